Context: an optimization exercise on an open-source flow, tuned for small area, a short achievable clock period and few clock cycles. The choices shown serve that exercise and are no tape-out recipe.
In this exercise RTL edits were held to simulation tests only and were not proved equivalent to the original.
Order is by start time. A run may have started before the one above it ended, and the first run may already hold edits.
The series may have gaps, and a smaller design here may also do less where the tests do not look.
Power is estimated from default activity; no workload was simulated.

<file path="flow/design.v">
module pipectrl(    
    input wire loaduse_hazard_i,
    input wire [32-1:0] jump_addr_i,
    input wire je_i,
    input wire mtype_stall_i,
    input wire trap_taken_i,
    input wire [32-1:0] trap_entry_i,
    input wire system_ret_i,
    input wire [32-1:0] system_retaddr_i,
    output reg stallpc_o,
    output reg je_o,
    output reg [32-1:0] jump_addr_o,
    output reg trap_taken_o,
    output reg [32-1:0] trap_entry_o,
    output reg system_ret_o,
    output reg [32-1:0] system_retaddr_o,
    output reg stallif_o,
    output reg flushif_o,
    output reg flushid_o,
    output reg stallid_o,
    output reg stallexe_o,
    output reg flushexe_o,
    output reg stallmem_o,
    output reg flushmem_o,
    output reg stallwb_o
);
assign jump_addr_o = jump_addr_i;
assign je_o = je_i;
assign trap_entry_o = trap_entry_i;
assign trap_taken_o = trap_taken_i;
assign system_ret_o = system_ret_i;
assign system_retaddr_o = system_retaddr_i;
wire redirect = trap_taken_i | system_ret_i;
assign stallpc_o = (loaduse_hazard_i | mtype_stall_i) & ~redirect;
assign stallif_o = (loaduse_hazard_i | mtype_stall_i) & ~redirect;
assign stallid_o = mtype_stall_i & ~redirect;
assign stallexe_o = mtype_stall_i & ~redirect;
assign stallmem_o = mtype_stall_i & ~redirect;
assign stallwb_o = mtype_stall_i & ~redirect;
assign flushif_o = je_i | trap_taken_i | system_ret_i;
assign flushid_o = loaduse_hazard_i | je_i | trap_taken_i | system_ret_i ;
assign flushexe_o = trap_taken_i | system_ret_i;
assign flushmem_o = trap_taken_i | system_ret_i;
endmodule
module program_counter(
    input wire clk_i,
    input wire rst_i,
    input wire stall_i,
    input wire [32-1:0] jump_addr_i,
    input wire je_i,
    input wire [32-1:0] trap_entry_i, 
    input wire trap_taken_i,
    input wire [32-1:0] system_retaddr_i,  
    input wire system_ret_i,
    output reg[32-1:0] pc_o 
);
always @(posedge clk_i) begin
    if (rst_i) begin
        pc_o <= 32'b0 ;
    end else if (trap_taken_i)begin   
        pc_o <= trap_entry_i;
    end else if (system_ret_i) begin
        pc_o <= system_retaddr_i;
    end else if (stall_i) begin
        pc_o <= pc_o;    
    end else if (je_i) begin
        pc_o <= jump_addr_i;
    end else begin 
        pc_o <= pc_o +4;
    end
end
endmodule
module inst_fetch
    (
    input wire clk_i,
    input wire rst_i,
    input wire stall_i,
    input wire flush_i,
    input wire [32-1:0] inst_i,
    input wire [32-1:0] pc_i,
    output reg[32-1:0] pc_o,
    output reg[32-1:0] inst_o
    );
always @(posedge clk_i) begin
    if(rst_i)begin
        inst_o <= 32'h00000013;
        pc_o <= 0;
    end else if (flush_i) begin
        inst_o <= 32'h00000013;
        pc_o <= pc_i;        
    end else if (stall_i) begin
        inst_o <= inst_o;
        pc_o <= pc_o;
    end else begin 
        inst_o <= inst_i;
        pc_o <= pc_i; 
    end 
end 
endmodule
module regfiles(
    input wire rst_i,
    input wire clk_i,
    input wire [4:0]rs1_addr_i,
    input wire [4:0]rs2_addr_i,
    input wire [4:0]rd_addr_i,
    input wire [32-1:0] rd_data_i,
    input wire rd_we_i,
    output reg [32-1:0] rs1_data_o,
    output reg [32-1:0] rs2_data_o
);
reg [32-1:0] x[0:31];
wire we = rd_we_i & (|rd_addr_i);   
assign rs1_data_o = (we & (rs1_addr_i == rd_addr_i)) ? rd_data_i : x[rs1_addr_i];
assign rs2_data_o = (we & (rs2_addr_i == rd_addr_i)) ? rd_data_i : x[rs2_addr_i];
integer i;
always @(posedge clk_i)begin
    if(rst_i)begin
        for (i=0;i<32;i=i+1)
        x[i] <= 0;
    end else begin
        if(we) begin
            x[rd_addr_i] <= rd_data_i;
        end
    end
end
endmodule
module csrfile (
    input wire clk_i,
    input wire rst_i,
    input wire timer_irq_i,
    input wire software_irq_i,
    input wire external_irq_i,  
    input wire [11:0] csr_raddr_i,
    input wire [32-1:0] mempc_i,
    input wire system_ret_i,
    input wire [32-1:0] exception_i,
    input wire [32-1:0] exceptionpc_i,
    input wire csr_we_i,
    input wire [11:0] csr_waddr_i,
    input wire [32-1:0] csr_wdata_i,
    output reg [32-1:0] csr_rdata_o,
    output reg [32-1:0] trap_entry_o,
    output reg trap_taken_o,
    output reg [32-1:0] system_retaddr_o,
    output reg system_ret_o
);
wire [32-1:0] mvendorid = 0;
wire [32-1:0] marchid = 0;
wire [32-1:0] mimpid = 0;
wire [32-1:0] mhartid = 0;
reg [32-1:0] misa;
wire [1:0]  mxl = 2'b01 ;  
wire [25:0] mextensions = 26'b00000000000001000100000000;  
assign misa = {mxl, 4'b0, mextensions};
reg [32-1:0] mstatus;
reg [32-1:0] mip;  
reg [32-1:0] mie;
reg [32-1:0] mtvec;
reg [32-1:0] mcounteren;
reg [32-1:0] mscratch;  
reg [32-1:0] mepc;
reg [32-1:0] mcause;
reg [32-1:0] mtval;
reg [63:0] mcycle;   
always @(posedge clk_i) begin  
    if (rst_i) begin
        mip <= 0;
    end else begin
        mip <= {20'b0, external_irq_i, 3'b0, timer_irq_i, 3'b0, software_irq_i, 3'b0} & mie;
    end
end
always @(posedge clk_i) begin  
    if (rst_i) begin
        mie <= 0;
    end else if (csr_we_i && csr_waddr_i == 12'h304) begin
        mie <= {20'b0,csr_wdata_i[11],3'b0,csr_wdata_i[7],3'b0,csr_wdata_i[3],3'b0};  
    end else begin
        mie <= mie;
    end
end
always @(posedge clk_i) begin  
    if (rst_i) begin
        mcycle <= 64'b0;
    end else if (csr_we_i) begin
        case (csr_waddr_i)
            12'hB00 :
                mcycle [31:0] <= csr_wdata_i;
            12'hB80 :
                mcycle [63:32] <= csr_wdata_i;
            default : mcycle <= mcycle;
        endcase
    end else begin
        mcycle <= mcycle + 1;
    end
end
always @(posedge clk_i) begin  
    if (rst_i) begin
        mstatus <=  {19'b0, 2'b11, 7'b0, 1'b1, 3'b0};  
    end else if (trap_taken) begin
        mstatus[3] <= 0;  
        mstatus[7] <= mstatus[3];  
    end else if (system_ret_i) begin
        mstatus[3] <= mstatus[7];  
        mstatus[7] <= 1;  
    end else if (csr_we_i && csr_waddr_i == 12'h300) begin
        mstatus <= csr_wdata_i; 
    end else begin
        mstatus <= mstatus;
    end
end
always @(posedge clk_i) begin  
    if (rst_i) begin
        mcause <= 0;
    end else if (trap_taken) begin
        mcause <= interrupt_cause;
    end else if (csr_we_i && csr_waddr_i == 12'h342) begin
        mcause <= csr_wdata_i; 
    end else begin
        mcause <= mcause;
    end
end
always @(posedge clk_i) begin  
    if (rst_i) begin
        mtvec <= 0;
    end else if (csr_we_i && csr_waddr_i == 12'h305) begin
        mtvec <= csr_wdata_i; 
    end else begin
        mtvec <= mtvec;
    end
end
always @(posedge clk_i) begin  
    if (rst_i) begin
        mtval <= 0;
    end else if (csr_we_i && csr_waddr_i == 12'h343) begin
        mtval <= csr_wdata_i; 
    end else begin
        mtval <= mtval;
    end
end
always @(posedge clk_i) begin  
    if (rst_i) begin
        mepc <= 0;
    end else if (exception_i != 0) begin
        mepc <= exceptionpc_i;    
    end else if (trap_taken && (exception_i == 0)) begin
        mepc <= mempc_i;
    end else if (csr_we_i && csr_waddr_i == 12'h341) begin
        mepc <= csr_wdata_i; 
    end else begin
        mepc <= mepc;
    end
end
always @(posedge clk_i) begin  
    if (rst_i) begin
        mscratch <= 0;
    end else if (csr_we_i && csr_waddr_i == 12'h340) begin
        mscratch <= csr_wdata_i; 
    end else begin
        mscratch <= mscratch;
    end
end
always @(posedge clk_i) begin  
    if (rst_i) begin
        mcounteren <= 0;
    end else if (csr_we_i && csr_waddr_i == 12'h306) begin
        mcounteren <= csr_wdata_i; 
    end else begin
        mcounteren <= mcounteren;
    end
end
always @ (*) begin  
    if ((csr_waddr_i == csr_raddr_i) && (csr_we_i)) begin   
        csr_rdata_o = csr_wdata_i;
    end else begin
        case (csr_raddr_i)
            12'hF11: csr_rdata_o = mvendorid;
            12'hF12: csr_rdata_o = marchid;
            12'hF13: csr_rdata_o = mimpid;
            12'hF14: csr_rdata_o = mhartid;
            12'h301: csr_rdata_o = misa;
            12'hB00, 12'hC00: csr_rdata_o = mcycle[31:0];
            12'hB80, 12'hC80: csr_rdata_o = mcycle[63:32];
            12'h300: csr_rdata_o = mstatus;
            12'h304: csr_rdata_o = mie;
            12'h305: csr_rdata_o = mtvec;
            12'h340: csr_rdata_o = mscratch;
            12'h341: csr_rdata_o = mepc;
            12'h342: csr_rdata_o = mcause;
            12'h344: csr_rdata_o = mip;
            12'h343: csr_rdata_o = mtval;
            default: csr_rdata_o = 0;
        endcase  
    end 
end 
reg [32-1:0] interrupt_cause;  
reg [32-1:0] trap_entry;
reg trap_taken;
wire [32-1:0] mtvec_base;
assign mtvec_base = {mtvec[31:2],2'b00};
always @(*) begin
    trap_taken = 0;
    interrupt_cause = 0;
    trap_entry = 0;
    if (mstatus[3] & (exception_i == 0)) begin
        if (external_irq_i & mie[11]) begin
            trap_taken = 1;
            interrupt_cause = {1'b1,27'b0,4'd11};
            trap_entry = (mtvec[1:0] == 2'b00)? mtvec_base:mtvec_base + (interrupt_cause[30:0] << 2);
        end else if (timer_irq_i & mie[7]) begin
            trap_taken = 1;
            interrupt_cause = {1'b1,27'b0,4'd7};
            trap_entry = (mtvec[1:0] == 2'b00)? mtvec_base:mtvec_base + (interrupt_cause[30:0] << 2);
        end else if (software_irq_i & mie[3]) begin
            trap_taken = 1;
            interrupt_cause = {1'b1,27'b0,4'd3};
            trap_entry = (mtvec[1:0] == 2'b00)? mtvec_base:mtvec_base + (interrupt_cause[30:0] << 2);
        end else begin
            trap_taken = 0;
            interrupt_cause = 0;
            trap_entry = 0;
        end
    end else if (exception_i != 0) begin
        trap_taken= 1;
        interrupt_cause = exception_i;
        trap_entry = mtvec_base;
    end 
end
assign trap_taken_o = trap_taken;
assign trap_entry_o = trap_entry;
assign system_ret_o = system_ret_i;
assign system_retaddr_o = mepc ;
endmodule
module decode (
    input wire clk_i,
    input wire rst_i,
    input wire [32-1:0] pc_i,
    input wire [32-1:0] inst_i,
    input wire [32-1:0] reg_data1_i,
    input wire [32-1:0] reg_data2_i,
    input wire [32-1:0] csr_data_i,
    input wire flush_i,
    input wire stall_i,
    output reg [4:0] rs1_addr_o,
    output reg [4:0] rs2_addr_o,
    output reg [11:0] csr_addr_o,
    output reg [32-1:0] pc_o,
    output reg [32-1:0] imm_o,
    output reg [4:0] rd_addr_o,
    output reg rd_we_o,
    output reg [2:0] opfunc3_o,
    output reg [2:0] optype_o,
    output reg shiftsel_o,
    output reg addsubsel_o,
    output reg typesel_o,
    output reg mem_re_o,
    output reg mem_we_o,
    output reg csr_we_o,
    output reg system_ret_o,
    output reg [32-1:0] exception_o,
    output reg [32-1:0] exceptionpc_o,    
    output reg [32-1:0] rs1_o,
    output reg [32-1:0] rs2_o,
    output reg [4:0] fwd_raddr1_o,
    output reg [4:0] fwd_raddr2_o,
    output reg [11:0] fwd_csr_addr_o,
    output reg [32-1:0] fwd_csr_data_o,
    output reg loaduse_hazard_o
);
wire [32-1:0] rv32inst = inst_i;
wire [6:0] opcode = rv32inst[6:0];
wire [2:0] opfunc3 = (LUItype|AUPICtype)? 3'b000:rv32inst[14: 12];
wire [6:0] opfunc7 = rv32inst[32-1 : 25];
assign rs1_addr_o = rv32inst[19:15];
assign rs2_addr_o = rv32inst[24:20];
assign csr_addr_o = rv32inst[31:20];
wire [4:0] rd_addr = rv32inst[11:7];
reg [2:0] optype;
wire mem_re,mem_we;
assign mem_re = Ltype ;
assign mem_we = Stype ;
wire reg_we;
assign reg_we = Itype | Rtype | Ltype | LUItype | AUPICtype | JALtype | JALRtype | Mtype | CSRtype;
wire csr_we;
assign csr_we = CSRtype;
wire [32-1:0] immI,immL,immS,immU,immJ,immB,immCSR;
assign immI = {{20{rv32inst[31]}}, rv32inst[31:20]};
assign immL = {{20{rv32inst[31]}}, rv32inst[31:20]};
assign immS = {{20{rv32inst[31]}}, rv32inst[31:25],rv32inst[11:7]};
assign immU = {rv32inst[31:12], 12'b0};
assign immJ = {{12{rv32inst[31]}}, rv32inst[19:12], rv32inst[20], rv32inst[30:21],1'b0};
assign immB = {{20{inst_i[31]}}, inst_i[7], inst_i[30:25], inst_i[11:8], 1'b0};
assign immCSR = {27'b0,rv32inst[19:15]};
wire Itype = (opcode == 7'b0010011);
wire Rtype = (opcode == 7'b0110011) && (opfunc7 != 7'b0000001);
wire Mtype = (opcode == 7'b0110011) && (opfunc7 == 7'b0000001);
wire Ltype = (opcode == 7'b0000011);
wire Stype = (opcode == 7'b0100011);
wire LUItype = (opcode == 7'b0110111) ;
wire AUPICtype = (opcode == 7'b0010111);
wire JALtype = (opcode == 7'b1101111);
wire JALRtype = (opcode == 7'b1100111);
wire Btype = (opcode == 7'b1100011);
wire CSRtype = (opcode == 7'b1110011) && (opfunc3 != 3'b000);
wire MRETtype = (opcode == 7'b1110011) && (opfunc3 == 3'b000) && (rv32inst[31:20] == 12'b001100000010);
wire ECALLtype = (opcode == 7'b1110011) && (opfunc3 == 3'b000) && (rv32inst[31:20] == 12'b000000000000);
wire shiftsel = (opfunc7 == 7'b0100000)? 1 : 0 ;  
wire addsubsel = (opcode == 7'b0110011) && (opfunc7 == 7'b0100000) && (opfunc3 == 3'b000);  
wire typesel = (JALtype || LUItype)?  1:0 ;  
wire raddr1_thesame = (rs1_addr_o == rd_addr_o) && (Rtype || Stype || Btype || Itype || Ltype || JALRtype || CSRtype || MRETtype || Mtype);
wire raddr2_thesame = (rs2_addr_o == rd_addr_o) && (Rtype || Stype || Btype || Mtype);
assign loaduse_hazard_o = (raddr1_thesame | raddr2_thesame ) && mem_re_o;
wire [32-1:0] exception;
assign exception = (ECALLtype)? 'd11:0;  
wire [32-1:0] imm;
assign imm = ({32{Itype}} & immI)
    |({32{Ltype}} & immL)
    |({32{Stype}} & immS)
    |({32{LUItype}} & immU)
    |({32{AUPICtype}} & immU)
    |({32{JALtype}} & immJ)
    |({32{JALRtype}} & immI)
    |({32{Btype}} & immB)
    |({32{CSRtype}} & immCSR)
        ;
always @(*) begin
    if (Rtype)
        optype = 3'b000;
    else if (Itype)
        optype = 3'b001;
    else if (Btype)
        optype = 3'b010;
    else if (Stype)
        optype = 3'b011;
    else if (LUItype | AUPICtype) 
        optype = 3'b100;
    else if (Mtype) 
        optype = 3'b101;
    else if (JALtype | JALRtype)
        optype = 3'b110;
    else 
        optype = 3'b111; 
end
always @(posedge clk_i) begin
    if(rst_i || flush_i) begin
        pc_o <= (flush_i)? pc_i:0;
        fwd_raddr1_o <= 0;
        fwd_raddr2_o <= 0;
        rs1_o <= 0;
        rs2_o <= 0;   
        rd_addr_o <= 0;
        rd_we_o <= 1;  
        imm_o <= 0;
        opfunc3_o <= 0;
        optype_o <= 1;
        shiftsel_o <= 0;
        addsubsel_o <= 0;
        typesel_o <=0;
        mem_re_o <= 0;
        mem_we_o <= 0;
        fwd_csr_addr_o <= 0;
        fwd_csr_data_o <= 0;
        csr_we_o <= 0;
        system_ret_o <= 0;
        exception_o <= 0;
        exceptionpc_o <= 0;
    end else if(stall_i)begin
        pc_o <= pc_o;
        fwd_raddr1_o <= fwd_raddr1_o;
        fwd_raddr2_o <= fwd_raddr2_o;
        rs1_o <= rs1_o;
        rs2_o <= rs2_o;   
        rd_addr_o <= rd_addr_o;
        rd_we_o <= rd_we_o;  
        imm_o <= imm_o;
        opfunc3_o <= opfunc3_o;
        optype_o <= optype_o;
        shiftsel_o <= shiftsel_o;
        addsubsel_o <= addsubsel_o;
        typesel_o <= typesel_o;
        mem_re_o <= mem_re_o;
        mem_we_o <= mem_we_o;    
        fwd_csr_addr_o <= fwd_csr_addr_o;
        fwd_csr_data_o <= fwd_csr_data_o;
        csr_we_o <= csr_we_o;
        system_ret_o <= system_ret_o;
        exception_o <= exception_o;
        exceptionpc_o <= exceptionpc_o;
    end else begin
        pc_o <= pc_i;
        fwd_raddr1_o <= rs1_addr_o;
        fwd_raddr2_o <= rs2_addr_o;
        rd_addr_o <= rd_addr;
        rd_we_o <= reg_we;
        rs1_o <= reg_data1_i;
        rs2_o <= reg_data2_i;
        imm_o <= imm;
        opfunc3_o <= opfunc3;
        optype_o <= optype;
        shiftsel_o <= shiftsel; 
        addsubsel_o <= addsubsel;
        typesel_o <= typesel;
        mem_re_o <= mem_re;
        mem_we_o <= mem_we;
        fwd_csr_addr_o <= csr_addr_o;
        fwd_csr_data_o <= csr_data_i;
        csr_we_o <= csr_we; 
        system_ret_o <= MRETtype;
        exception_o <= exception;
        exceptionpc_o <= pc_i;
    end
end
endmodule
module mul (
    input wire clk_i,
    input wire rst_i,
    input wire start_i,
    input wire[32-1:0] a_i,
    input wire [32-1:0] b_i,
    output reg [32*2-1:0] mulresult_o,
    output reg isdone_o
);
wire is_a_zero, is_b_zero;
assign is_a_zero = ~(|a_i);
assign is_b_zero = ~(|b_i);
wire [32-1 : 0] op_a, op_b;
assign op_a = a_i;
assign op_b = b_i;
wire              is_calc_done;
reg  [32-1 : 0] reg32;
reg  [32*2 : 0] result;        
reg  [ 5 : 0]     cnt;
assign is_calc_done = ~|cnt;
localparam           S_IDLE        = 3'b000;
localparam           S_CALC        = 3'b001;
localparam           S_DONE        = 3'b011;
reg [2 : 0] S, S_nxt;
always @(posedge clk_i)
begin
    if (rst_i|~start_i|isdone_o)   
        S <= S_IDLE;
    else
        S <= S_nxt;
end
always @(*)
begin
    case (S)
        S_IDLE:
            S_nxt = (is_a_zero | is_b_zero)? S_DONE : S_CALC;
        S_CALC:
            S_nxt = (is_calc_done)? S_DONE : S_CALC;
        S_DONE:
            S_nxt = S_IDLE;
        default:
            S_nxt = S_IDLE;
    endcase
end
wire mul_add = result[0];
wire [32-1 : 0] adder_opa, adder_opb;
assign adder_opa = reg32;
assign adder_opb = result[32*2-1: 32];
wire [32 : 0] adder_tmp = adder_opa + adder_opb;
wire [32*2 : 0] result_tmp = {adder_tmp, result[31: 0]};
always @(posedge clk_i)
begin
    if (S == S_IDLE && start_i==1'b1)
    begin
      if (is_a_zero | is_b_zero)
      begin
          result <= 65'b0;
      end
      else
      begin
          cnt <= 'd31;
          reg32 <= op_a;
          result <= {1'b0, 32'b0, op_b};   
      end
    end
    else if (S == S_CALC)
    begin
        cnt <= cnt - 'd1;
        result <= (mul_add)? {1'b0, result_tmp[64 : 1]} : {1'b0, result[64 : 1]};
    end
end
always @(posedge clk_i)
begin
    if (S == S_DONE) begin
        mulresult_o <=  result[32*2-1:0];
        isdone_o <= 1'b1;
    end else begin
        mulresult_o <= mulresult_o;
        isdone_o <= 1'b0;
    end
end
endmodule
module div(
    input wire clk_i,
    input wire rst_i,
    input wire [32-1 : 0] a_i,
    input wire [32-1 : 0] b_i,
    input wire start_i,
    input wire is_q_i,
    output reg [32-1 : 0] divresult_o,
    output reg isdone_o
);
wire is_a_zero, is_b_zero;
assign is_a_zero = (a_i == 32'b0);
assign is_b_zero = (b_i == 32'b0);
wire [32-1 : 0] op_a, op_b;
assign op_a = a_i;
assign op_b = b_i;
wire              is_calc_done;
reg  [32-1 : 0] reg32;
reg  [32*2 : 0] result;        
reg  [ 5 : 0]     cnt;
assign is_calc_done = ~|cnt;
wire [32-1 : 0] quotient, remainder;
assign quotient = result[31 : 0];
assign remainder = result[64 : 33];
localparam S_IDLE        = 3'b000,
           S_CALC        = 3'b001,
           S_DONE        = 3'b011;
reg [2 : 0] S, S_next;
always @(posedge clk_i)
begin
    if (rst_i | ~start_i | isdone_o)   
        S <= S_IDLE;
    else
        S <= S_next;
end
always @(*)
begin
    case (S)
        S_IDLE:
            S_next = (start_i)? (is_a_zero | is_b_zero)? S_DONE : S_CALC : S_IDLE;
        S_CALC:
            S_next = (is_calc_done)? S_DONE : S_CALC;
        S_DONE:
            S_next = S_IDLE;
        default:
            S_next = S_IDLE;
    endcase
end
wire div_sub = (result[63: 32] >= reg32); 
wire [32 : 0] sub_tmp = result[63: 32] - reg32;
wire [64 : 0] result_tmp = {sub_tmp, result[31: 0]};
always @(posedge clk_i)
begin
    if ( (S == S_IDLE) & start_i)
    begin
        if (is_b_zero)
        begin                    
            result[64: 33] <= a_i;
            result[32]  <= 1'b0;
            result[31: 0] <= {32{1'b1}};
        end
        else
        begin
            cnt <= 'd32;
            reg32 <= op_b;
            result <= {1'b0, 32'b0, op_a};   
        end
    end
    else if (S == S_CALC)
    begin
        cnt <= cnt - 'd1;
        result <= (div_sub)? {result_tmp[63 : 0], 1'b1} : {result[63 : 0], 1'b0};
    end
end
always @(posedge clk_i)
begin
    if (S == S_DONE)
        isdone_o <= 1;
    else
        isdone_o <= 0;
end
always @(posedge clk_i)
begin
    if (S == S_DONE) begin
        if (is_q_i)
            divresult_o <= quotient;
        else
            divresult_o <= remainder;
    end else
        divresult_o <= divresult_o;
end
endmodule
module exe (
    input wire rst_i,  
    input wire clk_i,
    input wire stall_i,
    input wire flush_i,
    input wire [32-1:0] pc_i,
    input wire [32-1:0] imm_i,
    input wire [4:0]rd_addr_i,
    input wire rd_we_i,
    input wire [2:0] opfunc3_i,
    input wire [2:0] optype_i,
    input wire shiftsel_i,
    input wire addsubsel_i,
    input wire typesel_i,
    input wire mem_re_i,
    input wire mem_we_i,
    input wire [11:0] csr_addr_i,
    input wire csr_we_i,
    input wire system_ret_i,
    input wire [32-1:0] exception_i,
    input wire [32-1:0] exceptionpc_i,
    input wire [32-1:0] rs1_i,
    input wire [32-1:0] rs2_i,
    input wire [32-1:0] csr_data_i,
    output reg [32-1:0] pc_o,
    output reg [4:0] rd_addr_o,
    output reg [32-1:0] rd_data_o,
    output reg rd_we_o,
    output reg [32-1:0] mem_addr_o,
    output reg mem_re_o,
    output reg mem_we_o,
    output reg [2:0] opfunc3_o,
    output reg [32-1:0] csr_data_o,
    output reg [11:0] csr_addr_o,
    output reg csr_we_o,
    output reg system_ret_o,
    output reg [32-1:0] exception_o,
    output reg [32-1:0] exceptionpc_o,
    output reg [32-1:0] jump_addr_o,
    output reg je_o,
    output reg mtype_stall_o
);
wire [32-1:0] op1,op2;
assign op1 = (optype_i == 4)? (typesel_i)? 0:pc_i : rs1_i;
assign op2 = (optype_i == 1 || optype_i == 4)? imm_i:rs2_i;
reg [32-1:0] op_result,mtypea,mtypeb,csr_data;
reg csr_we;
wire [32-1:0] mem_addr;
assign mem_addr = (mem_re_i | mem_we_i)? $signed(rs1_i) + $signed(imm_i) : 0;
wire [32-1:0] divresult;
wire [63:0] mulresult;
wire [63:0] invertresult = ~mulresult+1;
wire mulstart = (optype_i == 5) & (opfunc3_i[2] == 0);
wire divstart = (optype_i == 5) & (opfunc3_i[2] == 1);
wire is_q_operation = (optype_i == 5) & (opfunc3_i[1] == 0);
wire mulisdone,divisdone;
wire is_b_zero = ~(|rs2_i);
always @(*) begin
    op_result = 0;
    mtypea = 0;
    mtypeb = 0;
    je_o = 0;
    jump_addr_o = 0;
    mtype_stall_o = 0;
    csr_data = 0;
    csr_we = 0;
    if (optype_i == 0 || optype_i == 1 || optype_i == 4) begin  
        case(opfunc3_i)
            3'b000: op_result = (addsubsel_i)? op1 + (~op2 +1'b1) : op1 + op2 ;  
            3'b001: op_result = op1 << op2[4:0];  
            3'b010: op_result = ($signed(op1) < $signed(op2))? 1 : 0;  
            3'b011: op_result = (op1 < op2)? 1 : 0;  
            3'b100: op_result = op1 ^ op2;  
            3'b110: op_result = op1 | op2;  
            3'b111: op_result = op1 & op2;  
            3'b101: op_result = (shiftsel_i)? ($signed(op1) >>> op2[4:0]) : ($signed(op1) >> op2[4:0]);  
        endcase
    end else if (optype_i == 2)begin  
        jump_addr_o = pc_i + imm_i;
        case(opfunc3_i)
            3'b000: je_o = (op1 == op2)? 1:0 ;  
            3'b001: je_o = (op1 != op2)? 1:0 ;  
            3'b100: je_o = ($signed(op1) < $signed(op2))? 1:0 ;  
            3'b101: je_o = ($signed(op1) >= $signed(op2))? 1:0 ;  
            3'b110: je_o = (op1 < op2)? 1:0 ;  
            3'b111: je_o = (op1 >= op2)? 1:0 ;  
            default : je_o = 0;
        endcase
    end else if (optype_i == 3)begin  
        op_result = op2;
    end else if (optype_i == 5)begin  
        mtype_stall_o = ((!mulisdone) & (mulstart)) | ((!divisdone) & (divstart)) ;
        case(opfunc3_i)
            3'b000: begin   
                mtypea = rs1_i;
                mtypeb = rs2_i;
                op_result = mulresult[32-1:0] & {32{mulisdone}}; 
            end
            3'b001: begin  
                mtypea = (rs1_i[31] == 1)? ~rs1_i+1:rs1_i;
                mtypeb = (rs2_i[31] == 1)? ~rs2_i+1:rs2_i;
                op_result =(rs1_i[31] ^ rs2_i[31])? invertresult[63:32] & {32{mulisdone}} : mulresult[63:32] & {32{mulisdone}}; 
            end
            3'b010: begin  
                mtypea = (rs1_i[31] == 1)? ~rs1_i+1:rs1_i;
                mtypeb = rs2_i;
                op_result = (rs1_i[31] == 1)? invertresult[63:32] & {32{mulisdone}} : mulresult[63:32] & {32{mulisdone}}; 
            end
            3'b011: begin  
                mtypea = rs1_i;
                mtypeb = rs2_i;
                op_result = mulresult[63:32] & {32{mulisdone}}; 
            end
            3'b100: begin   
                mtypea = (rs1_i[31] == 1)? -rs1_i:rs1_i;
                mtypeb = (rs2_i[31] == 1)? -rs2_i:rs2_i;
                op_result = (is_b_zero)? divresult & {32{divisdone}}: (rs1_i[31] ^ rs2_i[31])? -divresult & {32{divisdone}}: divresult & {32{divisdone}};
            end
            3'b101: begin  
                mtypea = rs1_i;
                mtypeb = rs2_i;
                op_result = divresult & {32{divisdone}};
            end
            3'b110: begin  
                mtypea = (rs1_i[31] == 1)? -rs1_i:rs1_i;
                mtypeb = (rs2_i[31] == 1)? -rs2_i:rs2_i;
                op_result = (rs1_i[31] == 1)? -divresult & {32{divisdone}}: divresult & {32{divisdone}};  
            end
            3'b111: begin  
                mtypea = rs1_i;
                mtypeb = rs2_i;
                op_result = divresult & {32{divisdone}};
            end
            default:op_result = 0;
        endcase
    end else if (optype_i == 6)begin  
        op_result = pc_i + 4 ;
        jump_addr_o = typesel_i?  pc_i + imm_i : (rs1_i + imm_i) & {{31{1'b1}},1'b0};  
        je_o = 1;
    end else if (csr_we_i)begin  
        case(opfunc3_i)
            3'b001:begin  
                op_result = csr_data_i;
                csr_data = op1; 
                csr_we = 1;
            end
            3'b010:begin  
                op_result = csr_data_i;
                csr_data = csr_data_i | op1 ;
                csr_we = (op1 == 0)? 0:1;
            end
            3'b011:begin  
                op_result = csr_data_i;
                csr_data = csr_data_i & ~op1;
                csr_we = (op1 == 0)? 0:1;
            end
            3'b101:begin  
                op_result = csr_data_i;
                csr_data = imm_i; 
                csr_we = 1;
            end
            3'b110:begin  
                op_result = csr_data_i;
                csr_data = csr_data_i | imm_i;
                csr_we = (imm_i == 0)? 0:1;
            end
            3'b111:begin  
                op_result = csr_data_i;
                csr_data = csr_data_i & ~imm_i;
                csr_we = (imm_i == 0)? 0:1;
            end
            default:begin
                op_result = 0;
                csr_data = 0;
                csr_we = 0;
            end
        endcase
    end else begin
        op_result = 0;
        je_o = 0;
        jump_addr_o = 0;
    end
end
mul mul0(
    .clk_i(clk_i),
    .rst_i(rst_i),
    .a_i(mtypea),
    .b_i(mtypeb),
    .start_i(mulstart),
    .mulresult_o(mulresult),
    .isdone_o(mulisdone)
);
div div0(
    .clk_i(clk_i),
    .rst_i(rst_i),
    .a_i(mtypea),
    .b_i(mtypeb),
    .start_i(divstart),
    .is_q_i(is_q_operation),
    .divresult_o(divresult),
    .isdone_o(divisdone)
);
always@(posedge clk_i) begin
    if (rst_i | flush_i) begin
        pc_o <= 0;
        rd_addr_o <= 0;
        rd_data_o <= 0;
        rd_we_o <= 0;
        mem_addr_o <= 0;
        mem_re_o <= 0 ;
        mem_we_o <= 0 ;
        opfunc3_o <= 0;
        csr_addr_o <= 0;
        csr_data_o <= 0;
        csr_we_o <= 0;
        system_ret_o <= 0;
        exception_o <= 0;
        exceptionpc_o <= 0;
    end else if (stall_i)begin
        pc_o <= pc_o;
        rd_addr_o <= rd_addr_o;
        rd_data_o <= rd_data_o;
        rd_we_o <= rd_we_o;
        mem_addr_o <= mem_addr_o;
        mem_re_o <= mem_re_o;
        mem_we_o <= mem_we_o ;
        opfunc3_o <= opfunc3_o;
        csr_addr_o <= csr_addr_o;
        csr_data_o <= csr_data_o;
        csr_we_o <= csr_we_o;
        system_ret_o <= system_ret_o;
        exception_o <= exception_o;
        exceptionpc_o <= exceptionpc_o;
    end else begin
        pc_o <= pc_i;
        rd_addr_o <= rd_addr_i;
        rd_data_o <= op_result;
        rd_we_o <= rd_we_i;
        mem_addr_o <= mem_addr;
        mem_re_o <= mem_re_i;
        mem_we_o <= mem_we_i ;
        opfunc3_o <= opfunc3_i;
        csr_addr_o <= csr_addr_i;
        csr_data_o <= csr_data;
        csr_we_o <= csr_we;
        system_ret_o <= system_ret_i;
        exception_o <= exception_i;
        exceptionpc_o <= exceptionpc_i;
    end
end    
endmodule
module mem(
    input wire rst_i,
    input wire clk_i,
    input wire stall_i,
    input wire flush_i,
    input wire [32-1:0] pc_i,
    input wire [4:0] rd_addr_i,
    input wire [32-1:0] rd_data_i,
    input wire rd_we_i,
    input wire [32-1:0] mem_addr_i,
    input wire mem_re_i,
    input wire mem_we_i,
    input wire [2:0] opfunc3_i,
    input wire [11:0] csr_addr_i,
    input wire [32-1:0] csr_data_i,
    input wire csr_we_i, 
    input wire system_ret_i,
    input wire [32-1:0] exception_i,
    input wire [32-1:0] exceptionpc_i,    
    input wire [32-1:0] ram_data_i,
    output reg [32-1:0] ram_addr_o,
    output reg [32-1:0] ram_data_o,
    output reg ram_we_o,
    output reg ram_re_o,
    output reg [4:0]rd_addr_o,
    output reg [32-1:0] rd_data_o,
    output reg rd_we_o,
    output reg [11:0] csr_addr_o,
    output reg [32-1:0] csr_data_o,
    output reg csr_we_o,
    output reg [32-1:0] pc_o,
    output reg system_ret_o,
    output reg [32-1:0] exception_o,
    output reg [32-1:0] exceptionpc_o
);
assign pc_o = pc_i;  
assign system_ret_o = system_ret_i;  
assign exception_o = exception_i;
assign exceptionpc_o = exceptionpc_i;
wire[1:0] ram_addr_offset;
assign ram_addr_offset = mem_addr_i[1:0] & 2'b11;  
assign ram_re_o = mem_re_i;
assign ram_we_o = mem_we_i;
reg [32-1:0] rd_data;
always @(*) begin
    rd_data = rd_data_i;
    if(mem_re_i)begin
        case(opfunc3_i)
            3'b000:begin  
                case(ram_addr_offset)
                    2'b00:rd_data = {{24{ram_data_i[7]}}, ram_data_i[7:0]};
                    2'b01:rd_data = {{24{ram_data_i[15]}}, ram_data_i[15:8]};
                    2'b10:rd_data = {{24{ram_data_i[23]}}, ram_data_i[23:16]};
                    2'b11:rd_data = {{24{ram_data_i[31]}}, ram_data_i[31:24]};
                endcase
            end
            3'b001:begin  
                case(ram_addr_offset)
                    2'b00:rd_data = {{16{ram_data_i[15]}}, ram_data_i[15:0]};
                    2'b10:rd_data = {{16{ram_data_i[31]}}, ram_data_i[31:16]};
                    default:rd_data = 0;
                endcase
            end
            3'b010:begin  
                rd_data = ram_data_i;
            end
            3'b100:begin  
                case(ram_addr_offset)
                    2'b00:rd_data = {24'b0, ram_data_i[7:0]};
                    2'b01:rd_data = {24'b0, ram_data_i[15:8]};
                    2'b10:rd_data = {24'b0, ram_data_i[23:16]};
                    2'b11:rd_data = {24'b0, ram_data_i[31:24]};
                endcase
            end
            3'b101:begin  
                case(ram_addr_offset)
                    2'b00:rd_data = {16'b0, ram_data_i[15:0]};
                    2'b10:rd_data = {16'b0, ram_data_i[31:16]};
                    default:rd_data = 0;
                endcase
            end
            default:begin
                rd_data = rd_data_i;
            end
        endcase
    end
end
always @(*) begin
    ram_addr_o = 0;
    ram_data_o = 0;
    if(mem_we_i) begin
        case(opfunc3_i)
            3'b000:begin  
                ram_addr_o = mem_addr_i;
                case(ram_addr_offset)
                    2'b00:ram_data_o = {ram_data_i[31:8],rd_data_i[7:0]};
                    2'b01:ram_data_o = {ram_data_i[31:16],rd_data_i[7:0], ram_data_i[7:0]};
                    2'b10:ram_data_o = {ram_data_i[31:24],rd_data_i[7:0], ram_data_i[15:0]};
                    2'b11:ram_data_o = {rd_data_i[7:0],ram_data_i[23:0]};
                endcase
            end
            3'b001:begin  
                ram_addr_o = mem_addr_i;
                case(ram_addr_offset)
                    2'b00:ram_data_o = {ram_data_i[31:16],rd_data_i[15:0]};
                    2'b10:ram_data_o = {rd_data_i[15:0],ram_data_i[15:0]};
                    default:ram_data_o = 0;
                endcase
            end
            3'b010:begin  
                ram_addr_o = mem_addr_i;
                ram_data_o = rd_data_i;
            end
            default:begin
                ram_addr_o = 0;
                ram_data_o = 0;
            end
        endcase
    end else if(mem_re_i) begin
        case(opfunc3_i)
            3'b000,3'b001,3'b010,3'b100,3'b101: ram_addr_o = mem_addr_i;
            default: ram_addr_o = 0;
        endcase
    end
end
always @(posedge clk_i) begin
    if(rst_i | flush_i) begin
        rd_addr_o <= 0;
        rd_data_o <= 0;
        rd_we_o <= 0;
        csr_addr_o <= 0;
        csr_data_o <= 0;
        csr_we_o <= 0;
    end else if (stall_i) begin
        rd_addr_o <= rd_addr_o;
        rd_data_o <= rd_data_o;
        rd_we_o <= rd_we_o ;
        csr_addr_o <= csr_addr_o;
        csr_data_o <= csr_data_o;
        csr_we_o <= csr_we_o;
    end else begin
        rd_addr_o <= rd_addr_i;
        rd_data_o <= rd_data;
        rd_we_o <= rd_we_i ;
        csr_addr_o <= csr_addr_i;
        csr_data_o <= csr_data_i;
        csr_we_o <= csr_we_i;
    end 
end
endmodule
module writeback (
    input wire rst_i,
    input wire clk_i,
    input wire stall_i,
    input wire [4:0] rd_addr_i,
    input wire [32-1:0] rd_data_i,
    input wire rd_we_i,
    input wire [11:0] csr_addr_i,
    input wire [32-1:0] csr_data_i,
    input wire csr_we_i,
    output reg [4:0]rd_addr_o,
    output reg [32-1:0] rd_data_o,
    output reg rd_we_o,
    output reg [11:0] csr_addr_o,
    output reg [32-1:0] csr_data_o,
    output reg csr_we_o
);
always @(posedge clk_i) begin
    if(rst_i) begin
        rd_addr_o <= 0;
        rd_data_o <= 0;
        rd_we_o <= 0;
        csr_addr_o <= 0;
        csr_data_o <= 0;
        csr_we_o <= 0;
    end else if (stall_i) begin
        rd_addr_o <= rd_addr_o;
        rd_data_o <= rd_data_o;
        rd_we_o <= rd_we_o ;
        csr_addr_o <= csr_addr_o;
        csr_data_o <= csr_data_o;
        csr_we_o <= csr_we_o;
    end else begin
        rd_addr_o <= rd_addr_i;
        rd_data_o <= rd_data_i;
        rd_we_o <= rd_we_i;
        csr_addr_o <= csr_addr_i;
        csr_data_o <= csr_data_i;
        csr_we_o <= csr_we_i;
    end 
end
endmodule
module forwarding (
    input wire [4:0] rs1_addr_i,
    input wire [4:0] rs2_addr_i,
    input wire [32-1:0] rs1_data_i,
    input wire [32-1:0] rs2_data_i,
    input wire [11:0] csr_addr_i,
    input wire [32-1:0] csr_data_i,
    input wire [4:0] exe_rdaddr_i,
    input wire [32-1:0] exe_rddata_i,
    input wire exe_rdwe,
    input wire [11:0] exe_csraddr_i,
    input wire [32-1:0] exe_csrdata_i,
    input wire exe_csrwe_i,
    input wire [4:0]mem_rdaddr_i,
    input wire [32-1:0]mem_rddata_i,
    input wire mem_rdwe,
    input wire [11:0] mem_csraddr_i,
    input wire [32-1:0] mem_csrdata_i,
    input wire mem_csrwe_i,
    input wire [4:0]wb_rdaddr_i,
    input wire [32-1:0]wb_rddata_i,
    input wire wb_rdwe,
    input wire [11:0] wb_csraddr_i,
    input wire [32-1:0] wb_csrdata_i,
    input wire wb_csrwe_i,
    output reg [32-1:0] rs1_data_o,
    output reg [32-1:0] rs2_data_o,
    output reg [32-1:0] csr_data_o
);
wire exeid_addr1_same,exeid_addr2_same,exeid_csr_same;
wire exe_addr_not0;
wire memid_addr1_same,memid_addr2_same,memid_csr_same;
wire mem_addr_not0;
wire wbid_addr1_same,wbid_addr2_same,wbid_csr_same;
wire wb_addr_not0;
assign exeid_addr1_same = (rs1_addr_i == exe_rdaddr_i);
assign exeid_addr2_same = (rs2_addr_i == exe_rdaddr_i);
assign exeid_csr_same = (csr_addr_i == exe_csraddr_i);
assign memid_addr1_same = (rs1_addr_i == mem_rdaddr_i);
assign memid_addr2_same = (rs2_addr_i == mem_rdaddr_i);
assign memid_csr_same = (csr_addr_i == mem_csraddr_i);
assign wbid_addr1_same = (rs1_addr_i == wb_rdaddr_i);
assign wbid_addr2_same = (rs2_addr_i == wb_rdaddr_i);
assign wbid_csr_same = (csr_addr_i == wb_csraddr_i);
assign exe_addr_not0 = (|exe_rdaddr_i);
assign mem_addr_not0 = (|mem_rdaddr_i);
assign wb_addr_not0 = (|wb_rdaddr_i);
wire exedata1_forward,exedata2_forward,execsr_forward;
wire memdata1_forward,memdata2_forward,memcsr_forward;
wire wbdata1_forward,wbdata2_forward,wbcsr_forward;
assign exedata1_forward = (exe_rdwe & exe_addr_not0 & exeid_addr1_same);
assign exedata2_forward = (exe_rdwe & exe_addr_not0 & exeid_addr2_same);
assign execsr_forward = (exe_csrwe_i & exeid_csr_same);
assign memdata1_forward = (mem_rdwe & mem_addr_not0 & memid_addr1_same);
assign memdata2_forward = (mem_rdwe & mem_addr_not0 & memid_addr2_same);
assign memcsr_forward = (mem_csrwe_i & memid_csr_same);
assign wbdata1_forward = (wb_rdwe & wb_addr_not0 & wbid_addr1_same);
assign wbdata2_forward = (wb_rdwe & wb_addr_not0 & wbid_addr2_same);
assign wbcsr_forward = (wb_csrwe_i & wbid_csr_same);
always @(*) begin  
    if (exedata1_forward) 
        rs1_data_o = exe_rddata_i; 
    else if (memdata1_forward) 
        rs1_data_o = mem_rddata_i;
    else if (wbdata1_forward) 
        rs1_data_o = wb_rddata_i;
    else 
        rs1_data_o = rs1_data_i;
end
always @(*) begin   
    if (exedata2_forward) 
        rs2_data_o = exe_rddata_i; 
    else if (memdata2_forward) 
        rs2_data_o = mem_rddata_i;
    else if (wbdata2_forward)
        rs2_data_o = wb_rddata_i;
    else 
        rs2_data_o = rs2_data_i;
end
always @(*) begin  
    if (execsr_forward) 
        csr_data_o = exe_csrdata_i; 
    else if (memcsr_forward) 
        csr_data_o = mem_csrdata_i;
    else if (wbcsr_forward)
        csr_data_o = wb_csrdata_i;
    else 
        csr_data_o = csr_data_i;
end
endmodule
module coretop (
    input wire rst_i,
    input wire clk_i,
    input wire [32-1:0] rom_data_i,
    output reg [32-1:0] rom_addr_o,
    input wire [32-1:0] ram_data_i,
    output reg [32-1:0] ram_addr_o,
    output reg [32-1:0] ram_wdata_o,
    output reg ram_we_o,
    output reg ram_req_o,
    input wire timer_irq_i,
    input wire software_irq_i,
    input wire external_irq_i  
);
assign rom_addr_o = pc_wire;
assign ram_addr_o  = memrom_ramaddr;
assign ram_wdata_o = memrom_ramdata;
assign ram_we_o    = memrom_memwe;
assign ram_req_o = memrom_memre | memrom_memwe ;
assign romif_inst = rom_data_i;
assign rommem_ramdata = ram_data_i;
wire [32-1:0] pipectrlpc_jumpaddr;
wire pipectrlpc_je;
wire [32-1:0] pipectrlpc_trapentry;
wire pipectrlpc_traptaken;
wire [32-1:0]pipectrlpc_retaddr;
wire pipectrlpc_ret;
wire pipectrl_stallpc;
wire pipectrl_stallif;
wire pipectrl_stallid;
wire pipectrl_stallexe;
wire pipectrl_stallmem;
wire pipectrl_stallwb;
wire pipectrl_flushif;
wire pipectrl_flushid; 
wire pipectrl_flushexe;
wire pipectrl_flushmem;
wire[32-1:0] pc_wire;
wire [32-1:0] romif_inst;
wire [32-1:0] rommem_ramdata;
wire[32-1:0] ifid_inst;
wire[32-1:0] ifid_pc;
wire[32-1:0] regid_data1;
wire[32-1:0] regid_data2;
wire[4:0] idreg_addr1;
wire[4:0] idreg_addr2;
wire [11:0] idcsr_addr;
wire [32-1:0] csrid_data;
wire[32-1:0] idexe_pc;
wire[32-1:0] idexe_imm;
wire[4:0] idexe_rdaddr;
wire idexe_we;
wire [2:0]idexe_optype;
wire [2:0]idexe_opfunc3;
wire idexe_shiftsel;
wire idexe_addsubsel;
wire idexe_typesel;
wire idexe_memwe;
wire idexe_memre;
wire idexe_csrwe;
wire idexe_system_ret;
wire [32-1:0] idexe_exception;
wire [32-1:0] idexe_exceptionpc;
wire[32-1:0] idfwd_rs1;
wire[32-1:0] idfwd_rs2;
wire [4:0] idfwd_addr1;
wire [4:0] idfwd_addr2;
wire [11:0] idfwd_csraddr;  
wire [32-1:0] idfwd_csrdata;
wire idpipectrl_loadusehazard;
wire [32-1:0] fwdexe_rs1;
wire [32-1:0] fwdexe_rs2;
wire [32-1:0] fwdexe_csrdata;
wire [32-1:0] exemem_pc;
wire [4:0] exemem_rdaddr;
wire [32-1:0]exemem_rddata;
wire exemem_we;
wire [32-1:0] exemem_memaddr;
wire exemem_memre;
wire exemem_memwe;
wire [2:0]exemem_opfunc3;
wire [11:0] exemem_csraddr;
wire [32-1:0] exemem_csrdata;
wire exemem_csrwe;
wire exemem_system_ret;
wire [32-1:0] exemem_exception;
wire [32-1:0] exemem_exceptionpc;
wire [32-1:0] exepipe_jumpaddr;
wire exepipe_je;
wire exepipe_stall;
wire[4:0] memwb_rdaddr;
wire[32-1:0] memwb_rddata;
wire memwb_we;
wire [11:0] memwb_csraddr;
wire [32-1:0] memwb_csrdata;
wire memwb_csrwe;
wire [32-1:0] memcsr_pc;
wire memcsr_system_ret;
wire [32-1:0] memcsr_exception;
wire [32-1:0] memcsr_exceptionpc;
wire [32-1:0] memrom_ramaddr;
wire [32-1:0] memrom_ramdata;
wire memrom_memwe;
wire memrom_memre;
wire [4:0] wbreg_rdaddr;
wire [32-1:0] wbreg_rddata;
wire wbreg_we;
wire [11:0] wbcsr_csraddr;
wire [32-1:0] wbcsr_csrdata;
wire wbcsr_csrwe;
wire clint_software_irq = software_irq_i;
wire clint_timer_irq = timer_irq_i;
wire clint_external_irq = external_irq_i;
wire [32-1:0] csrpipe_entry;
wire csrpipe_taken;
wire [32-1:0] csrpipe_retaddr;
wire csrpipe_ret;
wire [32-1:0] fwd_retaddr = (memwb_csrwe && memwb_csraddr == 12'h341) ? memwb_csrdata :
                               (wbcsr_csrwe && wbcsr_csraddr == 12'h341) ? wbcsr_csrdata : csrpipe_retaddr;
pipectrl pipectrl0 (
    .loaduse_hazard_i(idpipectrl_loadusehazard),
    .jump_addr_i(exepipe_jumpaddr),
    .je_i(exepipe_je),
    .mtype_stall_i(exepipe_stall),
    .trap_entry_i(csrpipe_entry),
    .trap_taken_i(csrpipe_taken),
    .system_ret_i(csrpipe_ret),
    .system_retaddr_i(fwd_retaddr),
    .jump_addr_o(pipectrlpc_jumpaddr),
    .je_o(pipectrlpc_je),
    .stallpc_o(pipectrl_stallpc),
    .trap_taken_o(pipectrlpc_traptaken),
    .trap_entry_o(pipectrlpc_trapentry),
    .system_ret_o(pipectrlpc_ret),
    .system_retaddr_o(pipectrlpc_retaddr),
    .stallif_o(pipectrl_stallif),
    .flushif_o(pipectrl_flushif),
    .flushid_o(pipectrl_flushid),
    .stallid_o(pipectrl_stallid),
    .stallexe_o(pipectrl_stallexe),
    .flushexe_o(pipectrl_flushexe),
    .stallmem_o(pipectrl_stallmem),
    .flushmem_o(pipectrl_flushmem),
    .stallwb_o(pipectrl_stallwb)
);
program_counter program_counter0(
    .clk_i(clk_i),
    .rst_i(rst_i),
    .pc_o(pc_wire),
    .stall_i(pipectrl_stallpc),
    .jump_addr_i(pipectrlpc_jumpaddr),
    .je_i(pipectrlpc_je),
    .trap_entry_i(pipectrlpc_trapentry),
    .trap_taken_i(pipectrlpc_traptaken),
    .system_ret_i(pipectrlpc_ret),
    .system_retaddr_i(pipectrlpc_retaddr)
);
inst_fetch inst_fetch0(
    .clk_i(clk_i),
    .rst_i(rst_i),
    .stall_i(pipectrl_stallif),
    .flush_i(pipectrl_flushif),
    .inst_i(romif_inst),
    .pc_i(pc_wire), 
    .inst_o(ifid_inst),
    .pc_o(ifid_pc)
);
regfiles regfiles0(
    .clk_i(clk_i),
    .rst_i(rst_i),
    .rs1_addr_i(idreg_addr1),
    .rs2_addr_i(idreg_addr2),
    .rd_addr_i(wbreg_rdaddr),
    .rd_data_i(wbreg_rddata),
    .rd_we_i(wbreg_we),
    .rs1_data_o(regid_data1),
    .rs2_data_o(regid_data2)
);
csrfile csrflie0 (
    .clk_i(clk_i),
    .rst_i(rst_i),
    .timer_irq_i(clint_timer_irq),
    .software_irq_i(clint_software_irq),
    .external_irq_i(clint_external_irq),
    .csr_raddr_i(idcsr_addr),
    .mempc_i(memcsr_pc),
    .system_ret_i(memcsr_system_ret),
    .exception_i(memcsr_exception),
    .exceptionpc_i(memcsr_exceptionpc),
    .csr_waddr_i(wbcsr_csraddr),
    .csr_wdata_i(wbcsr_csrdata),
    .csr_we_i(wbcsr_csrwe),
    .csr_rdata_o(csrid_data),
    .trap_entry_o(csrpipe_entry),
    .trap_taken_o(csrpipe_taken),
    .system_ret_o(csrpipe_ret),
    .system_retaddr_o(csrpipe_retaddr)
);
decode decode0(
    .clk_i(clk_i),
    .rst_i(rst_i),
    .flush_i(pipectrl_flushid),
    .stall_i(pipectrl_stallid),
    .inst_i(ifid_inst),
    .pc_i(ifid_pc),
    .reg_data1_i(regid_data1),
    .reg_data2_i(regid_data2),
    .csr_data_i(csrid_data),
    .rs1_addr_o(idreg_addr1),
    .rs2_addr_o(idreg_addr2),
    .pc_o(idexe_pc),
    .imm_o(idexe_imm),
    .rd_addr_o(idexe_rdaddr),
    .rd_we_o(idexe_we),
    .optype_o(idexe_optype),
    .opfunc3_o(idexe_opfunc3),
    .shiftsel_o(idexe_shiftsel),
    .addsubsel_o(idexe_addsubsel),
    .typesel_o(idexe_typesel),
    .mem_re_o(idexe_memre),
    .mem_we_o(idexe_memwe),
    .csr_we_o(idexe_csrwe),
    .system_ret_o(idexe_system_ret),
    .exception_o(idexe_exception),
    .exceptionpc_o(idexe_exceptionpc),
    .csr_addr_o(idcsr_addr),
    .rs1_o(idfwd_rs1),
    .rs2_o(idfwd_rs2),
    .fwd_raddr1_o(idfwd_addr1),
    .fwd_raddr2_o(idfwd_addr2),
    .fwd_csr_addr_o(idfwd_csraddr),
    .fwd_csr_data_o(idfwd_csrdata),
    .loaduse_hazard_o(idpipectrl_loadusehazard)
);
exe exe0(
    .clk_i(clk_i),
    .rst_i(rst_i),
    .stall_i(pipectrl_stallexe),
    .flush_i(pipectrl_flushexe),
    .jump_addr_o(exepipe_jumpaddr),
    .je_o(exepipe_je),
    .mtype_stall_o(exepipe_stall),
    .pc_i(idexe_pc),
    .imm_i(idexe_imm),
    .rd_addr_i(idexe_rdaddr),
    .rd_we_i(idexe_we),
    .optype_i(idexe_optype),
    .opfunc3_i(idexe_opfunc3),
    .shiftsel_i(idexe_shiftsel),
    .addsubsel_i(idexe_addsubsel),
    .typesel_i(idexe_typesel),
    .mem_re_i(idexe_memre),
    .mem_we_i(idexe_memwe),
    .csr_addr_i(idfwd_csraddr),
    .csr_we_i(idexe_csrwe),
    .system_ret_i(idexe_system_ret),
    .exception_i(idexe_exception),
    .exceptionpc_i(idexe_exceptionpc),
    .pc_o(exemem_pc),
    .rd_addr_o(exemem_rdaddr),
    .rd_data_o(exemem_rddata),
    .rd_we_o(exemem_we),
    .mem_addr_o(exemem_memaddr),
    .mem_re_o(exemem_memre),
    .mem_we_o(exemem_memwe),
    .opfunc3_o(exemem_opfunc3),
    .csr_addr_o(exemem_csraddr),
    .csr_data_o(exemem_csrdata),
    .csr_we_o(exemem_csrwe),
    .system_ret_o(exemem_system_ret),
    .exception_o(exemem_exception),
    .exceptionpc_o(exemem_exceptionpc),
    .rs1_i(fwdexe_rs1),
    .rs2_i(fwdexe_rs2),
    .csr_data_i(fwdexe_csrdata)
);
mem mem0(
    .clk_i(clk_i),
    .rst_i(rst_i),
    .stall_i(pipectrl_stallmem),
    .flush_i(pipectrl_flushmem),
    .pc_i(exemem_pc),
    .rd_addr_i(exemem_rdaddr),
    .rd_data_i(exemem_rddata),
    .rd_we_i(exemem_we),
    .mem_addr_i(exemem_memaddr),
    .mem_re_i(exemem_memre),
    .mem_we_i(exemem_memwe),
    .opfunc3_i(exemem_opfunc3),
    .csr_addr_i(exemem_csraddr),
    .csr_data_i(exemem_csrdata),
    .csr_we_i(exemem_csrwe),
    .system_ret_i(exemem_system_ret),
    .exception_i(exemem_exception),
    .exceptionpc_i(exemem_exceptionpc),
    .ram_data_i(rommem_ramdata),
    .ram_addr_o(memrom_ramaddr),
    .ram_data_o(memrom_ramdata),
    .ram_we_o(memrom_memwe),
    .ram_re_o(memrom_memre),
    .rd_addr_o(memwb_rdaddr),
    .rd_data_o(memwb_rddata),
    .rd_we_o(memwb_we),
    .csr_addr_o(memwb_csraddr),
    .csr_data_o(memwb_csrdata),
    .csr_we_o(memwb_csrwe),
    .pc_o(memcsr_pc),
    .system_ret_o(memcsr_system_ret),
    .exception_o(memcsr_exception),
    .exceptionpc_o(memcsr_exceptionpc)
);
writeback writeback0(
    .clk_i(clk_i),
    .rst_i(rst_i),
    .stall_i(pipectrl_stallwb),
    .rd_addr_i(memwb_rdaddr),
    .rd_data_i(memwb_rddata),
    .rd_we_i(memwb_we),
    .csr_addr_i(memwb_csraddr),
    .csr_data_i(memwb_csrdata),
    .csr_we_i(memwb_csrwe),
    .rd_addr_o(wbreg_rdaddr),
    .rd_data_o(wbreg_rddata),
    .rd_we_o(wbreg_we),
    .csr_addr_o(wbcsr_csraddr),
    .csr_data_o(wbcsr_csrdata),
    .csr_we_o(wbcsr_csrwe)
);
forwarding forwarding0(
    .rs1_addr_i(idfwd_addr1),
    .rs2_addr_i(idfwd_addr2),
    .rs1_data_i(idfwd_rs1),
    .rs2_data_i(idfwd_rs2),
    .csr_addr_i(idfwd_csraddr),
    .csr_data_i(idfwd_csrdata),
    .exe_rdaddr_i(exemem_rdaddr),
    .exe_rddata_i(exemem_rddata),
    .exe_rdwe(exemem_we),
    .exe_csraddr_i(exemem_csraddr),
    .exe_csrdata_i(exemem_csrdata),
    .exe_csrwe_i(exemem_csrwe),
    .mem_rdaddr_i(memwb_rdaddr),
    .mem_rddata_i(memwb_rddata),
    .mem_rdwe(memwb_we),
    .mem_csraddr_i(memwb_csraddr),
    .mem_csrdata_i(memwb_csrdata),
    .mem_csrwe_i(memwb_csrwe),
    .wb_rdaddr_i(wbreg_rdaddr),
    .wb_rddata_i(wbreg_rddata),
    .wb_rdwe(wbreg_we),
    .wb_csraddr_i(wbcsr_csraddr),
    .wb_csrdata_i(wbcsr_csrdata),
    .wb_csrwe_i(wbcsr_csrwe),
    .rs1_data_o(fwdexe_rs1),
    .rs2_data_o(fwdexe_rs2),
    .csr_data_o(fwdexe_csrdata)
);
endmodule
</file>
<file path="flow/run.sh">
#!/bin/bash
# synth_recipe.tcl (not shown) runs the flow's synth.tcl, then flattens the netlist and writes it again
# the make line also repeats each setting of config.mk as NAME=value (left out here)
make -C /OpenROAD-flow-scripts/flow DESIGN_CONFIG=/design/flow/config.mk WORK_HOME=/design/flow/orfs CLKGATE_MAP_FILE= SYNTH_SCRIPT=/design/flow/synth_recipe.tcl finish
</file>
<file path="flow/config.mk">
export PLATFORM = sky130hd
export DESIGN_NAME = coretop
export DESIGN_NICKNAME = coretop
export VERILOG_FILES = /design/flow/design.v
export SDC_FILE = /design/flow/constraint.sdc
export NUM_CORES = 4
export LEC_CHECK = 0
export CAP_MARGIN = 20
export CORE_MARGIN = 2
export CORE_UTILIZATION = 40
export SLEW_MARGIN = 20
</file>
<file path="flow/constraint.sdc">
create_clock -name core_clock -period 12.0 [get_ports {clk_i}]
set_input_delay 2.4000 -clock core_clock [delete_from_list [all_inputs] [get_ports {clk_i}]]
set_output_delay 2.4000 -clock core_clock [all_outputs]
set_load 0.01 [all_outputs]
</file>
==> results.py, run 1 <==
metrics = {
    "timing": {
        "fmax_mhz": 104.0,
        "finalHoldViolCount": 0,
        "finalMaxSlewViolations": 0,
        "slew_headroom_pct": 12.24,
        "holdWs_ns": 0.4250,
        "setup_slack_ns": 2.383,
        "tns_ns": 0,
        "worstMarginPinSlew_ns": 1.308,
        "min_period_over_period_pct": 80.14,
        "rsz0062_at_grt": "false",
        "setup_violations": 0,
        "finClkSkew_ns": 0.06392,
        "min_period_ns": 9.617,
    },
    "final_layout": {
        "largest_reg_flops": 1024,
        "utilization_pct": 44.78,
        "seqCellArea_mm2": 0.05906,
        "n_fill_cell": 32150,
        "multi_input_area_mm2": 0.07312,
        "regMostFlops": "regfiles0.x",
        "mostFrequentLayoutCells": "nand2_1, edfxtp_1, a21oi_1",
        "synthToLayoutAreaGrowth_pct": 11.35,
        "final_common_cell": "nand2_1",
        "reg.largest.list": "regfiles0.x x1024, exe0.div0.result x65",
        "nets": 13970,
        "drive_gt1_share_pct": 13.20,
    },
    "synth": {
        "ys_top_cells_by_area": "edfxtp_1, dfxtp_1, mux4_2",
        "synth.avg_cell_area_um2": 9.731,
        "synth_ff_type": "edfxtp_1",
        "synth_top_area_cell": "edfxtp_1",
        "synth_seq_cells": 2270,
        "synthArstFlopShare_pct": 0,
        "synthCells": 14070,
        "yosysWarnings": 49,
        "synth_top_area_share_pct": 29.75,
        "synth_edf_count": 1356,
        "syn_area_mm2": 0.1369,
        "ys_seq_area_share_pct": 43.12,
        "synthDistinctLibCells": 117,
    },
    "critical_path": {
        "ff2ff_path_depth": 21,
        "cp.required_ns": 12.64,
        "crit_fanout": 32,
        "critPathKind": "flip-flop to flip-flop",
        "cp.arrival_ns": 10.25,
        "cp_cell_sequence": "xor2_1 > nor4b_4 > buf_4 > nand2_2 > a211oi_1 > a2bb2oi_1 > nand2_1 > o21ai_0 > inv_1 > ha_1 > nor3_1 > nand3_1 > nor4_1 > and4_1 > o21ai_0 > a21oi_1 > a21o_1 > nand2_1 > nor2_1 > nand3_1 > and2_1",
        "start_kind": "flip-flop",
        "critPathMaxStageDelay_ns": 0.90,
        "slowest_stage": "nand3_1",
        "crit_path_end_kind": "flip-flop",
    },
    "clock_tree": {
        "cts_resized": 0,
        "clkSinkCount": 2270,
        "cts_tree": "yes",
        "ctsHoldBuffers": 0,
        "htreeDepth": 5,
        "cts_made_buffers": 268,
        "cts-root-buf": "clkbuf_16",
        "clock_path_buffers": 4,
        "clkTransAtPathRegs_ns": 0.06,
        "cts_setup_buffers": 0,
        "clk_latency_ns": 0.94,
    },
    "status": {
        "status": "no timing/DRC/antenna violations",
    },
    "floorplan": {
        "pin_count": 167,
        "die_area_mm2": 0.3469,
        "start_util_pct": 40.22,
        "die_x_um": 589.0,
        "fp.coreArea_mm2": 0.3403,
        "die_y_um": 589.0,
        "rows": 214,
    },
    "route": {
        "drt_iter0_drc": 17690,
        "drc": 0,
        "wl_per_cell_um": 32.64,
        "firstDrtPassIters": 10,
        "dr_total_vias": 118000,
        "wl_um": 601500,
        "ant_nets": 0,
        "routed_via_density": 6.402,
    },
    "global_route": {
        "grt_pass1_wl_um": 837300,
        "grt_busiest_layer": "met2",
        "use_met1_pct": 44.44,
        "use_met2_pct": 49.56,
        "track_usage_pct": 33.51,
        "grt_pass1_vias": 108900,
        "antenna_found_initial": 48,
        "use_met3_pct": 7.949,
        "grt.overflow.total": 0,
        "grt_max_degree": 208,
    },
    "power": {
        "vdd_drop_max_mv": 0.1558,
        "power.total_mw": 28.33,
        "p_per_area_mw_per_mm2": 185.9,
        "internal_power_mw": 16.96,
        "leakagePower_nw": 53.27,
        "combPwrFrac_pct": 36.2,
        "p_switching_mw": 11.37,
        "power.share.switching_pct": 40.15,
        "p_clk_share_pct": 29.3,
        "pwr-share-seq_pct": 34.5,
    },
    "hold_path": {
        "holdPathStages": 0,
        "hp-class": "flip-flop to flip-flop",
    },
    "place": {
        "dp_hpwl_um": 413400,
        "place_ws_ns": 2.726,
        "gp_congestion": 1.089,
        "port_buffers": 166,
    },
    "run": {
        "maxCapViolCount": 0,
    },
}
==> critical path, delay by kind of cell (launching register included) <==
kind | cells | cell delay, ns
DFF | 1 | 0.72
and+or+nand+nor | 11 | 5.34
AOI/OAI and AO/OA | 6 | 2.08
adders and majority gates | 1 | 0.42
xor gates and xnor gates | 1 | 0.28
buffers and inverters | 2 | 0.43
==> worst paths after layout <==
| check | from | endpoint | slack [ns] |
|---|---|---|---|
| min reg2reg | exe0.mul0.result[9]$_DFFE_PP_ | exe0.mul0.mulresult_o[9]$_DFFE_PP_ | 0.42 |
| max reg2reg | writeback0.rd_addr_o[1]$_SDFFE_PP0N_ | decode0.pc_o[31]$_DFFE_PP_ | 2.38 |
| max | writeback0.rd_addr_o[1]$_SDFFE_PP0N_ | decode0.pc_o[31]$_DFFE_PP_ | 2.38 |
| min | exe0.mul0.result[9]$_DFFE_PP_ | exe0.mul0.mulresult_o[9]$_DFFE_PP_ | 0.42 |
==> metal layers <==
metal | part of all wire, % | vias to the layer above
li1 | - | 50760
met1 | 39 | 58110
met2 | 43 | 7564
met3 | 11 | 1555
met4 | 7.3 | 12
met5 | 0.014 | -
==> cells in the mapped netlist (all sizes together), types with 20 or more instances <==
library cell / n
buf: 204
o211ai: 82
dfxtp: 914
o31a: 21
and2: 1077
or3: 66
o31ai: 61
a221oi: 83
nand2: 1811
inv: 237
mux2: 105
mux2i: 344
nand2b: 60
nand4: 82
clkbuf: 1068
a31oi: 80
nor2b: 86
o22ai: 92
a2bb2oi: 23
a21oi: 1169
or2: 38
o21a: 41
xnor2: 319
nor3: 284
and4: 20
ha: 232
and3: 98
o221ai: 46
o21ai: 683
nand3: 300
a311oi: 87
a222oi: 64
a21boi: 25
a211oi: 245
nor4: 84
xor2: 145
nor2: 1103
a21o: 91
o21bai: 33
a22oi: 169
mux4: 641
edfxtp: 1356
or4: 28
==> cell families after synthesis <==
logic type | count (synthesis) | synth area share (%)
buffers and inverters | 1514 | 4.306
XOR/XNOR | 464 | 2.969
multiplexers | 1090 | 13.93
AND/OR/NAND/NOR | 5195 | 18.15
flip-flops | 2270 | 43.12
adder cells (fa/ha/maj) | 239 | 2.216
other | 1 | 0.002740
AO/OA/AOI/OAI | 3293 | 15.31
==> layout make-up <==
| cell class | count | area share, % |
|---|---|---|
| Multi-Input combinational cell | 10310 | 47.97 |
| Sequential cell | 2270 | 38.75 |
| Clock buffer | 362 | 4.908 |
| Tap cell | 4536 | 3.724 |
| Timing Repair Buffer | 571 | 3.220 |
| Clock inverter | 114 | 0.7873 |
| Inverter | 242 | 0.5976 |
| Antenna cell | 22 | 0.03612 |
==> power groups by stage <==
| stage | combinational (mW) | clock (mW) | sequential, mW |
|---|---|---|---|
| 6_report | 10.3 | 8.31 | 9.76 |
| 3_5_place_dp | 9.79 | 0 | 9.87 |
| 5_1_grt | 10.6 | 8.64 | 9.78 |
| 2_1_floorplan | 6.17 | 0 | 9.42 |
| 3_3_place_gp | 9.81 | 0 | 9.87 |
| 4_1_cts | 9.83 | 8.35 | 9.71 |
==> stage by stage <==
step | cells | area [um^2]
after global routing | 18410 | 152400
after CTS | 18400 | 152200
after floorplan | 14100 | 137000
after detailed placement | 17930 | 143600
final | 18430 | 152400
after global placement | 17930 | 143500
Testbench counts, summed over its fixed seeds: cycles 66,944.
==> run 2: changes to the inputs <==
==> flow/design.v (replaced) <==
module regfiles(
    input wire clk_i,
    input wire [4:0] rs1_addr_i,
    input wire [4:0] rs2_addr_i,
    input wire [4:0] rd_addr_i,
    input wire [32-1:0] rd_data_i,
    input wire rd_we_i,
    output wire [32-1:0] rs1_data_o,
    output wire [32-1:0] rs2_data_o
);
reg [32-1:0] x[1:31];
assign rs1_data_o = (rs1_addr_i == 5'd0) ? 32'd0 : x[rs1_addr_i];
assign rs2_data_o = (rs2_addr_i == 5'd0) ? 32'd0 : x[rs2_addr_i];
always @(posedge clk_i) begin
    if (rd_we_i)
        x[rd_addr_i] <= rd_data_i;
end
endmodule
module csrfile (
    input wire clk_i,
    input wire rst_i,
    input wire timer_irq_i,
    input wire software_irq_i,
    input wire external_irq_i,
    input wire [11:0] addr_i,
    input wire [2:0] op_i,           
    input wire [32-1:0] src_i,    
    input wire csr_i,                
    output reg [32-1:0] rdata_o,
    input wire trap_i,               
    input wire [32-1:0] trap_pc_i,
    input wire [32-1:0] trap_cause_i,
    input wire mret_i,               
    output wire irq_o,               
    output wire [3:0] irq_cause_o,
    output wire [32-1:0] mtvec_o,
    output wire [32-1:0] mepc_o
);
reg [32-1:0] mstatus, mtvec, mscratch, mepc, mcause, mtval;
reg [2:0] mie;       
reg [2:0] mip;       
reg [63:0] mcycle;
wire [32-1:0] mie_w = {20'b0, mie[2], 3'b0, mie[1], 3'b0, mie[0], 3'b0};
wire [32-1:0] mip_w = {20'b0, mip[2], 3'b0, mip[1], 3'b0, mip[0], 3'b0};
always @(*) begin
    case (addr_i)
        12'h301: rdata_o = 32'h40001100;
        12'h300: rdata_o = mstatus;
        12'h304: rdata_o = mie_w;
        12'h305: rdata_o = mtvec;
        12'h340: rdata_o = mscratch;
        12'h341: rdata_o = mepc;
        12'h342: rdata_o = mcause;
        12'h343: rdata_o = mtval;
        12'h344: rdata_o = mip_w;
        12'hB00, 12'hC00: rdata_o = mcycle[31:0];
        12'hB80, 12'hC80: rdata_o = mcycle[63:32];
        default: rdata_o = 32'd0;
    endcase
end
wire [32-1:0] wdata = (op_i[1:0] == 2'b01) ? src_i :
                         (op_i[1:0] == 2'b10) ? (rdata_o | src_i) : (rdata_o & ~src_i);
wire we = csr_i & ((op_i[1:0] == 2'b01) | (src_i != 32'd0));
always @(posedge clk_i) begin
    if (rst_i) begin
        mstatus <= 32'h00001808;
        mtvec <= 0;
        mscratch <= 0;
        mepc <= 0;
        mcause <= 0;
        mtval <= 0;
        mie <= 0;
        mip <= 0;
        mcycle <= 0;
    end else begin
        mip <= {external_irq_i, timer_irq_i, software_irq_i} & mie;
        if (we && addr_i == 12'hB00)
            mcycle[31:0] <= wdata;
        else if (we && addr_i == 12'hB80)
            mcycle[63:32] <= wdata;
        else
            mcycle <= mcycle + 64'd1;
        if (trap_i) begin
            mstatus[3] <= 1'b0;
            mstatus[7] <= mstatus[3];
            mepc <= trap_pc_i;
            mcause <= trap_cause_i;
        end else if (mret_i) begin
            mstatus[3] <= mstatus[7];
            mstatus[7] <= 1'b1;
        end else if (we) begin
            case (addr_i)
                12'h300: mstatus <= wdata;
                12'h304: mie <= {wdata[11], wdata[7], wdata[3]};
                12'h305: mtvec <= wdata;
                12'h340: mscratch <= wdata;
                12'h341: mepc <= wdata;
                12'h342: mcause <= wdata;
                12'h343: mtval <= wdata;
                default: ;
            endcase
        end
    end
end
wire ext = external_irq_i & mie[2];
wire tim = timer_irq_i & mie[1];
wire sw  = software_irq_i & mie[0];
assign irq_o = mstatus[3] & (ext | tim | sw);
assign irq_cause_o = ext ? 4'd11 : tim ? 4'd7 : 4'd3;
assign mtvec_o = mtvec;
assign mepc_o = mepc;
endmodule
module muldiv (
    input wire clk_i,
    input wire rst_i,
    input wire start_i,              
    input wire kill_i,               
    input wire [2:0] f3_i,
    input wire [32-1:0] a_i,
    input wire [32-1:0] b_i,
    output reg done_o,
    output reg [32-1:0] result_o
);
reg busy;
reg iter;                
reg [4:0] cnt;
reg [32:0] hr;           
reg [31:0] lq;           
reg [32:0] md;           
reg negq, negr;
wire isdiv = f3_i[2];
wire isrem = f3_i[1];
wire dsigned = ~f3_i[0];
wire sa = f3_i[1] ^ f3_i[0];     
wire sb = (f3_i[1:0] == 2'b01);  
wire [32:0] mop = busy ? md : {sa & a_i[31], a_i};
wire [7:0] ch = busy ? lq[7:0] : b_i[7:0];
wire chs = busy & (cnt == 5'd0) & sb & lq[7];
wire [32:0] hin = busy ? hr : 33'd0;
wire signed [41:0] t = $signed(hin) + $signed(mop) * $signed({chs, ch});
wire [23:0] lsrc = busy ? lq[31:8] : b_i[31:8];
wire opzero = (a_i == 32'd0) | (b_i == 32'd0);
wire [31:0] absa = (dsigned & a_i[31]) ? -a_i : a_i;
wire [31:0] absb = (dsigned & b_i[31]) ? -b_i : b_i;
function [5:0] clz32(input [31:0] v);
    integer i;
    reg found;
    begin
        clz32 = 6'd32;
        found = 1'b0;
        for (i = 31; i >= 0; i = i - 1)
            if (!found && v[i]) begin
                clz32 = 31 - i;
                found = 1'b1;
            end
    end
endfunction
wire [5:0] clzq = clz32(lq);
wire [5:0] clzd = clz32(md[31:0]);
wire dzero = (md[31:0] == 32'd0);
wire dsmall = (clzd < clzq);              
wire [4:0] dd = clzd[4:0] - clzq[4:0];   
wire [63:0] sh = {32'd0, lq} << (5'd31 - dd);
wire [33:0] diff = {1'b0, hr[31:0], lq[31]} - {2'b0, md[31:0]};
wire qb = ~diff[33];
wire [31:0] rnew = qb ? diff[31:0] : {hr[30:0], lq[31]};
wire [31:0] qnew = {lq[30:0], qb};
reg [31:0] fin;
reg neg;
always @(*) begin
    done_o = 1'b0;
    fin = 32'd0;
    neg = 1'b0;
    result_o = 32'd0;
    if (!isdiv) begin
        if (!busy) begin
            done_o = opzero;
        end else begin
            done_o = (cnt == 5'd0);
        end
        result_o = (f3_i[1:0] == 2'b00) ? {t[7:0], lq[31:8]} : t[39:8];
        if (!busy) result_o = 32'd0;
    end else begin
        if (busy && !iter) begin
            done_o = dzero | dsmall;
            fin = isrem ? lq : (dzero ? 32'hFFFFFFFF : 32'd0);
            neg = isrem & negr;
        end else if (busy && iter) begin
            done_o = (cnt == 5'd0);
            fin = isrem ? rnew : qnew;
            neg = isrem ? negr : negq;
        end
        result_o = neg ? -fin : fin;
    end
end
always @(posedge clk_i) begin
    if (rst_i || kill_i || !start_i) begin
        busy <= 1'b0;
        iter <= 1'b0;
    end else if (!isdiv) begin
        if (!busy) begin
            if (!opzero) begin
                busy <= 1'b1;
                cnt <= 5'd2;
            end
        end else begin
            cnt <= cnt - 5'd1;
            if (cnt == 5'd0) busy <= 1'b0;
        end
    end else begin
        if (!busy) begin
            busy <= 1'b1;
            iter <= 1'b0;
        end else if (!iter) begin
            if (dzero | dsmall) begin
                busy <= 1'b0;
            end else begin
                iter <= 1'b1;
                cnt <= dd;
            end
        end else begin
            cnt <= cnt - 5'd1;
            if (cnt == 5'd0) begin
                busy <= 1'b0;
                iter <= 1'b0;
            end
        end
    end
end
always @(posedge clk_i) begin
    if (!isdiv) begin
        hr <= t[40:8];
        lq <= {t[7:0], lsrc};
        if (!busy) md <= mop;
    end else if (!busy) begin
        lq <= absa;
        md <= {1'b0, absb};
        negq <= dsigned & (a_i[31] ^ b_i[31]);
        negr <= dsigned & a_i[31];
    end else if (!iter) begin
        hr <= {1'b0, sh[63:32]};
        lq <= sh[31:0];
    end else begin
        hr <= {1'b0, rnew};
        lq <= qnew;
    end
end
endmodule
module coretop (
    input wire rst_i,
    input wire clk_i,
    input wire [32-1:0] rom_data_i,
    output wire [32-1:0] rom_addr_o,
    input wire [32-1:0] ram_data_i,
    output wire [32-1:0] ram_addr_o,
    output wire [32-1:0] ram_wdata_o,
    output wire ram_we_o,
    output wire ram_req_o,
    input wire timer_irq_i,
    input wire software_irq_i,
    input wire external_irq_i
);
reg [31:0] pc;
wire [31:0] inst = rom_data_i;
assign rom_addr_o = pc;
wire [6:0] opc = inst[6:0];
wire [2:0] f3 = inst[14:12];
wire [4:0] rs1 = inst[19:15];
wire [4:0] rs2 = inst[24:20];
wire [4:0] rd = inst[11:7];
wire op_lui   = (opc == 7'b0110111);
wire op_auipc = (opc == 7'b0010111);
wire op_jal   = (opc == 7'b1101111);
wire op_jalr  = (opc == 7'b1100111);
wire op_br    = (opc == 7'b1100011);
wire op_ld    = (opc == 7'b0000011);
wire op_st    = (opc == 7'b0100011);
wire op_imm   = (opc == 7'b0010011);
wire op_reg   = (opc == 7'b0110011);
wire op_sys   = (opc == 7'b1110011);
wire is_m     = op_reg & (inst[31:25] == 7'b0000001);
wire is_csr   = op_sys & (f3 != 3'b000);
wire is_ecall = op_sys & (f3 == 3'b000) & (inst[31:20] == 12'h000);
wire is_mret  = op_sys & (f3 == 3'b000) & (inst[31:20] == 12'h302);
wire use1 = op_jalr | op_br | op_ld | op_st | op_imm | op_reg | (is_csr & ~f3[2]);
wire use2 = op_br | op_st | op_reg;
wire wreg = (op_lui | op_auipc | op_jal | op_jalr | op_ld | op_imm | op_reg | is_csr) & (rd != 5'd0);
wire [31:0] immI = {{20{inst[31]}}, inst[31:20]};
wire [31:0] immS = {{20{inst[31]}}, inst[31:25], inst[11:7]};
wire [31:0] immB = {{20{inst[31]}}, inst[7], inst[30:25], inst[11:8], 1'b0};
wire [31:0] immU = {inst[31:12], 12'b0};
wire [31:0] immJ = {{12{inst[31]}}, inst[19:12], inst[20], inst[30:21], 1'b0};
wire [31:0] imm = op_st ? immS : op_br ? immB : (op_lui | op_auipc) ? immU : immI;
wire pred = op_jal | (op_br & inst[31]);
wire [31:0] pc_tgt = pc + (inst[2] ? immJ : immB);
wire [31:0] pc_seq = pc + 32'd4;
wire [31:0] pc_pred = pred ? pc_tgt : pc_seq;
wire br4 = (immB == 32'd4);      
wire [4:0] wb_rd;
wire [31:0] wb_data;
wire wb_we;
wire [31:0] rf1, rf2;
regfiles regfiles0 (
    .clk_i(clk_i),
    .rs1_addr_i(rs1),
    .rs2_addr_i(rs2),
    .rd_addr_i(wb_rd),
    .rd_data_i(wb_data),
    .rd_we_i(wb_we),
    .rs1_data_o(rf1),
    .rs2_data_o(rf2)
);
wire [31:0] rv1 = (wb_we && wb_rd == rs1) ? wb_data : rf1;
wire [31:0] rv2 = (wb_we && wb_rd == rs2) ? wb_data : rf2;
wire [31:0] a_in = op_lui ? 32'd0 : op_auipc ? pc : (is_csr & f3[2]) ? {27'd0, rs1} : rv1;
reg e_valid;
reg [31:0] e_pc, e_a, e_b, e_imm;
reg [4:0] e_rd;
reg [2:0] e_f3;
reg e_we, e_alu, e_reg, e_sub, e_br, e_jal, e_jalr, e_ld, e_st, e_csr, e_ecall, e_mret, e_m;
reg e_pred, e_br4, e_fa, e_fb;
reg [31:0] m_res, m_sd;
reg [4:0] m_rd;
reg [2:0] m_f3;
reg [3:0] m_be;
reg m_we, m_ld, m_st;
wire [31:0] ea = e_fa ? m_res : e_a;
wire [31:0] eb = e_fb ? m_res : e_b;
wire [31:0] op2 = (e_reg | e_br) ? eb : e_imm;
wire [32:0] sum = {1'b0, ea} + {1'b0, op2 ^ {32{e_sub}}} + {32'd0, e_sub};
wire ltu = ~sum[32];
wire lt = (ea[31] ^ op2[31]) ? ea[31] : sum[31];
wire eq = (ea == op2);
function [31:0] rev32(input [31:0] v);
    integer i;
    begin
        for (i = 0; i < 32; i = i + 1) rev32[i] = v[31 - i];
    end
endfunction
wire shl = (e_f3 == 3'b001);
wire [31:0] shin = shl ? rev32(ea) : ea;
wire [32:0] shx = {e_sub & ea[31] & ~shl, shin};
wire [32:0] shr = $signed(shx) >>> op2[4:0];
wire [31:0] shres = shl ? rev32(shr[31:0]) : shr[31:0];
reg [31:0] alu;
always @(*) begin
    case (e_alu ? e_f3 : 3'b000)
        3'b000: alu = sum[31:0];
        3'b001: alu = shres;
        3'b010: alu = {31'd0, lt};
        3'b011: alu = {31'd0, ltu};
        3'b100: alu = ea ^ op2;
        3'b101: alu = shres;
        3'b110: alu = ea | op2;
        default: alu = ea & op2;
    endcase
end
wire taken = e_f3[2] ? ((e_f3[1] ? ltu : lt) ^ e_f3[0]) : (eq ^ e_f3[0]);
wire [31:0] e_link = e_pc + 32'd4;
wire [31:0] e_btgt = e_pc + e_imm;
wire mispred = e_br & (taken != e_pred) & ~e_br4;
wire redirect = mispred | e_jalr;
wire [31:0] redirect_pc = e_jalr ? {sum[31:1], 1'b0} : (taken ? e_btgt : e_link);
wire md_done;
wire [31:0] md_res;
wire trap;
muldiv muldiv0 (
    .clk_i(clk_i),
    .rst_i(rst_i),
    .start_i(e_m),
    .kill_i(trap),
    .f3_i(e_f3),
    .a_i(ea),
    .b_i(eb),
    .done_o(md_done),
    .result_o(md_res)
);
wire irq;
wire [3:0] irq_cause;
wire [31:0] mtvec, mepc, csr_rdata;
assign trap = irq | e_ecall;
wire [31:0] trap_cause = irq ? {1'b1, 27'd0, irq_cause} : 32'd11;
wire [31:0] trap_pc = e_valid ? e_pc : pc;
wire [31:0] trap_vec = (irq && mtvec[1:0] != 2'b00) ? {mtvec[31:2] + {26'd0, irq_cause}, 2'b00}
                                                    : {mtvec[31:2], 2'b00};
csrfile csrfile0 (
    .clk_i(clk_i),
    .rst_i(rst_i),
    .timer_irq_i(timer_irq_i),
    .software_irq_i(software_irq_i),
    .external_irq_i(external_irq_i),
    .addr_i(e_imm[11:0]),
    .op_i(e_f3),
    .src_i(ea),
    .csr_i(e_csr & ~irq),
    .rdata_o(csr_rdata),
    .trap_i(trap),
    .trap_pc_i(trap_pc),
    .trap_cause_i(trap_cause),
    .mret_i(e_mret & ~irq),
    .irq_o(irq),
    .irq_cause_o(irq_cause),
    .mtvec_o(mtvec),
    .mepc_o(mepc)
);
wire [31:0] e_res = e_m ? md_res : e_csr ? csr_rdata : (e_jal | e_jalr) ? e_link : alu;
wire e_busy = e_m & ~md_done;                           
wire loaduse = e_ld & ((use1 & rs1 == e_rd) | (use2 & rs2 == e_rd));
wire kill_f = trap | e_mret | redirect;                 
wire hold_f = e_busy | loaduse;                         
always @(posedge clk_i) begin
    if (rst_i)
        pc <= 32'd0;
    else if (trap)
        pc <= trap_vec;
    else if (e_mret)
        pc <= mepc;
    else if (redirect)
        pc <= redirect_pc;
    else if (!hold_f)
        pc <= pc_pred;
end
always @(posedge clk_i) begin
    if (rst_i || kill_f || (loaduse && !e_busy)) begin
        e_valid <= 1'b0;
        e_we <= 1'b0; e_br <= 1'b0; e_jal <= 1'b0; e_jalr <= 1'b0; e_ld <= 1'b0;
        e_st <= 1'b0; e_csr <= 1'b0; e_ecall <= 1'b0; e_mret <= 1'b0; e_m <= 1'b0;
        e_fa <= 1'b0; e_fb <= 1'b0;
    end else if (!e_busy) begin
        e_valid <= 1'b1;
        e_we <= wreg; e_br <= op_br; e_jal <= op_jal; e_jalr <= op_jalr; e_ld <= op_ld;
        e_st <= op_st; e_csr <= is_csr; e_ecall <= is_ecall; e_mret <= is_mret; e_m <= is_m;
        e_fa <= use1 & e_we & (rs1 == e_rd);
        e_fb <= use2 & e_we & (rs2 == e_rd);
    end
end
always @(posedge clk_i) begin
    if (!e_busy) begin
        e_pc <= pc;
        e_a <= a_in;
        e_b <= rv2;
        e_imm <= imm;
        e_rd <= rd;
        e_f3 <= f3;
        e_alu <= op_imm | op_reg;
        e_reg <= op_reg;
        e_sub <= op_br | ((op_reg | op_imm) & (f3[2:1] == 2'b01)) |
                 (op_reg & (f3 == 3'b000) & inst[30]) | ((op_reg | op_imm) & (f3 == 3'b101) & inst[30]);
        e_pred <= pred;
        e_br4 <= br4;
    end
end
wire e_done = ~trap & ~e_busy;
always @(posedge clk_i) begin
    if (rst_i || !e_done) begin
        m_we <= 1'b0;
        m_ld <= 1'b0;
        m_st <= 1'b0;
    end else begin
        m_we <= e_we;
        m_ld <= e_ld;
        m_st <= e_st;
    end
end
always @(posedge clk_i) begin
    m_res <= e_res;
    m_rd <= e_rd;
    m_f3 <= e_f3;
    m_sd <= (e_f3[1:0] == 2'b00) ? {4{eb[7:0]}} : (e_f3[1:0] == 2'b01) ? {2{eb[15:0]}} : eb;
    m_be <= (e_f3[1:0] == 2'b00) ? (4'b0001 << sum[1:0]) :
            (e_f3[1:0] == 2'b01) ? (sum[1] ? 4'b1100 : 4'b0011) : 4'b1111;
end
assign ram_addr_o = m_res;
assign ram_req_o = m_ld | m_st;
assign ram_we_o = m_st;
assign ram_wdata_o = {m_be[3] ? m_sd[31:24] : ram_data_i[31:24],
                      m_be[2] ? m_sd[23:16] : ram_data_i[23:16],
                      m_be[1] ? m_sd[15:8]  : ram_data_i[15:8],
                      m_be[0] ? m_sd[7:0]   : ram_data_i[7:0]};
wire [7:0] ld_b = m_res[1] ? (m_res[0] ? ram_data_i[31:24] : ram_data_i[23:16])
                           : (m_res[0] ? ram_data_i[15:8] : ram_data_i[7:0]);
wire [15:0] ld_h = m_res[1] ? ram_data_i[31:16] : ram_data_i[15:0];
wire [31:0] ld_val = (m_f3[1:0] == 2'b00) ? {{24{ld_b[7] & ~m_f3[2]}}, ld_b} :
                     (m_f3[1:0] == 2'b01) ? {{16{ld_h[15] & ~m_f3[2]}}, ld_h} : ram_data_i;
assign wb_we = m_we;
assign wb_rd = m_rd;
assign wb_data = m_ld ? ld_val : m_res;
endmodule
==> run 2 against run 1 <==
  * Count of clock-buffer cells in the layout down 122
  * Design area fell by 20%
  * Combinational power grew 35%
  * Sequential power is 26% lower
  * Register-to-register slack improved by 0.05 ns
  * Critical path depth up 6
  * Global-route usage increased by 5.3 points
  * Core utilization grew 0.33 points
  * Cell count down 23%
  * Critical endpoint is now m_res[30]$_DFF_P_
  * Largest cell class unchanged
==> results.py, run 2 <==
metrics = {
    "floorplan": {
        "pin_count": 167,
        "die_area_mm2": 0.2773,
        "die_y_um": 526.6,
        "die_x_um": 526.6,
        "rows": 191,
        "fp.coreArea_mm2": 0.2712,
        "start_util_pct": 40.27,
    },
    "critical_path": {
        "regToRegEndpoint": "m_res[30]$_DFF_P_",
        "ff2ff_path_depth": 27,
        "timing.reg2reg.setup_slack_ns": 2.43,
        "cp.arrival_ns": 10.33,
        "cp.required_ns": 12.76,
        "crit_path_end_kind": "flip-flop",
        "critPathKind": "flip-flop to flip-flop",
        "crit_fanout": 33,
        "start_kind": "flip-flop",
        "r2r_start": "e_fa$_SDFFE_PP0P_",
    },
    "final_layout": {
        "mostFrequentLayoutCells": "edfxtp_1, nand2_1, nor2_1",
        "final_common_cell": "edfxtp_1",
        "largest_reg_flops": 992,
        "regMostFlops": "regfiles0.x",
        "nets": 11020,
        "reg.largest.list": "regfiles0.x x992, csrfile0.mcycle x64",
        "drive_gt1_share_pct": 14.52,
        "synthToLayoutAreaGrowth_pct": 12.02,
    },
    "clock_tree": {
        "cts_resized": 0,
        "htreeDepth": 4,
        "cts_made_buffers": 187,
        "clkTransAtPathRegs_ns": 0.06,
        "cts-root-buf": "clkbuf_16",
        "ctsHoldBuffers": 0,
        "cts_setup_buffers": 0,
        "clkSinkCount": 1626,
        "clock_path_buffers": 4,
        "clk_latency_ns": 0.93,
        "cts_tree": "yes",
    },
    "synth": {
        "syn_area_mm2": 0.1092,
        "synth_top_area_cell": "edfxtp_1",
        "yosysWarnings": 4,
        "synth_most_common_cell": "edfxtp_1",
        "synthTopCellsByCount": "edfxtp_1, nand2_1, nor2_1",
        "synth_seq_cells": 1626,
        "synth_edf_count": 1206,
        "ys_top_cells_by_area": "edfxtp_1, mux4_2, dfxtp_1",
        "synth.avg_cell_area_um2": 10.54,
        "synth_ff_type": "edfxtp_1",
        "synthDistinctLibCells": 114,
        "synthCells": 10370,
        "synthArstFlopShare_pct": 0,
        "ys_seq_area_share_pct": 40.85,
        "synth_top_area_share_pct": 33.15,
    },
    "route": {
        "firstDrtPassIters": 13,
        "ant_nets": 0,
        "wl_per_cell_um": 39.32,
        "dr_total_vias": 94870,
        "routed_via_density": 6.726,
        "wl_um": 554600,
        "drt_iter0_drc": 15010,
        "drc": 0,
    },
    "timing": {
        "tns_ns": 0,
        "setup_violations": 0,
        "finalMaxSlewViolations": 0,
        "holdWs_ns": 0.4487,
        "rsz0062_at_grt": "false",
        "slew_headroom_pct": 6.968,
        "worstMarginPinSlew_ns": 1.386,
        "fmax_mhz": 104.5,
        "min_period_over_period_pct": 79.75,
        "min_period_ns": 9.570,
        "finalHoldViolCount": 0,
        "finClkSkew_ns": 0.1281,
    },
    "power": {
        "p_per_area_mw_per_mm2": 221.7,
        "leakagePower_nw": 44.41,
        "vdd_drop_max_mv": 0.2494,
    },
    "hold_path": {
        "hold_end": "csrfile0.mcause[30]$_SDFFE_PP0P_",
        "hp-class": "flip-flop to flip-flop",
        "holdPathStages": 2,
        "min_from": "csrfile0.mcause[30]$_SDFFE_PP0P_",
    },
    "global_route": {
        "grt_pass1_vias": 89330,
        "grt.overflow.total": 0,
        "grt_pass1_wl_um": 752100,
        "antenna_found_initial": 27,
        "grt_max_degree": 133,
        "track_usage_pct": 38.78,
    },
    "place": {
        "gp_congestion": 1.086,
        "port_buffers": 166,
        "dp_hpwl_um": 406600,
    },
    "run": {
        "maxCapViolCount": 0,
    },
    "status": {
        "status": "no timing/DRC/antenna violations",
    },
}
==> run 2: critical path, cell delays in order, from the launching register on <==
cell     delay [ns]
dfxtp_2        0.51
buf_4          0.55
mux2i_1        1.01
inv_1          0.79
nor2_1         0.62
a21o_1         0.32
nor2_1         0.11
fa_1           0.54
inv_1          0.05
fa_1           0.55
fa_1           0.43
fa_1           0.49
inv_1          0.05
fa_1           0.44
ha_1           0.39
a21o_1         0.19
a21oi_1        0.13
nor2b_1        0.05
o21ai_0        0.25
o21ai_0        0.28
nor3_1         0.19
a21oi_1        0.20
a211o_1        0.34
a21oi_1        0.23
xnor2_1        0.18
mux2i_1        0.10
and2_1         0.19
o31a_1         0.28
==> run 2: kinds of logic (layout without fill, tap and decap cells) <==
| kind of cell | count (synthesis) | count (layout) | share of synthesized area [%] |
|---|---|---|---|
| buf+inv | 1204 | 1355 | 4.245 |
| other cells | 0 | 17 | 0 |
| simple gates | 2846 | 2846 | 11.76 |
| flops | 1626 | 1626 | 40.85 |
| mux | 1114 | 1114 | 15.94 |
| compound gates | 2623 | 2623 | 15.67 |
| fa+ha+maj | 576 | 576 | 8.494 |
| xor+xnor | 378 | 378 | 3.038 |
==> run 2: worst max-delay path by stage <==
| stage | startpoint | slack [ns] | endpoint |
|---|---|---|---|
| after floorplan | muldiv0.lq[30]$_DFF_P_ | 3.97 | e_br$_SDFFE_PP0P_ |
| after global placement | e_fa$_SDFFE_PP0P_ | 2.89 | m_res[30]$_DFF_P_ |
| after detailed placement | e_fa$_SDFFE_PP0P_ | 2.80 | m_res[30]$_DFF_P_ |
| after CTS | e_fa$_SDFFE_PP0P_ | 2.81 | m_res[30]$_DFF_P_ |
| after global routing | e_fa$_SDFFE_PP0P_ | 2.23 | m_res[30]$_DFF_P_ |
| final | e_fa$_SDFFE_PP0P_ | 2.43 | m_res[30]$_DFF_P_ |
==> run 2: stage by stage <==
| stage | setup slack, ns | total power, mW | cells | cell area [um^2] | utilization [%] |
|---|---|---|---|---|---|
| 2_1_floorplan | 3.970 | 14.84 | 10370 | 109200 | - |
| 3_3_place_gp | 2.895 | 20.74 | 13750 | 116100 | 42.80 |
| 3_5_place_dp | 2.800 | 20.69 | 13750 | 116200 | 42.83 |
| 4_1_cts | 2.806 | 26.62 | 14090 | 122300 | 45.10 |
| 5_1_grt | 2.234 | 27.92 | 14090 | 122300 | 45.10 |
| 6_report | 2.430 | 27.13 | 14110 | 122400 | 45.11 |
==> run 2: final cells by class <==
type                    instances  area [um^2]
fillers                     25060       148900
multi-input cells            7537        60690
flip-flops and latches       1626        44630
clock buffers                 240         4970
repair buffers                559         4661
well taps                    3570         4467
inverters                     460         1737
clock inverters                96         1170
diodes                         17        42.54
==> run 2: power by group <==
group / switching (mW) / total (mW) / internal [mW] / leakage, nW
Combinational: 9.60 / 13.9 / 4.32 / 26.8
Sequential: 0.441 / 7.25 / 6.81 / 14.7
Clock: 2.53 / 5.96 / 3.43 / 2.98
Total: 12.6 / 27.1 / 14.6 / 44.4
==> run 2: layer usage <==
layer	vias up	share of wire (%)	global-route usage [%]
met4	8	7.4	23.76
met2	6352	43	57.45
met5	-	0.0088	0
met3	1263	10	8.540
met1	48250	39	51.67
li1	39000	-	-
Testbench counts for the RTL of run 2, summed over its fixed seeds: cycles 31,524.
==> run 3: changes to the inputs <==
--- a/flow/design.v
+++ b/flow/design.v
@@ -122,7 +122,7 @@
     output reg [32-1:0] result_o
 );
 reg busy;
-reg iter;                
+reg [1:0] ph;
 reg [4:0] cnt;
 reg [32:0] hr;           
 reg [31:0] lq;           
@@ -160,43 +160,35 @@
 wire dzero = (md[31:0] == 32'd0);
 wire dsmall = (clzd < clzq);              
 wire [4:0] dd = clzd[4:0] - clzq[4:0];   
-wire [63:0] sh = {32'd0, lq} << (5'd31 - dd);
-wire [33:0] diff = {1'b0, hr[31:0], lq[31]} - {2'b0, md[31:0]};
-wire qb = ~diff[33];
-wire [31:0] rnew = qb ? diff[31:0] : {hr[30:0], lq[31]};
-wire [31:0] qnew = {lq[30:0], qb};
-reg [31:0] fin;
-reg neg;
+wire [63:0] sh = {32'd0, lq} << {~dd[4:1], 1'b0};
+wire [33:0] diff1 = {1'b0, hr[31:0], lq[31]} - {2'b0, md[31:0]};
+wire qb1 = ~diff1[33];
+wire [31:0] r1 = qb1 ? diff1[31:0] : {hr[30:0], lq[31]};
+wire [33:0] diff2 = {1'b0, r1, lq[30]} - {2'b0, md[31:0]};
+wire qb2 = ~diff2[33];
+wire [31:0] rnew = qb2 ? diff2[31:0] : {r1[30:0], lq[30]};
+wire [31:0] qnew = {lq[29:0], qb1, qb2};
+localparam PH_SETUP = 2'd0, PH_ITER = 2'd1, PH_FIX = 2'd2;
+wire negf = isrem ? negr : negq;
+wire [31:0] fin_iter = isrem ? rnew : qnew;
+wire [31:0] fin = (ph == PH_FIX) ? (isrem ? hr[31:0] : lq) :
+                  (isrem ? lq : (dzero ? 32'hFFFFFFFF : 32'd0));
+wire negs = (ph == PH_FIX) ? negf : (isrem & negr);
+wire [31:0] fin_neg = negs ? -fin : fin;
 always @(*) begin
-    done_o = 1'b0;
-    fin = 32'd0;
-    neg = 1'b0;
-    result_o = 32'd0;
     if (!isdiv) begin
-        if (!busy) begin
-            done_o = opzero;
-        end else begin
-            done_o = (cnt == 5'd0);
-        end
-        result_o = (f3_i[1:0] == 2'b00) ? {t[7:0], lq[31:8]} : t[39:8];
-        if (!busy) result_o = 32'd0;
+        done_o = busy ? (cnt == 5'd0) : opzero;
+        result_o = !busy ? 32'd0 : (f3_i[1:0] == 2'b00) ? {t[7:0], lq[31:8]} : t[39:8];
     end else begin
-        if (busy && !iter) begin
-            done_o = dzero | dsmall;
-            fin = isrem ? lq : (dzero ? 32'hFFFFFFFF : 32'd0);
-            neg = isrem & negr;
-        end else if (busy && iter) begin
-            done_o = (cnt == 5'd0);
-            fin = isrem ? rnew : qnew;
-            neg = isrem ? negr : negq;
-        end
-        result_o = neg ? -fin : fin;
+        done_o = busy & ((ph == PH_SETUP) ? (dzero | dsmall) :
+                         (ph == PH_ITER) ? ((cnt == 5'd0) & ~negf) : 1'b1);
+        result_o = (ph == PH_ITER) ? fin_iter : fin_neg;
     end
 end
 always @(posedge clk_i) begin
     if (rst_i || kill_i || !start_i) begin
         busy <= 1'b0;
-        iter <= 1'b0;
+        ph <= PH_SETUP;
     end else if (!isdiv) begin
         if (!busy) begin
             if (!opzero) begin
@@ -210,20 +202,27 @@
     end else begin
         if (!busy) begin
             busy <= 1'b1;
-            iter <= 1'b0;
-        end else if (!iter) begin
+            ph <= PH_SETUP;
+        end else if (ph == PH_SETUP) begin
             if (dzero | dsmall) begin
                 busy <= 1'b0;
             end else begin
-                iter <= 1'b1;
-                cnt <= dd;
+                ph <= PH_ITER;
+                cnt <= {1'b0, dd[4:1]};
             end
-        end else begin
+        end else if (ph == PH_ITER) begin
             cnt <= cnt - 5'd1;
             if (cnt == 5'd0) begin
-                busy <= 1'b0;
-                iter <= 1'b0;
+                if (negf) begin
+                    ph <= PH_FIX;
+                end else begin
+                    busy <= 1'b0;
+                    ph <= PH_SETUP;
+                end
             end
+        end else begin
+            busy <= 1'b0;
+            ph <= PH_SETUP;
         end
     end
 end
@@ -237,10 +236,10 @@
         md <= {1'b0, absb};
         negq <= dsigned & (a_i[31] ^ b_i[31]);
         negr <= dsigned & a_i[31];
-    end else if (!iter) begin
+    end else if (ph == PH_SETUP) begin
         hr <= {1'b0, sh[63:32]};
         lq <= sh[31:0];
-    end else begin
+    end else if (ph == PH_ITER) begin
         hr <= {1'b0, rnew};
         lq <= qnew;
     end
@@ -261,6 +260,9 @@
     input wire external_irq_i
 );
 reg [31:0] pc;
+wire [32:0] sum;
+reg e_sumres;
+reg [4:0] e_rd;
 wire [31:0] inst = rom_data_i;
 assign rom_addr_o = pc;
 wire [6:0] opc = inst[6:0];
@@ -291,10 +293,11 @@
 wire [31:0] immU = {inst[31:12], 12'b0};
 wire [31:0] immJ = {{12{inst[31]}}, inst[19:12], inst[20], inst[30:21], 1'b0};
 wire [31:0] imm = op_st ? immS : op_br ? immB : (op_lui | op_auipc) ? immU : immI;
-wire pred = op_jal | (op_br & inst[31]);
-wire [31:0] pc_tgt = pc + (inst[2] ? immJ : immB);
+wire jr_fwd = op_jalr & e_sumres & (rs1 == e_rd);
+wire pred = op_jal | (op_br & inst[31]) | jr_fwd;
+wire [31:0] pc_tgt = (jr_fwd ? sum[31:0] : pc) + (~inst[2] ? immB : inst[3] ? immJ : immI);
 wire [31:0] pc_seq = pc + 32'd4;
-wire [31:0] pc_pred = pred ? pc_tgt : pc_seq;
+wire [31:0] pc_pred = pred ? {pc_tgt[31:1], 1'b0} : pc_seq;
 wire br4 = (immB == 32'd4);      
 wire [4:0] wb_rd;
 wire [31:0] wb_data;
@@ -315,10 +318,9 @@
 wire [31:0] a_in = op_lui ? 32'd0 : op_auipc ? pc : (is_csr & f3[2]) ? {27'd0, rs1} : rv1;
 reg e_valid;
 reg [31:0] e_pc, e_a, e_b, e_imm;
-reg [4:0] e_rd;
 reg [2:0] e_f3;
 reg e_we, e_alu, e_reg, e_sub, e_br, e_jal, e_jalr, e_ld, e_st, e_csr, e_ecall, e_mret, e_m;
-reg e_pred, e_br4, e_fa, e_fb;
+reg e_pred, e_br4, e_fa, e_fb, e_jmp;
 reg [31:0] m_res, m_sd;
 reg [4:0] m_rd;
 reg [2:0] m_f3;
@@ -327,7 +329,7 @@
 wire [31:0] ea = e_fa ? m_res : e_a;
 wire [31:0] eb = e_fb ? m_res : e_b;
 wire [31:0] op2 = (e_reg | e_br) ? eb : e_imm;
-wire [32:0] sum = {1'b0, ea} + {1'b0, op2 ^ {32{e_sub}}} + {32'd0, e_sub};
+assign sum = {1'b0, ea} + {1'b0, op2 ^ {32{e_sub}}} + {32'd0, e_sub};
 wire ltu = ~sum[32];
 wire lt = (ea[31] ^ op2[31]) ? ea[31] : sum[31];
 wire eq = (ea == op2);
@@ -403,7 +405,7 @@
     .mtvec_o(mtvec),
     .mepc_o(mepc)
 );
-wire [31:0] e_res = e_m ? md_res : e_csr ? csr_rdata : (e_jal | e_jalr) ? e_link : alu;
+wire [31:0] e_res = e_m ? md_res : e_csr ? csr_rdata : e_jmp ? e_link : alu;
 wire e_busy = e_m & ~md_done;                           
 wire loaduse = e_ld & ((use1 & rs1 == e_rd) | (use2 & rs2 == e_rd));
 wire kill_f = trap | e_mret | redirect;                 
@@ -425,10 +427,12 @@
         e_valid <= 1'b0;
         e_we <= 1'b0; e_br <= 1'b0; e_jal <= 1'b0; e_jalr <= 1'b0; e_ld <= 1'b0;
         e_st <= 1'b0; e_csr <= 1'b0; e_ecall <= 1'b0; e_mret <= 1'b0; e_m <= 1'b0;
+        e_sumres <= 1'b0;
         e_fa <= 1'b0; e_fb <= 1'b0;
     end else if (!e_busy) begin
         e_valid <= 1'b1;
-        e_we <= wreg; e_br <= op_br; e_jal <= op_jal; e_jalr <= op_jalr; e_ld <= op_ld;
+        e_we <= wreg; e_br <= op_br; e_jal <= op_jal; e_jalr <= op_jalr & ~jr_fwd; e_ld <= op_ld;
+        e_sumres <= wreg & (op_lui | op_auipc | (op_imm & f3 == 3'b000) | (op_reg & ~is_m & f3 == 3'b000));
         e_st <= op_st; e_csr <= is_csr; e_ecall <= is_ecall; e_mret <= is_mret; e_m <= is_m;
         e_fa <= use1 & e_we & (rs1 == e_rd);
         e_fb <= use2 & e_we & (rs2 == e_rd);
@@ -448,6 +452,7 @@
                  (op_reg & (f3 == 3'b000) & inst[30]) | ((op_reg | op_imm) & (f3 == 3'b101) & inst[30]);
         e_pred <= pred;
         e_br4 <= br4;
+        e_jmp <= op_jal | op_jalr;
     end
 end
 wire e_done = ~trap & ~e_busy;
--- a/flow/config.mk
+++ b/flow/config.mk
@@ -8,4 +8,5 @@
 export CAP_MARGIN = 20
 export CORE_MARGIN = 2
 export CORE_UTILIZATION = 40
+export SETUP_SLACK_MARGIN = 5
 export SLEW_MARGIN = 20
==> run 3 against run 2 <==
  * Still clean on timing, DRC and antenna
  * Cell count up 4.4%
  * Synthesized cell count up 2.4%
  * Clock power up 1%
  * Clock skew down 0.0088 ns
  * Routed wire length up 6.1%
  * Worst hold slack better by 0.00052 ns
  * Fmax up 32%
  * Register-to-register slack better by 2.3 ns
  * Worst setup slack better by 2.3 ns
  * Flip-flop and latch count up 2
  * Core utilization up 1.7 points
  * Critical path depth up 1
  * Critical endpoint unchanged
  * Largest power group unchanged
==> results.py, run 3 <==
metrics = {
    "status": {
        "status": "no timing/DRC/antenna violations",
    },
    "timing": {
        "finClkSkew_ns": 0.1193,
        "tns_ns": 0,
        "min_period_ns": 7.224,
        "setup_violations": 0,
        "worstMarginPinSlew_ns": 1.338,
        "slew_headroom_pct": 10.65,
        "min_period_over_period_pct": 60.20,
        "rsz0062_at_grt": "true",
        "fmax_mhz": 138.4,
        "finalMaxSlewViolations": 0,
        "finalHoldViolCount": 0,
        "setup_slack_ns": 4.776,
    },
    "route": {
        "wl_per_cell_um": 39.96,
        "drc": 0,
        "firstDrtPassIters": 9,
        "wl_um": 588400,
        "ant_nets": 0,
        "routed_via_density": 6.819,
        "dr_total_vias": 100400,
        "drt_iter0_drc": 16550,
    },
    "synth": {
        "synth_edf_count": 1239,
        "synthDistinctLibCells": 107,
        "synth_ff_type": "edfxtp_1",
        "synth_top_area_cell": "edfxtp_1",
        "ys_seq_area_share_pct": 40.19,
        "yosysWarnings": 4,
        "synthCells": 10610,
        "synth.avg_cell_area_um2": 10.55,
        "ys_top_cells_by_area": "edfxtp_1, mux4_2, dfxtp_1",
        "synth_most_common_cell": "edfxtp_1",
        "synthTopCellsByCount": "edfxtp_1, nor2_1, nand2_1",
        "synth_top_area_share_pct": 33.23,
        "synthArstFlopShare_pct": 0,
        "synth_seq_cells": 1628,
        "syn_area_mm2": 0.1120,
    },
    "hold_path": {
        "min_from": "e_rd[2]$_DFFE_PP_",
        "hp-class": "flip-flop to flip-flop",
    },
    "clock_tree": {
        "cts_made_buffers": 190,
        "htreeDepth": 4,
        "clk_latency_ns": 0.92,
        "cts-root-buf": "clkbuf_16",
        "clkSinkCount": 1628,
        "clkTransAtPathRegs_ns": 0.07,
        "cts_tree": "yes",
        "clock_path_buffers": 4,
    },
    "floorplan": {
        "fp.coreArea_mm2": 0.2789,
        "rows": 194,
        "die_x_um": 533.1,
        "die_area_mm2": 0.2842,
        "die_y_um": 533.1,
        "start_util_pct": 40.14,
        "pin_count": 167,
    },
    "critical_path": {
        "critPathMaxStageDelay_ns": 0.60,
        "start_kind": "flip-flop",
        "slowest_stage": "fa_1",
        "r2r_start": "m_res[16]$_DFF_P_",
        "cp.required_ns": 12.67,
        "cp.arrival_ns": 7.89,
        "crit_fanout": 7,
        "critPathKind": "flip-flop to flip-flop",
        "crit_top_cell": "fa_1",
        "crit_path_start": "m_res[16]$_DFF_P_",
        "crit_path_end_kind": "flip-flop",
    },
    "global_route": {
        "antenna_found_initial": 54,
        "grt.overflow.total": 0,
        "grt_max_degree": 128,
        "grt_pass1_wl_um": 792700,
        "grt_pass1_vias": 94670,
        "track_usage_pct": 39.82,
    },
    "run": {
        "maxCapViolCount": 0,
    },
    "power": {
        "internal_power_mw": 16.84,
        "power.total_mw": 31.95,
        "vdd_drop_max_mv": 0.3756,
        "power.share.switching_pct": 47.29,
        "pwr-share-seq_pct": 22.8,
        "p_clk_share_pct": 18.8,
        "leakagePower_nw": 46.82,
        "p_per_area_mw_per_mm2": 244.8,
        "combPwrFrac_pct": 58.4,
        "p_switching_mw": 15.11,
    },
    "place": {
        "port_buffers": 166,
        "gp_congestion": 1.090,
        "place_ws_ns": 2.734,
        "dp_hpwl_um": 415600,
    },
    "final_layout": {
        "largest_reg_flops": 992,
        "synthToLayoutAreaGrowth_pct": 16.56,
        "drive_gt1_share_pct": 19.36,
        "final_common_cell": "edfxtp_1",
        "utilization_pct": 46.79,
        "regMostFlops": "regfiles0.x",
        "mostFrequentLayoutCells": "edfxtp_1, nor2_1, nand2_1",
        "reg.largest.list": "regfiles0.x x992, csrfile0.mcycle x64",
        "nets": 11500,
    },
}
-- run 3: changes by cell type in the layout (fill, tap and decap cells not counted), moves of 93 or more --
cell,delta
nand2_1,-306
nor2_1,+131
a21oi_1,-150
mux2_2,+93
buf_4,+113
a211oi_1,+99
-- run 3: cell families after synthesis --
family	Yosys count	synth area share, %
XOR/XNOR	383	2.996
multiplexers	1220	16.09
AO/OA/AOI/OAI	2806	16.71
AND/OR/NAND/NOR	2718	11.06
adder cells (fa/ha/maj)	608	8.652
flip-flops	1628	40.19
buffers and inverters	1251	4.308
-- run 3: repair_timing --
item | 4_1_cts | 5_1_grt
gates cloned | 12 | 6
pin swaps | 22 | 84
gates resized for setup | 418 | 260
endpoints found under the setup margin | 126 | 101
hold buffers | 0 | 0
buffers inserted | 93 | 92
-- run 3: per-stage QoR --
step	hold WS [ns]	cell area (um^2)	std cells
finish	0.4493	130500	14720
CTS	0.4531	128300	14600
global route	0.4647	130400	14700
detailed placement	0.4352	119200	14150
floorplan	0.3594	112100	10610
global placement	0.4309	119100	14140
-- run 3: worst paths after layout --
path              slack (ns)  depth (start not counted)                end
hold reg to reg         0.45                          0    m_rd[2]$_DFF_P_
setup reg to reg        4.78                         28  m_res[30]$_DFF_P_
setup / recovery        4.78                         28  m_res[30]$_DFF_P_
hold / removal          0.45                          0    m_rd[2]$_DFF_P_
-- run 3: layer usage --
metal / track usage (%) / routed length, um / vias to the layer above
met5: 0 / 275 / -
met4: 26.01 / 47310 / 38
met3: 11.17 / 69900 / 1715
met2: 58.62 / 250200 / 7354
met1: 51.22 / 220700 / 50560
li1: - / - / 40740
-- run 3: cell type report --
type / count / area (um^2)
well taps: 3724 / 4659
clock buffers: 247 / 5238
inverters: 488 / 1926
fillers: 25550 / 148400
multi-input cells: 7737 / 65160
repair buffers: 781 / 7430
flip-flops and latches: 1628 / 45020
clock inverters: 92 / 1002
diodes: 26 / 65.06
-- run 3: worst max-delay path: cells and delay by family, from the launching register on --
family                   cells  cell delay [ns]
AO/OA/AOI/OAI               11             2.07
XOR/XNOR                     1             0.20
adder cells (fa/ha/maj)      6             2.84
buffers and inverters        7             1.15
flip-flops                   1             0.42
multiplexers                 1             0.12
AND/OR/NAND/NOR              2             0.20
-- run 3: power by group through the flow --
stage               sequential (mW)  combinational [mW]  clock (mW)
floorplan                      7.07                9.27           0
global placement               7.34                15.8           0
detailed placement             7.33                15.8           0
CTS                            7.23                16.9        6.04
global route                   7.25                19.2        6.25
finish                         7.27                18.7        6.02
Testbench counts for the RTL of run 3, summed over its fixed seeds: cycles 29,173.
==> run 4: changes to the inputs <==
--- a/flow/design.v
+++ b/flow/design.v
@@ -5,12 +5,19 @@
     input wire [4:0] rd_addr_i,
     input wire [32-1:0] rd_data_i,
     input wire rd_we_i,
-    output wire [32-1:0] rs1_data_o,
-    output wire [32-1:0] rs2_data_o
+    output reg [32-1:0] rs1_data_o,
+    output reg [32-1:0] rs2_data_o
 );
 reg [32-1:0] x[1:31];
-assign rs1_data_o = (rs1_addr_i == 5'd0) ? 32'd0 : x[rs1_addr_i];
-assign rs2_data_o = (rs2_addr_i == 5'd0) ? 32'd0 : x[rs2_addr_i];
+integer i;
+always @(*) begin
+    rs1_data_o = 32'd0;
+    rs2_data_o = 32'd0;
+    for (i = 1; i < 32; i = i + 1) begin
+        rs1_data_o = rs1_data_o | ({32{rs1_addr_i == i}} & x[i]);
+        rs2_data_o = rs2_data_o | ({32{rs2_addr_i == i}} & x[i]);
+    end
+end
 always @(posedge clk_i) begin
     if (rd_we_i)
         x[rd_addr_i] <= rd_data_i;
@@ -122,124 +129,155 @@
     output reg [32-1:0] result_o
 );
 reg busy;
-reg [1:0] ph;
+reg fix;                 
+reg qzero;               
 reg [4:0] cnt;
+reg last;                
 reg [32:0] hr;           
 reg [31:0] lq;           
 reg [32:0] md;           
+reg [33:0] d3;           
 reg negq, negr;
 wire isdiv = f3_i[2];
 wire isrem = f3_i[1];
 wire dsigned = ~f3_i[0];
 wire sa = f3_i[1] ^ f3_i[0];     
 wire sb = (f3_i[1:0] == 2'b01);  
-wire [32:0] mop = busy ? md : {sa & a_i[31], a_i};
-wire [7:0] ch = busy ? lq[7:0] : b_i[7:0];
-wire chs = busy & (cnt == 5'd0) & sb & lq[7];
-wire [32:0] hin = busy ? hr : 33'd0;
-wire signed [41:0] t = $signed(hin) + $signed(mop) * $signed({chs, ch});
-wire [23:0] lsrc = busy ? lq[31:8] : b_i[31:8];
+wire chs = last & sb & lq[7];
+wire [9:0] y = {lq[7:0], 1'b0};         
+wire [34:0] m1 = {md[32], md[32], md};
+wire [34:0] m2 = {md[32], md, 1'b0};
+wire [34:0] pp0, pp1, pp2, pp3;
+wire [3:0] bneg;
+genvar gi;
+generate
+    for (gi = 0; gi < 4; gi = gi + 1) begin : booth
+        wire b_hi = y[2*gi+2], b_mid = y[2*gi+1], b_lo = y[2*gi];
+        wire one = b_mid ^ b_lo;
+        wire two = (b_hi & ~b_mid & ~b_lo) | (~b_hi & b_mid & b_lo);
+        wire [34:0] sel = ({35{one}} & m1) | ({35{two}} & m2);
+        assign bneg[gi] = b_hi;
+        if (gi == 0) assign pp0 = sel ^ {35{b_hi}};
+        if (gi == 1) assign pp1 = sel ^ {35{b_hi}};
+        if (gi == 2) assign pp2 = sel ^ {35{b_hi}};
+        if (gi == 3) assign pp3 = sel ^ {35{b_hi}};
+    end
+endgenerate
+wire [34:0] pp4 = {35{lq[7] & ~chs}} & m1;    
+wire [41:0] r_h = {{9{hr[32]}}, hr};
+wire [41:0] r_0 = {{7{pp0[34]}}, pp0};
+wire [41:0] r_1 = {{5{pp1[34]}}, pp1, 1'b0, bneg[0]};
+wire [41:0] r_2 = {{3{pp2[34]}}, pp2, 1'b0, bneg[1], 2'b00};
+wire [41:0] r_3 = {{1{pp3[34]}}, pp3, 1'b0, bneg[2], 4'b0000};
+wire [41:0] r_4 = {pp4[33:0], 1'b0, bneg[3], 6'b000000};
+wire [41:0] s1 = r_h ^ r_0 ^ r_1;
+wire [41:0] c1 = {(r_h[40:0] & r_0[40:0]) | (r_h[40:0] & r_1[40:0]) | (r_0[40:0] & r_1[40:0]), 1'b0};
+wire [41:0] s2 = r_2 ^ r_3 ^ r_4;
+wire [41:0] c2 = {(r_2[40:0] & r_3[40:0]) | (r_2[40:0] & r_4[40:0]) | (r_3[40:0] & r_4[40:0]), 1'b0};
+wire [41:0] s3 = s1 ^ c1 ^ s2;
+wire [41:0] c3 = {(s1[40:0] & c1[40:0]) | (s1[40:0] & s2[40:0]) | (c1[40:0] & s2[40:0]), 1'b0};
+wire [41:0] s4 = s3 ^ c3 ^ c2;
+wire [41:0] c4 = {(s3[40:0] & c3[40:0]) | (s3[40:0] & c2[40:0]) | (c3[40:0] & c2[40:0]), 1'b0};
+wire [41:0] t = s4 + c4;
 wire opzero = (a_i == 32'd0) | (b_i == 32'd0);
-wire [31:0] absa = (dsigned & a_i[31]) ? -a_i : a_i;
-wire [31:0] absb = (dsigned & b_i[31]) ? -b_i : b_i;
 function [5:0] clz32(input [31:0] v);
-    integer i;
-    reg found;
+    reg [7:0] nz;
+    reg [3:0] h;
+    reg [1:0] q;
+    reg [2:0] g;
+    reg [3:0] nib;
+    reg [1:0] c;
     begin
-        clz32 = 6'd32;
-        found = 1'b0;
-        for (i = 31; i >= 0; i = i - 1)
-            if (!found && v[i]) begin
-                clz32 = 31 - i;
-                found = 1'b1;
-            end
+        nz = {|v[31:28], |v[27:24], |v[23:20], |v[19:16], |v[15:12], |v[11:8], |v[7:4], |v[3:0]};
+        g[2] = ~(|nz[7:4]);
+        h = g[2] ? nz[3:0] : nz[7:4];
+        g[1] = ~(|h[3:2]);
+        q = g[1] ? h[1:0] : h[3:2];
+        g[0] = ~q[1];
+        nib = v[{~g, 2'b00} +: 4];
+        c = nib[3] ? 2'd0 : nib[2] ? 2'd1 : nib[1] ? 2'd2 : 2'd3;
+        clz32 = (nz == 8'd0) ? 6'd32 : {1'b0, g, c};
     end
 endfunction
-wire [5:0] clzq = clz32(lq);
-wire [5:0] clzd = clz32(md[31:0]);
-wire dzero = (md[31:0] == 32'd0);
-wire dsmall = (clzd < clzq);              
-wire [4:0] dd = clzd[4:0] - clzq[4:0];   
-wire [63:0] sh = {32'd0, lq} << {~dd[4:1], 1'b0};
-wire [33:0] diff1 = {1'b0, hr[31:0], lq[31]} - {2'b0, md[31:0]};
-wire qb1 = ~diff1[33];
-wire [31:0] r1 = qb1 ? diff1[31:0] : {hr[30:0], lq[31]};
-wire [33:0] diff2 = {1'b0, r1, lq[30]} - {2'b0, md[31:0]};
-wire qb2 = ~diff2[33];
-wire [31:0] rnew = qb2 ? diff2[31:0] : {r1[30:0], lq[30]};
-wire [31:0] qnew = {lq[29:0], qb1, qb2};
-localparam PH_SETUP = 2'd0, PH_ITER = 2'd1, PH_FIX = 2'd2;
+wire na = dsigned & a_i[31];
+wire nb = dsigned & b_i[31];
+wire [31:0] absa = na ? -a_i : a_i;
+wire [31:0] absb = nb ? -b_i : b_i;
+wire [5:0] clzn_a = clz32(a_i ^ {32{na}});
+wire [5:0] clza = (na && clzn_a != 6'd0) ? clzn_a - 6'd1 : clzn_a;
+wire [5:0] clzn_b = clz32(b_i ^ {32{nb}});
+wire [5:0] clzb = clzn_b[5] ? 6'd31 : clzn_b;      
+wire dzero = (b_i == 32'd0);
+wire dsmall = (clzb < clza);             
+wire [4:0] dd = clzb[4:0] - clza[4:0];   
+wire [63:0] sh = {32'd0, absa} << {~dd[4:1], 1'b0};
+wire [33:0] x = {hr[31:0], lq[31:30]};
+wire [34:0] ds1 = {1'b0, x} - {3'b0, md[31:0]};
+wire [34:0] ds2 = {1'b0, x} - {2'b0, md[31:0], 1'b0};
+wire [34:0] ds3 = {1'b0, x} - {1'b0, d3};
+wire ge1 = ~ds1[34], ge2 = ~ds2[34], ge3 = ~ds3[34];
+wire [31:0] rnew = ge3 ? ds3[31:0] : ge2 ? ds2[31:0] : ge1 ? ds1[31:0] : x[31:0];
+wire [31:0] qnew = {lq[29:0], ge2, ge3 | (ge1 & ~ge2)};
 wire negf = isrem ? negr : negq;
-wire [31:0] fin_iter = isrem ? rnew : qnew;
-wire [31:0] fin = (ph == PH_FIX) ? (isrem ? hr[31:0] : lq) :
-                  (isrem ? lq : (dzero ? 32'hFFFFFFFF : 32'd0));
-wire negs = (ph == PH_FIX) ? negf : (isrem & negr);
-wire [31:0] fin_neg = negs ? -fin : fin;
+wire [31:0] fin_neg = -(isrem ? hr[31:0] : lq);
 always @(*) begin
     if (!isdiv) begin
-        done_o = busy ? (cnt == 5'd0) : opzero;
+        done_o = busy ? last : opzero;
         result_o = !busy ? 32'd0 : (f3_i[1:0] == 2'b00) ? {t[7:0], lq[31:8]} : t[39:8];
+    end else if (!busy) begin
+        done_o = dzero;
+        result_o = isrem ? a_i : 32'hFFFFFFFF;
+    end else if (qzero) begin
+        done_o = 1'b1;
+        result_o = isrem ? lq : 32'd0;
+    end else if (fix) begin
+        done_o = 1'b1;
+        result_o = fin_neg;
     end else begin
-        done_o = busy & ((ph == PH_SETUP) ? (dzero | dsmall) :
-                         (ph == PH_ITER) ? ((cnt == 5'd0) & ~negf) : 1'b1);
-        result_o = (ph == PH_ITER) ? fin_iter : fin_neg;
+        done_o = last & ~negf;
+        result_o = isrem ? rnew : qnew;
     end
 end
 always @(posedge clk_i) begin
     if (rst_i || kill_i || !start_i) begin
         busy <= 1'b0;
-        ph <= PH_SETUP;
-    end else if (!isdiv) begin
-        if (!busy) begin
-            if (!opzero) begin
-                busy <= 1'b1;
-                cnt <= 5'd2;
-            end
-        end else begin
-            cnt <= cnt - 5'd1;
-            if (cnt == 5'd0) busy <= 1'b0;
-        end
+        fix <= 1'b0;
+    end else if (!busy) begin
+        busy <= isdiv ? ~dzero : ~opzero;
+        cnt <= isdiv ? {1'b0, dd[4:1]} : 5'd3;
+        last <= isdiv & (dd[4:1] == 4'd0);
     end else begin
-        if (!busy) begin
-            busy <= 1'b1;
-            ph <= PH_SETUP;
-        end else if (ph == PH_SETUP) begin
-            if (dzero | dsmall) begin
+        cnt <= cnt - 5'd1;
+        last <= (cnt == 5'd1);
+        if (isdiv && !qzero && cnt == 5'd0 && negf && !fix)
+            fix <= 1'b1;
+        else if (!isdiv || qzero || fix || cnt == 5'd0) begin
+            if (!isdiv ? (cnt == 5'd0) : 1'b1) begin
                 busy <= 1'b0;
-            end else begin
-                ph <= PH_ITER;
-                cnt <= {1'b0, dd[4:1]};
-            end
-        end else if (ph == PH_ITER) begin
-            cnt <= cnt - 5'd1;
-            if (cnt == 5'd0) begin
-                if (negf) begin
-                    ph <= PH_FIX;
-                end else begin
-                    busy <= 1'b0;
-                    ph <= PH_SETUP;
-                end
+                fix <= 1'b0;
             end
-        end else begin
-            busy <= 1'b0;
-            ph <= PH_SETUP;
         end
     end
 end
 always @(posedge clk_i) begin
-    if (!isdiv) begin
+    if (!busy) begin
+        qzero <= dsmall;
+        negq <= na ^ nb;
+        negr <= na;
+        if (!isdiv) begin
+            hr <= 33'd0;
+            lq <= b_i;
+            md <= {sa & a_i[31], a_i};
+        end else begin
+            hr <= {1'b0, sh[63:32]};
+            lq <= dsmall ? a_i : sh[31:0];
+            md <= {1'b0, absb};
+        d3 <= {2'b0, absb} + {1'b0, absb, 1'b0};
+        end
+    end else if (!isdiv) begin
         hr <= t[40:8];
-        lq <= {t[7:0], lsrc};
-        if (!busy) md <= mop;
-    end else if (!busy) begin
-        lq <= absa;
-        md <= {1'b0, absb};
-        negq <= dsigned & (a_i[31] ^ b_i[31]);
-        negr <= dsigned & a_i[31];
-    end else if (ph == PH_SETUP) begin
-        hr <= {1'b0, sh[63:32]};
-        lq <= sh[31:0];
-    end else if (ph == PH_ITER) begin
+        lq <= {t[7:0], lq[31:8]};
+    end else if (!fix) begin
         hr <= {1'b0, rnew};
         lq <= qnew;
     end
@@ -261,6 +299,7 @@
 );
 reg [31:0] pc;
 wire [32:0] sum;
+wire [31:0] ea, op2;
 reg e_sumres;
 reg [4:0] e_rd;
 wire [31:0] inst = rom_data_i;
@@ -294,10 +333,13 @@
 wire [31:0] immJ = {{12{inst[31]}}, inst[19:12], inst[20], inst[30:21], 1'b0};
 wire [31:0] imm = op_st ? immS : op_br ? immB : (op_lui | op_auipc) ? immU : immI;
 wire jr_fwd = op_jalr & e_sumres & (rs1 == e_rd);
-wire pred = op_jal | (op_br & inst[31]) | jr_fwd;
-wire [31:0] pc_tgt = (jr_fwd ? sum[31:0] : pc) + (~inst[2] ? immB : inst[3] ? immJ : immI);
+wire pred = op_jal | (op_br & (inst[31] | (f3 == 3'b001))) | jr_fwd;   
+wire [31:0] jr_s = ea ^ op2 ^ immI;
+wire [31:0] jr_c = {(ea[30:0] & op2[30:0]) | (ea[30:0] & immI[30:0]) | (op2[30:0] & immI[30:0]), 1'b0};
+wire [31:0] jr_tgt = jr_s + jr_c;
+wire [31:0] pc_tgt = pc + (inst[3] ? immJ : immB);
 wire [31:0] pc_seq = pc + 32'd4;
-wire [31:0] pc_pred = pred ? {pc_tgt[31:1], 1'b0} : pc_seq;
+wire [31:0] pc_pred = jr_fwd ? {jr_tgt[31:1], 1'b0} : pred ? pc_tgt : pc_seq;
 wire br4 = (immB == 32'd4);      
 wire [4:0] wb_rd;
 wire [31:0] wb_data;
@@ -326,9 +368,9 @@
 reg [2:0] m_f3;
 reg [3:0] m_be;
 reg m_we, m_ld, m_st;
-wire [31:0] ea = e_fa ? m_res : e_a;
+assign ea = e_fa ? m_res : e_a;
 wire [31:0] eb = e_fb ? m_res : e_b;
-wire [31:0] op2 = (e_reg | e_br) ? eb : e_imm;
+assign op2 = (e_reg | e_br) ? eb : e_imm;
 assign sum = {1'b0, ea} + {1'b0, op2 ^ {32{e_sub}}} + {32'd0, e_sub};
 wire ltu = ~sum[32];
 wire lt = (ea[31] ^ op2[31]) ? ea[31] : sum[31];
@@ -432,7 +474,7 @@
     end else if (!e_busy) begin
         e_valid <= 1'b1;
         e_we <= wreg; e_br <= op_br; e_jal <= op_jal; e_jalr <= op_jalr & ~jr_fwd; e_ld <= op_ld;
-        e_sumres <= wreg & (op_lui | op_auipc | (op_imm & f3 == 3'b000) | (op_reg & ~is_m & f3 == 3'b000));
+        e_sumres <= wreg & (op_lui | op_auipc | (op_imm & f3 == 3'b000) | (op_reg & ~is_m & f3 == 3'b000 & ~inst[30]));
         e_st <= op_st; e_csr <= is_csr; e_ecall <= is_ecall; e_mret <= is_mret; e_m <= is_m;
         e_fa <= use1 & e_we & (rs1 == e_rd);
         e_fb <= use2 & e_we & (rs2 == e_rd);
--- a/flow/config.mk
+++ b/flow/config.mk
@@ -8,5 +8,6 @@
 export CAP_MARGIN = 20
 export CORE_MARGIN = 2
 export CORE_UTILIZATION = 40
+export CTS_BUF_LIST = sky130_fd_sc_hd__clkbuf_8
 export SETUP_SLACK_MARGIN = 5
 export SLEW_MARGIN = 20
==> run 4 against run 3 <==
  * Clock skew shrank 0.00076 ns
  * Synthesized area up 1.8%
  * Count of clock-buffer cells in the layout increased by 82
  * Design area rose by 0.52%
  * First-iteration DRC count rose by 43%
  * Worst hold slack worse by 0.0054 ns
  * Non-clock buffer count is 52 higher
  * Worst setup slack improved by 0.057 ns
  * Critical path depth down 10
  * Global-route usage is 6.0 points higher
  * Largest power group unchanged
==> results.py, run 4 <==
metrics = {
    "clock_tree": {
        "clkTransAtPathRegs_ns": 0.06,
        "cts-root-buf": "clkbuf_8",
        "ctsHoldBuffers": 0,
        "clk_latency_ns": 1.13,
        "cts_tree": "yes",
        "htreeDepth": 5,
        "cts_made_buffers": 300,
        "clock_path_buffers": 4,
        "clkSinkCount": 1663,
    },
    "place": {
        "port_buffers": 166,
        "place_area_mm2": 0.1222,
        "gp_congestion": 1.093,
        "dpl.cell_count": 15660,
        "place_ws_ns": 3.149,
        "dp_hpwl_um": 476200,
    },
    "status": {
        "status": "no timing/DRC/antenna violations",
    },
    "final_layout": {
        "drive_gt1_share_pct": 13.37,
        "largest_reg_flops": 992,
        "utilization_pct": 46.16,
        "synthToLayoutAreaGrowth_pct": 15.06,
        "final_common_cell": "edfxtp_1",
        "mostFrequentLayoutCells": "edfxtp_1, nand2_1, a21oi_1",
        "fin_area_mm2": 0.1312,
        "nets": 12990,
        "fin_cells": 16390,
        "reg.largest.list": "regfiles0.x x992, csrfile0.mcycle x64, muldiv0.d3 x34",
        "regMostFlops": "regfiles0.x",
        "n_fill_cell": 26900,
    },
    "route": {
        "ant_nets": 0,
        "wl_per_cell_um": 42.62,
        "wl_um": 698600,
        "routed_via_density": 7.221,
        "drt_iter0_drc": 23730,
        "drc": 0,
        "dr_total_vias": 118400,
        "firstDrtPassIters": 13,
    },
    "power": {
        "vdd_drop_max_mv": 0.6050,
        "power.total_mw": 37.72,
        "internal_power_mw": 18.01,
        "p_switching_mw": 19.71,
        "pwr-share-seq_pct": 20.4,
        "combPwrFrac_pct": 65.0,
        "leakagePower_nw": 48.04,
        "power.share.switching_pct": 52.25,
        "p_per_area_mw_per_mm2": 287.6,
        "p_clk_share_pct": 14.6,
    },
    "run": {
        "maxCapViolCount": 0,
    },
    "timing": {
        "slew_headroom_pct": 10.08,
        "rsz0062_at_grt": "true",
        "setup_slack_ns": 4.832,
        "finalMaxSlewViolations": 0,
        "fmax_mhz": 139.5,
        "finClkSkew_ns": 0.1186,
        "min_period_ns": 7.168,
        "finalHoldViolCount": 0,
        "holdWs_ns": 0.4439,
        "min_period_over_period_pct": 59.73,
        "worstMarginPinSlew_ns": 1.349,
        "tns_ns": 0,
        "setup_violations": 0,
    },
    "floorplan": {
        "start_util_pct": 40.11,
        "fp.coreArea_mm2": 0.2842,
        "rows": 196,
        "die_x_um": 537.9,
        "die_y_um": 537.9,
        "pin_count": 167,
        "die_area_mm2": 0.2893,
    },
    "synth": {
        "synthTopCellsByCount": "edfxtp_1, nand2_1, a21oi_1",
        "synth_most_common_cell": "edfxtp_1",
        "synthDistinctLibCells": 107,
        "ys_top_cells_by_area": "edfxtp_1, dfxtp_1, ha_1",
        "synthCells": 12100,
        "ys_seq_area_share_pct": 40.39,
        "synthArstFlopShare_pct": 0,
        "synth.avg_cell_area_um2": 9.420,
        "synth_edf_count": 1275,
        "synth_top_area_cell": "edfxtp_1",
        "synth_top_area_share_pct": 33.58,
        "yosysWarnings": 4,
        "synth_ff_type": "edfxtp_1",
        "synth_seq_cells": 1663,
        "syn_area_mm2": 0.1140,
    },
    "critical_path": {
        "critPathKind": "flip-flop to flip-flop",
        "cp.arrival_ns": 7.91,
        "crit_path_start": "e_fb$_SDFFE_PP0N_",
        "start_kind": "flip-flop",
        "crit_fanout": 11,
        "crit_path_end_kind": "flip-flop",
        "cp.required_ns": 12.74,
        "r2r_start": "e_fb$_SDFFE_PP0N_",
        "ff2ff_path_depth": 18,
    },
    "global_route": {
        "grt_pass1_vias": 107700,
        "antenna_found_initial": 72,
        "grt_pass1_wl_um": 915700,
        "grt_max_degree": 194,
        "grt.overflow.total": 0,
        "track_usage_pct": 45.83,
    },
    "hold_path": {
        "holdPathStages": 0,
        "hp-class": "flip-flop to flip-flop",
        "min_from": "e_rd[1]$_DFFE_PN_",
    },
}
run 4: routing by layer:
layer | up-vias | track usage, % | share of wire [%]
met5 | - | 0.1809 | 0.034
met3 | 2933 | 17.55 | 15
li1 | 46700 | - | -
met2 | 10930 | 64.53 | 40
met1 | 57770 | 57.03 | 36
met4 | 28 | 33.06 | 9.4
run 4: worst max-delay path, stage by stage (launching register included):
cell and delay (ns):
dfxtp_4 0.52, mux2i_2 0.83, nand2_1 0.45, o21ai_0 0.41
xnor2_1 0.18, ha_1 0.42, a21o_1 0.22, a32oi_1 0.22
a21o_1 0.25, o211ai_1 0.21, and2_1 0.28, o21a_1 0.19
nor2_1 0.15, xnor2_2 0.29, a21oi_1 0.40, o2111ai_1 0.21
a221oi_1 0.76, a211o_1 0.33, o221ai_1 0.50
run 4: final cells by class:
cell class	count	area (um^2)	area share [%]
Inverter	458	1763	1.344
Sequential cell	1663	46070	35.12
Clock inverter	214	1297	0.9890
Timing Repair Buffer	833	7737	5.898
Clock buffer	329	4528	3.452
Multi-Input combinational cell	9100	65000	49.55
Tap cell	3762	4707	3.588
Antenna cell	33	82.58	0.06295
run 4: power groups by stage:
stage | Sequential [mW] | Combinational [mW] | Clock, mW
floorplan | 7.37 | 12.7 | 0
global placement | 7.77 | 21.0 | 0
detailed placement | 7.77 | 21.1 | 0
CTS | 7.66 | 22.2 | 5.46
global route | 7.68 | 25.4 | 5.70
finish | 7.70 | 24.5 | 5.49
run 4: logic make-up after synthesis:
kind of cell,Yosys count,share of synthesized area [%]
buffers and inverters,1343,4.497
adders and majority gates,656,8.160
AOI/OAI and AO/OA,4001,23.92
xor gates and xnor gates,534,4.102
muxes,522,5.065
and+or+nand+nor,3384,13.86
DFF,1663,40.39
run 4: worst paths after layout:
kind | end | slack (ns)
min reg2reg | m_rd[1]$_DFF_P_ | 0.44
min | m_rd[1]$_DFF_P_ | 0.44
max | m_res[19]$_DFF_P_ | 4.83
max reg2reg | m_res[19]$_DFF_P_ | 4.83
run 4: what timing repair did:
action | CTS | global route
cloned | 5 | 24
setup buffers | 35 | 87
resized for setup | 124 | 173
endpoints found under the setup margin | 186 | 140
endpoints found under the hold margin | 0 | 0
pin swaps | 15 | 38
Testbench counts for the RTL of run 4, summed over its fixed seeds: cycles 29,119.

-- port drivers added, routing unchanged --
The flow's constraints put no driver on any port. The routed layouts listed below were extracted and timed again, unchanged, in two steps.
Step 1, drivers: a clkbuf_16 drives clk_i and a buf_2 each remaining input, both assumed.
Step 2 adds t to the input delays and takes it off the output delays; t is the mean of the earliest and latest rising clock arrival at the registers after step 1. Input paths then give back, and output paths get back, about the clock's delay inside the block.
a / b / c = ideal ports / drivers / drivers and shift; a / b = the first two.
run | t, ns | setup WS [ns] | worst data-port slew with drivers (ns) | cell pins on the clock port's net
run 1 | 1.012 | 2.383 / 2.383 / 2.383 | 0.08 | 1
run 2 | 0.974 | 2.430 / 2.430 / 2.430 | 0.09 | 1
run 3 | 0.971 | 4.776 / 4.776 / 4.220 | 0.08 | 1
run 4 | 1.190 | 4.832 / 4.832 / 4.060 | 0.12 | 1
After both steps every run listed still meets setup and hold. For run 4, which loses most, drivers alone change the setup slack by 0.000 ns; drivers and shift together by -0.772 ns.
